From an optimization exercise on the open Yosys and OpenROAD flow, aimed at a short achievable clock period and few clock cycles; shortcuts taken in it are not production practice.
In this exercise RTL edits were held to simulation tests only and were not proved equivalent to the original.
Runs are listed by start time; runs that overlapped did not see each other's results, and the first one shown may already differ from the original design.
Some runs may be left out. An edit can pass the tests and still lose a function that they never use.
Power is estimated from default activity; no workload was simulated.

==> design/flow/design.v <==
`timescale 1ns / 1ps
module Register(
		input [15:0] DIN,
		input WR_EN,
		input Reset,
		input CLK,
		output reg [15:0] DOUT
    );
	always @(posedge CLK or posedge Reset) begin
		if(Reset == 1)
			DOUT <= 0;
		else if (WR_EN == 1'b1)
				DOUT <= DIN;
		else
			DOUT <= DOUT;
	end
endmodule
`timescale 1ns / 1ps
module Decoder#(parameter N = 4, M = 16)(
		 input [N - 1 : 0] In,
		 input Reset,
		 output [M - 1 : 0] Out
    );
	 assign Out = (1 << In) & (~Reset);
endmodule
`timescale 1ns / 1ps
module SignExtender(
		input [15:0] In,
		input Reset,
		output reg [15:0] Out
    );
	parameter SIGN_BIT = 3;
	reg [15 -(SIGN_BIT + 1): 0] SignRail;
	always @(In or Reset)
		if (In[SIGN_BIT])
			SignRail <= 16'hFFFF;
		else
			SignRail <= 16'h0;
	always @(In or Reset or SignRail)
		if (Reset == 1)
			Out <= 0;
		else
			Out <= {SignRail, In[SIGN_BIT:0]};
endmodule
`timescale 1ns / 1ps
module ZeroExtender(
		input [15:0] In,
		input Reset,
		output reg [15:0] Out
	);
	parameter MSB = 3;
	wire [15 - (MSB + 1) : 0] ZeroRail = 16'h0;
	always @(In or Reset or ZeroRail)
		if (Reset)
			Out <= 16'b0;
		else 
			Out <= {ZeroRail, In[MSB:0]};
endmodule
`timescale 1ns / 1ps
module RegisterFile(
		input [3:0] RsAddr,
		input [2:0] RsShortAddr,
		input [2:0] RtAddr,
		input [3:0] RdAddr,
		input [2:0] RdShortAddr,
		input [3:0] WriteAddr,
		input [15:0] WriteData,
		input WriteEnable,
		input Reset,
		input Clock,
		output reg [15:0] Rs,
		output reg [15:0] RsShort,
		output reg [15:0] Rt,
		output reg [15:0] Rd,
		output reg [15:0] RdShort
	);
	wire [14:0] EnableLine;
	wire [15:0] OutputMatrix[15:0], DecodedAddr;
	Decoder Addresser (
		 .In(WriteAddr), 
		 .Reset(Reset), 
		 .Out(DecodedAddr)
	);
	assign EnableLine = DecodedAddr[15:1];
	assign OutputMatrix[0] = 0;
	generate
		genvar i;
		for (i = 1; i < 16; i = i + 1) begin : RegisterMatrix
			Register Reg(
				.DIN(WriteData), 
				.WR_EN(~Reset & WriteEnable & EnableLine[i - 1]), 
				.Reset(Reset), 
				.CLK(Clock), 
				.DOUT(OutputMatrix[i])
			);
		end
	endgenerate
	always @(Reset, RsAddr, RsShortAddr, RtAddr, RdAddr, RdShortAddr, OutputMatrix[RsAddr], OutputMatrix[RsShortAddr], OutputMatrix[RtAddr], OutputMatrix[RdAddr], OutputMatrix[RdShortAddr]) begin
		if (Reset) begin
			Rs <= 0;
			RsShort <= 0;
			Rt <= 0;
			Rd <= 0;
			RdShort <= 0;
		end
		else begin
			Rs <= OutputMatrix[RsAddr];
			RsShort <= OutputMatrix[RsShortAddr];
			Rt <= OutputMatrix[RtAddr];
			Rd <= OutputMatrix[RdAddr];
			RdShort <= OutputMatrix[RdShortAddr];
		end
	end
endmodule
`timescale 1ns / 1ns
module ALU(
		input [15:0] A,
		input [15:0] B,
		input [2:0] S,
		output GR,
		output EQ,
		output LT,
		output OVFL,
		output Z,
		output reg [15:0] R
    );
	 parameter Add = 3'd0, Sub = 3'd1, And = 3'd2, Or = 3'd3, Not = 3'd4, LeftShift = 3'd5, RightShift = 3'd6, Comp = 3'd7;
	 assign GR = A > B;
	 assign EQ = A == B;
	 assign LT = A < B;
	 assign Z = R == 0;
	 assign OVFL = ((S == Add) & ((A[15] & B[15] & ~R[15]) | (~A[15] & ~B[15] & R[15])))
						| ((S == Sub) & ((A[15] & ~B[15] & ~R[15]) | (~A[15] & B[15] & ~R[15])));
	 always @(S, A, B)
		case(S)
			Add: 
				R <= A + B;	
			Sub:
				R <= A - B;
			And:
				R <= A & B;
			Or:
				R <= A | B;
			Not:
				R <= ~A;
			LeftShift:
				R <= A << B;
			RightShift:
				R <= A >> B;
			Comp: begin
				if (A > B) 
					R <= 16'b1;
				else if (A < B)
					R <= 16'hFFFF;
				else
					R <= 16'b0;
			end
			default:
				R <= 16'd0;
		endcase
endmodule
`timescale 1ns / 1ps
module ALU_Subsystem(
		 input [15:0] A, B, PC_In, SE, SEL1, ZE,
		 input ALU_SrcA, ZE_SE,
		 input [1:0] ALU_SrcB,
		 input [2:0] ALU_Op,
		 input Reset, Clock,
		 output reg [15:0] ALU_Out, 
		 output [15:0] ALU_Result,
		 output EQ, GR, LT, Zero, Ovfl
    );
	 reg [15:0] SrcA, SrcB, ZE_Or_SE;
	 ALU MainALU (
		 .A(SrcA), 
		 .B(SrcB), 
		 .S(ALU_Op), 
		 .GR(GR), 
		 .EQ(EQ), 
		 .LT(LT), 
		 .OVFL(Ovfl), 
		 .Z(Zero), 
		 .R(ALU_Result)
    );
	always @(posedge Clock or posedge Reset)
		if (Reset)
			ALU_Out <= 0;
		else
			ALU_Out <= ALU_Result;
	 always @(A, PC_In, ALU_SrcA)
        if (ALU_SrcA)
            SrcA <= A;
        else
            SrcA <= PC_In;
	 always @(B, ZE_Or_SE, SEL1, ALU_SrcB) 
        case(ALU_SrcB)
            2'b00:
                SrcB <= B;
            2'b01:
                SrcB <= 16'd2;
            2'b10:
                SrcB <= SEL1;
            2'b11:
                SrcB <= ZE_Or_SE;
        endcase
	 always @(ZE, SE, ZE_SE)
        if (ZE_SE)
            ZE_Or_SE <= SE;
        else
            ZE_Or_SE <= ZE;
endmodule
`timescale 1ns / 1ps
module DecodeSubsystem(
		input [10:0] InstrParam, 
		input [15:0] ALUIN, MemoryIn, PCIN,
		input UpperLower, WriteEnable, HoldOldPCValue, OldNew,
		input [1:0] RegDest, RegData, RsRd, RsRt,
		input Reset, Clock,
		output reg [15:0] A, B,
		output [10:0] JumpImmediate, 
		output [15: 0] ZE, SE, SEL1
	);
	reg [15:0] ImmediateLoad, WriteData;
	wire [15:0] Upper, Lower, RsOut, RsShortOut, RtOut, RdOut, RdShort;
	wire [15:0] Rs, RsShort, Rt, Rd;
	reg [3:0] WriteAddr;
	always @(RegDest, InstrParam) begin
		case(RegDest)
			2'b00: 
				WriteAddr <= InstrParam[10:7];  
			2'b01: 
				WriteAddr <= {1'b0, InstrParam[10:8]};  
			2'b10: 
				WriteAddr <= 4'd5;  
			3'b11:
				WriteAddr <= 4'd0;
		endcase
	end
	wire [15:0] OldPCValue;
	Register OldPC (
		.DIN(PCIN), 
		.WR_EN(~HoldOldPCValue), 
		.Reset(Reset), 
		.CLK(Clock), 
		.DOUT(OldPCValue)
	);
	always @(RegData, RegDest, InstrParam, MemoryIn, ALUIN, PCIN, OldPCValue, ImmediateLoad, OldNew) begin
		case(RegData)
			2'b00: 
				WriteData <= MemoryIn;
			2'b01: 
				WriteData <= ALUIN;
			2'b10: 
				if (OldNew)
					WriteData <= PCIN;
				else 
					WriteData <= OldPCValue;
			3'b11:
				WriteData <= ImmediateLoad;
		endcase
	end
	assign Upper = {InstrParam[7:0], RdShort[7:0]};
	assign Lower = {RdShort[15:8], InstrParam[7:0]};
	always @(Upper, Lower, UpperLower) begin
		if (UpperLower) begin
			ImmediateLoad <= Lower;
		end
		else begin
			ImmediateLoad <= Upper;
		end
	end
	RegisterFile RegFile (
		.RsAddr(InstrParam[6:3]), 
		.RsShortAddr(InstrParam[6:4]), 
		.RtAddr(InstrParam[2:0]), 
		.RdAddr(InstrParam[10:7]), 
		.RdShortAddr(InstrParam[10:8]), 
		.WriteAddr(WriteAddr), 
		.WriteData(WriteData), 
		.WriteEnable(WriteEnable), 
		.Reset(Reset), 
		.Clock(Clock), 
		.Rs(RsOut), 
		.RsShort(RsShortOut), 
		.Rt(RtOut), 
		.Rd(RdOut), 
		.RdShort(RdShort)
	);
	ZeroExtender #(.MSB(3)) Z (
		.In(InstrParam[3:0]), 
		.Reset(Reset), 
		.Out(ZE)
	);
	SignExtender #(.SIGN_BIT(3)) S (
		.In(InstrParam[3:0]), 
		.Reset(Reset), 
		.Out(SE)
    );
	assign SEL1 = SE << 1'b1;
	assign JumpImmediate = InstrParam[10:0];
	Register RsReg (
		.DIN(RsOut), 
		.WR_EN(1'b1), 
		.Reset(Reset), 
		.CLK(Clock), 
		.DOUT(Rs)
	);
	Register RsShortReg (
		.DIN(RsShortOut), 
		.WR_EN(1'b1), 
		.Reset(Reset), 
		.CLK(Clock), 
		.DOUT(RsShort)
	);
	Register RtReg (
		.DIN(RtOut), 
		.WR_EN(1'b1), 
		.Reset(Reset), 
		.CLK(Clock), 
		.DOUT(Rt)
	);
	Register RdReg (
		.DIN(RdOut), 
		.WR_EN(1'b1), 
		.Reset(Reset), 
		.CLK(Clock), 
		.DOUT(Rd)
	);
	always @(Rs, RsShort, Rt, Rd, RsRd, RsRt) begin			
		case(RsRd)
			2'b00:
				A <= Rs;
			2'b01:
				A <= RsShort;
			2'b10:
				A <= Rd;
			2'b11:
				A <= SEL1;
		endcase
		case(RsRt)
			2'b00:
				B <= RsShort;
			2'b01:
				B <= Rt;
			2'b10:
				B <= Rd;
			2'b11:
				B <= 0;
		endcase
	end
endmodule
`timescale 1ns / 1ps
module PCMemorySubsystem(
		input [10:0] JumpImmediate,
		input [15:0] ALU_Result,
		input [15:0] ALU_Out,
		input [15:0] SrcA,
		input [15:0] SrcB,
		input [1:0] PC_Source,
		input PC_Write,
		input InstData,
		input IR_Write,
		input MemWrite,
		input [15:0] MemRData,
		input Reset,
		input Clock,
		output [15:0] PC_Out,
		output [15:0] MemoryOut,
		output [15:0] Instruction,
		output [13:0] MemAddr,
		output [15:0] MemWData,
		output MemWE
	);
	reg [15:0] MemoryAddress, PC_In;
	Register PC (
		.DIN(PC_In), 
		.WR_EN(PC_Write), 
		.Reset(Reset), 
		.CLK(Clock), 
		.DOUT(PC_Out)
	);
	assign MemAddr = MemoryAddress[14:1];
	assign MemWData = SrcB;
	assign MemWE = MemWrite;
	assign MemoryOut = MemRData;
	Register InstructionRegister (
		.DIN(MemoryOut), 
		.WR_EN(IR_Write), 
		.Reset(Reset), 
		.CLK(Clock), 
		.DOUT(Instruction)
	);
	always @(PC_Out, JumpImmediate, ALU_Result, ALU_Out, SrcA, PC_Source) begin
		case(PC_Source)
			2'b00:
				PC_In <= {PC_Out[15:11], JumpImmediate};
			2'b01:
				PC_In <= ALU_Result;
			2'b10:
				PC_In <= ALU_Out;
			2'b11:
				PC_In <= SrcA;
		endcase
	end
	always @(PC_Out, ALU_Out, InstData) begin
		if (InstData)
			MemoryAddress <= ALU_Out;
		else
			MemoryAddress <= PC_Out;
	end
endmodule
`timescale 1ns / 1ps
module PCMemoryDecodeSubsystem(
		input [15:0] ALU_Out, ALU_Result,
		input [1:0] PC_Source, RegData, RegDest, RsRd, RsRt,
		input PC_Write, InstData, MemoryWrite, IR_Write, WriteReg, UpperLower, HoldOldPCValue, OldNew,
		input [15:0] MemRData,
		input Reset, Clock,
		output [13:0] MemAddr,
		output [15:0] MemWData,
		output MemWE,
		output [15:0] A, B, PC_Out, ZE, SE, SEL1,
		output [4:0] Opcode
	);
	wire [10:0] JumpImmediate;
	wire [15:0] DataMemory, Instruction;
	assign Opcode = Instruction[15:11];
	PCMemorySubsystem PC_Memory (
		.JumpImmediate(JumpImmediate), 
		.ALU_Out(ALU_Out), 
		.ALU_Result(ALU_Result),
		.SrcA(A), 
		.SrcB(B), 
		.PC_Source(PC_Source), 
		.PC_Write(PC_Write), 
		.InstData(InstData), 
		.IR_Write(IR_Write), 
		.MemWrite(MemoryWrite), 
		.MemRData(MemRData),
		.Reset(Reset), 
		.Clock(Clock), 
		.PC_Out(PC_Out), 
		.MemoryOut(DataMemory), 
		.Instruction(Instruction),
		.MemAddr(MemAddr),
		.MemWData(MemWData),
		.MemWE(MemWE)
	);
	DecodeSubsystem RegFileOutputs (
		.InstrParam(Instruction[10:0]), 
		.ALUIN(ALU_Out),
		.PCIN(PC_Out),
		.MemoryIn(DataMemory),  
		.RsRt(RsRt), 
		.UpperLower(UpperLower), 
		.WriteEnable(WriteReg), 
		.RegDest(RegDest), 
		.RegData(RegData), 
		.RsRd(RsRd), 
		.HoldOldPCValue(HoldOldPCValue),
		.OldNew(OldNew),
		.Reset(Reset), 
		.Clock(Clock), 
		.A(A), 
		.B(B), 
		.JumpImmediate(JumpImmediate), 
		.ZE(ZE), 
		.SE(SE), 
		.SEL1(SEL1)
	);
endmodule
`timescale 1ns / 1ps
module PCMemoryDecodeALU_Subsystem(
		input WritePC,
		input InstData,
		input WriteMemory,
		input WriteIR,
		input HoldOldPCValue,
		input OldNew,
		input [1:0] RegData,
		input [1:0] RegDest,
		input WriteRegister,
		input [1:0] RsRd,
		input [1:0] RsRt,
		input ZE_SE,
		input ALU_SrcA,
		input [1:0] ALU_SrcB,
		input UpperLower,
		input [2:0] ALU_Op,
		input [1:0] PC_Src,
		input [15:0] MemRData,
		input Reset, 
		input Clock,
		output [13:0] MemAddr,
		output [15:0] MemWData,
		output MemWE,
		output [4:0] Opcode,
		output EQ, GR, LT, Zero, Ovfl
	);
	wire [15:0] ALU_Out, ALU_Result, A, B, ZE, SE, SEL1, PC_Out;
	PCMemoryDecodeSubsystem OperandsAndMemory (
		.ALU_Out(ALU_Out),
		.ALU_Result(ALU_Result),
		.PC_Source(PC_Src), 
		.RegData(RegData), 
		.RegDest(RegDest), 
		.RsRd(RsRd), 
		.PC_Write(WritePC), 
		.InstData(InstData), 
		.MemoryWrite(WriteMemory), 
		.IR_Write(WriteIR), 
		.WriteReg(WriteRegister), 
		.RsRt(RsRt), 
		.UpperLower(UpperLower), 
		.HoldOldPCValue(HoldOldPCValue),
		.OldNew(OldNew),
		.MemRData(MemRData),
		.Reset(Reset), 
		.Clock(Clock),
		.MemAddr(MemAddr),
		.MemWData(MemWData),
		.MemWE(MemWE),
		.PC_Out(PC_Out),
		.A(A), 
		.B(B), 
		.ZE(ZE), 
		.SE(SE), 
		.SEL1(SEL1), 
		.Opcode(Opcode)
	);
	ALU_Subsystem ALU (
		.A(A), 
		.B(B), 
		.PC_In(PC_Out), 
		.SE(SE), 
		.SEL1(SEL1), 
		.ZE(ZE), 
		.ALU_SrcA(ALU_SrcA), 
		.ZE_SE(ZE_SE), 
		.ALU_SrcB(ALU_SrcB), 
		.ALU_Op(ALU_Op), 
		.Reset(Reset), 
		.Clock(Clock), 
		.ALU_Out(ALU_Out), 
		.ALU_Result(ALU_Result),
		.EQ(EQ), 
		.GR(GR), 
		.LT(LT), 
		.Zero(Zero), 
		.Ovfl(Ovfl)
	);
endmodule
`timescale 1ns / 1ps
module FiniteStateMachineInVerilog(
		input Clock,Reset,
		input [4:0] opcode,
		output reg PCWrite, MemRead, MemWrite, IRWrite, ALUSrcA, InstData, WriteReg, ZeSe, UpperLower, BNE, BEQ, BLT, BLET, BGT, BGET, HoldOldPCValue, OldNew,
		output reg[1:0] ALUSrcB, PCSource, RegDest, RegData, RsRd, RsRt,
		output reg[2:0] ALUOp
	);
	reg[4:0] currentState, nextState;
	localparam startState = 5'd0, nextPCState = 5'd1, jumpState = 5'd2, callState = 5'd3, Load1State = 5'd4, load2State = 5'd5, 
				  store2State = 5'd6, luiState = 5'd7, lliState = 5'd8, addiState = 5'd9, srlState = 5'd10, sllState = 5'd11, 
				  beqState = 5'd12, bneState = 5'd13, bltState = 5'd14, bgtState = 5'd15, bletState = 5'd16, bgetState = 5'd17, 
				  addState = 5'd18, subState = 5'd19, andState = 5'd20, orState = 5'd21, notState = 5'd22, compState = 5'd23, 
				  nopState = 5'd25, jrState = 5'd26, regstoreState = 5'd27, ResetState = 5'd28, Load3State = 5'd29, Store3State = 5'd30, Store1State = 5'd31;
	localparam add=5'b00000, addi=5'b00001, sub=5'b00010, jump=5'b00011, call=5'b00100, beq=5'b00101, bne=5'b00110, load=5'b00111,
				  lli=5'b01000, lui=5'b01001, store=5'b01010, OR=5'b01011, AND=5'b01100, NOT=5'b01101, nop=5'b01110, comp=5'b01111, 
				  sll=5'b10000, srl=5'b10001, blt=5'b10010, bgt=5'b10011, blet=5'b10100, bget=5'b10101, jr=5'b10110; 
	always @(currentState, opcode)
		case (currentState)
		ResetState: 	nextState <= startState;
		startState:		nextState <= nextPCState;
		nextPCState:	case(opcode)
							jump:		nextState <= jumpState;
							call:		nextState <= callState;
							load:	   nextState <= Load1State;
							store:   nextState <= Store1State;
							lui:		nextState <= luiState;
							lli: 		nextState <= lliState;
							srl:	 	nextState <= srlState;
							sll:	 	nextState <= sllState;
							bne:	 	nextState <= bneState;
							beq:	 	nextState <= beqState;
							blt:	 	nextState <= bltState;
							bgt:	 	nextState <= bgtState;
							blet:	 	nextState <= bletState;
							bget:	 	nextState <= bgetState;
							addi:	 	nextState <= addiState;
							add:	 	nextState <= addState;
							sub:	 	nextState <= subState;
							AND:	 	nextState <= andState;
							OR:		nextState <= orState;
							NOT:	 	nextState <= notState;
							comp:	 	nextState <= compState;
							nop:		nextState <= nopState;
							jr:		nextState <= jrState;
							default: nextState <= currentState;
							endcase
		jumpState:		nextState <= ResetState;
		callState:		nextState <= ResetState;
		Load1State:		nextState <= load2State;
		load2State:		nextState <= Load3State;
		Load3State:		nextState <= ResetState;
		Store1State: 	nextState <= store2State;
		store2State:	nextState <= Store3State;
		Store3State: 	nextState <= ResetState;
		luiState:		nextState <= startState;
		lliState: 		nextState <= startState;
		srlState:	 	nextState <= regstoreState;
		sllState:	 	nextState <= regstoreState;
		bneState:	 	nextState <= ResetState;
		beqState:	 	nextState <= ResetState;
		bltState:	 	nextState <= ResetState;
		bgtState:	 	nextState <= ResetState;
		bletState:	 	nextState <= ResetState;
		bgetState:	 	nextState <= ResetState;
		addiState:	 	nextState <= regstoreState;
		addState:	 	nextState <= regstoreState;
		subState:	 	nextState <= regstoreState;
		andState:	 	nextState <= regstoreState;
		orState:		nextState <= regstoreState;
		notState:	 	nextState <= regstoreState;
		nopState:		nextState <= startState;
		compState:	 	nextState <= regstoreState;
		jrState:			nextState <= ResetState;
		regstoreState:	nextState <= startState;
					default:		nextState <= currentState;
		endcase
	always @(posedge Reset, posedge Clock) begin
		if(Reset) currentState <= ResetState;
		else currentState <= nextState;
	end
	always @(currentState) begin
		OldNew <= 0;
		HoldOldPCValue = 1;
		case(currentState)
		ResetState: begin
			PCWrite <= 0;
			InstData <= 0;
			MemRead <= 0;
			MemWrite <= 0;
			IRWrite <= 0;
			InstData <= 0;
			ALUSrcA <= 0;
			ALUSrcB <= 2'b00;
			PCSource <= 2'b00;
			WriteReg <= 0;
			ZeSe <= 0;
			UpperLower <= 0;
			RsRt <= 0;
			BNE <= 0;
			BEQ <= 0;
			BLT <= 0;
			BLET <= 0;
			BGT <= 0;
			BGET <= 0;
			RegDest <= 2'b00;
			RegData <= 2'b00;
			RsRd <= 2'b00;
			ALUOp = 3'b000;
		end
		startState: begin 
						PCWrite <= 1;
						InstData <= 0;
						OldNew <= 0;
						MemRead <= 1;
						MemWrite <= 0;
						IRWrite <= 1;
						ALUSrcA <= 0;
						ALUSrcB <= 2'b01;
						PCSource <= 2'b01;
						WriteReg <= 0;
						ZeSe <= 0;
						UpperLower <= 0;
						RsRt <= 0;
						BNE <= 0;
						BEQ <= 0;
						BLT <= 0;
						BLET <= 0;
						BGT <= 0;
						BGET <= 0;
						RegDest <= 2'b00;
						RegData <= 2'b00;
						RsRd <= 2'b00;
						ALUOp = 3'b000;
						HoldOldPCValue = 0;
						end
		nextPCState:		begin 
						PCWrite <= 0;
						InstData <= 0;
						MemRead <= 0;
						MemWrite <= 0;
						IRWrite <= 0;
						ALUSrcA <= 0;
						ALUSrcB <= 2'b10;
						PCSource <= 2'b01;
						WriteReg <= 0;
						ZeSe <= 1;
						UpperLower <= 0;
						RsRt <= 0;
						BNE <= 0;
						BEQ <= 0;
						BLT <= 0;
						BLET <= 0;
						BGT <= 0;
						BGET <= 0;
						RegDest <= 2'b00;
						RegData <= 2'b00;
						RsRd <= 2'b00;
						ALUOp = 3'b000;
						HoldOldPCValue = 1;
						end
		jumpState:	begin 
						PCWrite <= 1;
						InstData <= 0;
						MemRead <= 0;
						MemWrite <= 0;
						IRWrite <= 0;
						ALUSrcA <= 0;
						ALUSrcB <= 2'b00;
						PCSource <= 2'b00;
						WriteReg <= 0;
						ZeSe <= 0;
						UpperLower <= 0;
						RsRt <= 0;
						BNE <= 0;
						BEQ <= 0;
						BLT <= 0;
						BLET <= 0;
						BGT <= 0;
						BGET <= 0;
						RegDest <= 2'b00;
						RegData <= 2'b00;
						RsRd <= 2'b00;
						ALUOp = 3'b000;
						end
		callState:	begin 
						PCWrite <= 1;
						OldNew <= 1;
						InstData <= 0;
						MemRead <= 0;
						MemWrite <= 0;
						IRWrite <= 0;
						ALUSrcA <= 0;
						ALUSrcB <= 2'b00;
						PCSource <= 2'b00;
						WriteReg <= 1;
						ZeSe <= 0;
						UpperLower <= 0;
						RsRt <= 0;
						BNE <= 0;
						BEQ <= 0;
						BLT <= 0;
						BLET <= 0;
						BGT <= 0;
						BGET <= 0;
						RegDest <= 2'b10;
						RegData <= 2'b10;
						RsRd <= 00;
						ALUOp = 3'b000;
						end	
		Load1State:begin 
						PCWrite <= 0;
						InstData <= 1;
						MemRead <= 0;
						MemWrite <= 0;
						IRWrite <= 0;
						ALUSrcA <= 1;
						ALUSrcB <= 2'b11;
						PCSource <= 2'b00;
						WriteReg <= 0;
						ZeSe <= 0;
						UpperLower <= 0;
						RsRt <= 0;
						BNE <= 0;
						BEQ <= 0;
						BLT <= 0;
						BLET <= 0;
						BGT <= 0;
						BGET <= 0;
						RegDest <= 2'b00;
						RegData <= 2'b00;
						RsRd <= 2'b01;
						RsRt <= 2;
						ALUOp = 3'b000;
						end
		load2State: begin 
						PCWrite <= 0;
						InstData <= 1;
						MemRead <= 0;
						MemWrite <= 0;
						IRWrite <= 0;
						ALUSrcA <= 0;
						ALUSrcB <= 2'b00;
						PCSource <= 2'b00;
						WriteReg <= 0;
						ZeSe <= 0;
						UpperLower <= 0;
						RsRt <= 2;
						BNE <= 0;
						BEQ <= 0;
						BLT <= 0;
						BLET <= 0;
						BGT <= 0;
						BGET <= 0;
						RegDest <= 2'b00;
						RegData <= 2'b00;
						RsRd <= 2'b01;
						ALUOp = 3'b000;
						end
		Load3State: begin 
			PCWrite <= 0;
			InstData <= 1;
			MemRead <= 1;
			MemWrite <= 0;
			IRWrite <= 0;
			ALUSrcA <= 0;
			ALUSrcB <= 2'b00;
			PCSource <= 2'b00;
			WriteReg <= 1;
			ZeSe <= 0;
			UpperLower <= 0;
			RsRt <= 0;
			BNE <= 0;
			BEQ <= 0;
			BLT <= 0;
			BLET <= 0;
			BGT <= 0;
			BGET <= 0;
			RegDest <= 2'b00;
			RegData <= 2'b00;
			RsRd <= 2'b00;
			ALUOp = 3'b000;
		end
		Store1State: begin
						PCWrite <= 0;
						InstData <= 1;
						MemRead <= 0;
						MemWrite <= 0;
						IRWrite <= 0;
						ALUSrcA <= 1;
						ALUSrcB <= 2'b11;
						PCSource <= 2'b00;
						WriteReg <= 0;
						ZeSe <= 0;
						UpperLower <= 0;
						RsRt <= 0;
						BNE <= 0;
						BEQ <= 0;
						BLT <= 0;
						BLET <= 0;
						BGT <= 0;
						BGET <= 0;
						RegDest <= 2'b00;
						RegData <= 2'b00;
						RsRd <= 2'b01;
						RsRt <= 2;
						ALUOp = 3'b000;
						end
		store2State:begin 
						PCWrite <= 0;
						InstData <= 1;
						MemRead <= 0;
						MemWrite <= 0;
						IRWrite <= 0;
						ALUSrcA <= 1;
						ALUSrcB <= 2'b11;
						PCSource <= 2'b00;
						WriteReg <= 0;
						ZeSe <= 0;
						UpperLower <= 0;
						RsRt <= 2;
						BNE <= 0;
						BEQ <= 0;
						BLT <= 0;
						BLET <= 0;
						BGT <= 0;
						BGET <= 0;
						RegDest <= 2'b00;
						RegData <= 2'b00;
						RsRd <= 2'b01;
						ALUOp = 3'b000;
						end
		Store3State:begin 
						PCWrite <= 0;
						InstData <= 1;
						MemRead <= 0;
						MemWrite <= 1;
						IRWrite <= 0;
						ALUSrcA <= 0;
						ALUSrcB <= 2'b00;
						PCSource <= 2'b00;
						WriteReg <= 0;
						ZeSe <= 0;
						UpperLower <= 0;
						RsRt <= 2;
						BNE <= 0;
						BEQ <= 0;
						BLT <= 0;
						BLET <= 0;
						BGT <= 0;
						BGET <= 0;
						RegDest <= 2'b00;
						RegData <= 2'b00;
						RsRd <= 2'b01;
						ALUOp = 3'b000;
						end
		luiState:	begin 
						PCWrite <= 0;
						InstData <= 0;
						MemRead <= 0;
						MemWrite <= 0;
						IRWrite <= 0;
						ALUSrcA <= 0;
						ALUSrcB <= 2'b00;
						PCSource <= 2'b00;
						WriteReg <= 1;
						ZeSe <= 0;
						UpperLower <= 0;
						RsRt <= 0;
						BNE <= 0;
						BEQ <= 0;
						BLT <= 0;
						BLET <= 0;
						BGT <= 0;
						BGET <= 0;
						RegDest <= 2'b01;
						RegData <= 2'b11;
						RsRd <= 2'b00;
						ALUOp = 3'b000;
						end
		lliState: 	begin 
						PCWrite <= 0;
						InstData <= 0;
						MemRead <= 0;
						MemWrite <= 0;
						IRWrite <= 0;
						ALUSrcA <= 0;
						ALUSrcB <= 2'b00;
						PCSource <= 2'b00;
						WriteReg <= 1;
						ZeSe <= 0;
						UpperLower <= 1;
						RsRt <= 0;
						BNE <= 0;
						BEQ <= 0;
						BLT <= 0;
						BLET <= 0;
						BGT <= 0;
						BGET <= 0;
						RegDest <= 2'b01;
						RegData <= 2'b11;
						RsRd <= 2'b00;
						ALUOp = 3'b000;
						end
		addiState:	begin 
						PCWrite <= 0;
						InstData <= 0;
						MemRead <= 0;
						MemWrite <= 0;
						IRWrite <= 0;
						ALUSrcA <= 1;
						ALUSrcB <= 2'b11;
						PCSource <= 2'b00;
						WriteReg <= 0;
						ZeSe <= 1;
						UpperLower <= 0;
						RsRt <= 0;
						BNE <= 0;
						BEQ <= 0;
						BLT <= 0;
						BLET <= 0;
						BGT <= 0;
						BGET <= 0;
						RegDest <= 2'b00;
						RegData <= 2'b00;
						RsRd <= 2'b01;
						ALUOp = 3'b000;
						end
		srlState:	begin 
						PCWrite <= 0;
						InstData <= 0;
						MemRead <= 0;
						MemWrite <= 0;
						IRWrite <= 0;
						ALUSrcA <= 1;
						ALUSrcB <= 2'b11;
						PCSource <= 2'b00;
						WriteReg <= 0;
						ZeSe <= 0;
						UpperLower <= 0;
						RsRt <= 0;
						BNE <= 0;
						BEQ <= 0;
						BLT <= 0;
						BLET <= 0;
						BGT <= 0;
						BGET <= 0;
						RegDest <= 2'b00;
						RegData <= 2'b00;
						RsRd <= 2'b01;
						ALUOp = 3'b110;
						end
		sllState:	begin 
						PCWrite <= 0;
						InstData <= 0;
						MemRead <= 0;
						MemWrite <= 0;
						IRWrite <= 0;
						ALUSrcA <= 1;
						ALUSrcB <= 2'b11;
						PCSource <= 2'b00;
						WriteReg <= 0;
						ZeSe <= 0;
						UpperLower <= 0;
						RsRt <= 0;
						BNE <= 0;
						BEQ <= 0;
						BLT <= 0;
						BLET <= 0;
						BGT <= 0;
						BGET <= 0;
						RegDest <= 2'b00;
						RegData <= 2'b00;
						RsRd <= 2'b01;
						ALUOp = 3'b101;
						end
		bneState:	begin 
						PCWrite <= 0;
						InstData <= 0;
						MemRead <= 0;
						MemWrite <= 0;
						IRWrite <= 0;
						ALUSrcA <= 1;
						ALUSrcB <= 2'b00;
						PCSource <= 2'b10;
						WriteReg <= 0;
						ZeSe <= 0;
						UpperLower <= 0;
						RsRt <= 0;
						BNE <= 1;
						BEQ <= 0;
						BLT <= 0;
						BLET <= 0;
						BGT <= 0;
						BGET <= 0;
						RegDest <= 2'b00;
						RegData <= 2'b00;
						RsRd <= 2'b10;
						ALUOp = 3'b001;
						end
		beqState:	begin 
						PCWrite <= 0;
						InstData <= 0;
						MemRead <= 0;
						MemWrite <= 0;
						IRWrite <= 0;
						ALUSrcA <= 1;
						ALUSrcB <= 2'b00;
						PCSource <= 2'b10;
						WriteReg <= 0;
						ZeSe <= 0;
						UpperLower <= 0;
						RsRt <= 0;
						BNE <= 0;
						BEQ <= 1;
						BLT <= 0;
						BLET <= 0;
						BGT <= 0;
						BGET <= 0;
						RegDest <= 2'b00;
						RegData <= 2'b00;
						RsRd <= 2'b10;
						ALUOp = 3'b001;
						end
		bltState:	begin 
						PCWrite <= 0;
						InstData <= 0;
						MemRead <= 0;
						MemWrite <= 0;
						IRWrite <= 0;
						ALUSrcA <= 1;
						ALUSrcB <= 2'b00;
						PCSource <= 2'b10;
						WriteReg <= 0;
						ZeSe <= 0;
						UpperLower <= 0;
						RsRt <= 0;
						BNE <= 0;
						BEQ <= 0;
						BLT <= 1;
						BLET <= 0;
						BGT <= 0;
						BGET <= 0;
						RegDest <= 2'b00;
						RegData <= 2'b00;
						RsRd <= 2'b10;
						ALUOp = 3'b001;
						end
		bgtState:   begin 
						PCWrite <= 0;
						InstData <= 0;
						MemRead <= 0;
						MemWrite <= 0;
						IRWrite <= 0;
						ALUSrcA <= 1;
						ALUSrcB <= 2'b00;
						PCSource <= 2'b10;
						WriteReg <= 0;
						ZeSe <= 0;
						UpperLower <= 0;
						RsRt <= 0;
						BNE <= 0;
						BEQ <= 0;
						BLT <= 0;
						BLET <= 0;
						BGT <= 1;
						BGET <= 0;
						RegDest <= 2'b00;
						RegData <= 2'b00;
						RsRd <= 2'b10;
						ALUOp = 3'b001;
						end
		bletState:	begin 
						PCWrite <= 0;
						InstData <= 0;
						MemRead <= 0;
						MemWrite <= 0;
						IRWrite <= 0;
						ALUSrcA <= 1;
						ALUSrcB <= 2'b00;
						PCSource <= 2'b10;
						WriteReg <= 0;
						ZeSe <= 0;
						UpperLower <= 0;
						RsRt <= 0;
						BNE <= 0;
						BEQ <= 0;
						BLT <= 0;
						BLET <= 1;
						BGT <= 0;
						BGET <= 0;
						RegDest <= 2'b00;
						RegData <= 2'b00;
						RsRd <= 2'b10;
						ALUOp = 3'b001;
						end
		bgetState:	begin 
						PCWrite <= 0;
						InstData <= 0;
						MemRead <= 0;
						MemWrite <= 0;
						IRWrite <= 0;
						ALUSrcA <= 1;
						ALUSrcB <= 2'b00;
						PCSource <= 2'b10;
						WriteReg <= 0;
						ZeSe <= 0;
						UpperLower <= 0;
						RsRt <= 0;
						BNE <= 0;
						BEQ <= 0;
						BLT <= 0;
						BLET <= 0;
						BGT <= 0;
						BGET <= 1;
						RegDest <= 2'b00;
						RegData <= 2'b00;
						RsRd <= 2'b10;
						ALUOp = 3'b001;
						end
		addState:	begin 
						PCWrite <= 0;
						InstData <= 0;
						MemRead <= 0;
						MemWrite <= 0;
						IRWrite <= 0;
						ALUSrcA <= 1;
						ALUSrcB <= 2'b00;
						PCSource <= 2'b01;
						WriteReg <= 0;
						ZeSe <= 0;
						UpperLower <= 0;
						RsRt <= 1;
						BNE <= 0;
						BEQ <= 0;
						BLT <= 0;
						BLET <= 0;
						BGT <= 0;
						BGET <= 0;
						RegDest <= 2'b00;
						RegData <= 2'b00;
						RsRd <= 2'b00;
						ALUOp = 3'b000;
						end
		subState: 	begin 
						PCWrite <= 0;
						InstData <= 0;
						MemRead <= 0;
						MemWrite <= 0;
						IRWrite <= 0;
						ALUSrcA <= 1;
						ALUSrcB <= 2'b00;
						PCSource <= 2'b01;
						WriteReg <= 0;
						ZeSe <= 0;
						UpperLower <= 0;
						RsRt <= 1;
						BNE <= 0;
						BEQ <= 0;
						BLT <= 0;
						BLET <= 0;
						BGT <= 0;
						BGET <= 0;
						RegDest <= 2'b00;
						RegData <= 2'b00;
						RsRd <= 2'b00;
						ALUOp = 3'b001;
						end
		andState: 	begin 
						PCWrite <= 0;
						InstData <= 0;
						MemRead <= 0;
						MemWrite <= 0;
						IRWrite <= 0;
						ALUSrcA <= 1;
						ALUSrcB <= 2'b00;
						PCSource <= 2'b01;
						WriteReg <= 0;
						ZeSe <= 0;
						UpperLower <= 0;
						RsRt <= 1;
						BNE <= 0;
						BEQ <= 0;
						BLT <= 0;
						BLET <= 0;
						BGT <= 0;
						BGET <= 0;
						RegDest <= 2'b00;
						RegData <= 2'b00;
						RsRd <= 2'b00;
						ALUOp = 3'b010;
						end
		orState:	 	begin 
						PCWrite <= 0;
						InstData <= 0;
						MemRead <= 0;
						MemWrite <= 0;
						IRWrite <= 0;
						ALUSrcA <= 1;
						ALUSrcB <= 2'b00;
						PCSource <= 2'b01;
						WriteReg <= 0;
						ZeSe <= 0;
						UpperLower <= 0;
						RsRt <= 1;
						BNE <= 0;
						BEQ <= 0;
						BLT <= 0;
						BLET <= 0;
						BGT <= 0;
						BGET <= 0;
						RegDest <= 2'b00;
						RegData <= 2'b00;
						RsRd <= 2'b00;
						ALUOp = 3'b011;
						end
		notState:	begin 
						PCWrite <= 0;
						InstData <= 0;
						MemRead <= 0;
						MemWrite <= 0;
						IRWrite <= 0;
						ALUSrcA <= 1;
						ALUSrcB <= 2'b00;
						PCSource <= 2'b01;
						WriteReg <= 0;
						ZeSe <= 0;
						UpperLower <= 0;
						RsRt <= 1;
						BNE <= 0;
						BEQ <= 0;
						BLT <= 0;
						BLET <= 0;
						BGT <= 0;
						BGET <= 0;
						RegDest <= 2'b00;
						RegData <= 2'b00;
						RsRd <= 2'b00;
						ALUOp = 3'b100;
						end
		nopState:	begin 
						PCWrite <= 0;
						InstData <= 0;
						MemRead <= 0;
						MemWrite <= 0;
						IRWrite <= 0;
						ALUSrcA <= 0;
						ALUSrcB <= 2'b00;
						PCSource <= 2'b00;
						WriteReg <= 0;
						ZeSe <= 0;
						UpperLower <= 0;
						RsRt <= 0;
						BNE <= 0;
						BEQ <= 0;
						BLT <= 0;
						BLET <= 0;
						BGT <= 0;
						BGET <= 0;
						RegDest <= 2'b00;
						RegData <= 2'b00;
						RsRd <= 2'b00;
						ALUOp = 3'b000;
						end
		compState:	begin 
						PCWrite <= 0;
						InstData <= 0;
						MemRead <= 0;
						MemWrite <= 0;
						IRWrite <= 0;
						ALUSrcA <= 1;
						ALUSrcB <= 2'b00;
						PCSource <= 2'b01;
						WriteReg <= 0;
						ZeSe <= 0;
						UpperLower <= 0;
						RsRt <= 1;
						BNE <= 0;
						BEQ <= 0;
						BLT <= 0;
						BLET <= 0;
						BGT <= 0;
						BGET <= 0;
						RegDest <= 2'b00;
						RegData <= 2'b00;
						RsRd <= 2'b00;
						ALUOp = 3'b111;
						end
		jrState:		begin
						PCWrite <= 1;
						InstData <= 0;
						MemRead <= 0;
						MemWrite <= 0;
						IRWrite <= 0;
						ALUSrcA <= 1;
						ALUSrcB <= 2'b00;
						PCSource <= 2'b11;
						WriteReg <= 0;
						ZeSe <= 0;
						UpperLower <= 0;
						RsRt <= 0;
						BNE <= 0;
						BEQ <= 0;
						BLT <= 0;
						BLET <= 0;
						BGT <= 0;
						BGET <= 0;
						RegDest <= 2'b00;
						RegData <= 2'b00;
						RsRd <= 2'b10;
						ALUOp = 3'b000;
						end
		regstoreState: begin 
							PCWrite <= 0;
							InstData <= 0;
							MemRead <= 0;
							MemWrite <= 0;
							IRWrite <= 0;
							ALUSrcA <= 0;
							ALUSrcB <= 2'b00;
							PCSource <= 2'b00;
							WriteReg <= 1;
							ZeSe <= 0;
							UpperLower <= 0;
							RsRt <= 1;
							BNE <= 0;
							BEQ <= 0;
							BLT <= 0;
							BLET <= 0;
							BGT <= 0;
							BGET <= 0;
							RegDest <= 2'b00;
							RegData <= 2'b01;
							RsRd <= 2'b00;
							ALUOp = 3'b000;
							end
					default: begin
								PCWrite <= 0;
								InstData <= 0;
								MemRead <= 0;
								MemWrite <= 0;
								IRWrite <= 0;
								ALUSrcA <= 0;
								ALUSrcB <= 2'b00;
								PCSource <= 2'b00;
								WriteReg <= 1;
								ZeSe <= 0;
								UpperLower <= 0;
								RsRt <= 1;
								BNE <= 0;
								BEQ <= 0;
								BLT <= 0;
								BLET <= 0;
								BGT <= 0;
								BGET <= 0;
								RegDest <= 2'b00;
								RegData <= 2'b01;
								RsRd <= 2'b00;
								ALUOp = 3'b000;
								end
		endcase
	end
endmodule
`timescale 1ns / 1ps
module IntegratedDatapath(
	input Reset,
	input Clock,
	output [13:0] MemAddr,
	output [15:0] MemWData,
	output MemWE,
	input [15:0] MemRData
);
wire InstData;
wire WritePC, PCWrite, WriteMemory, WriteIR, WriteRegister, ZE_SE, UpperLower, ALU_SrcA, HoldOldPCValue, OldNew; 
wire BNE, BEQ, BLT, BLET, BGT, BGET;
wire EQ, GR, LT, Ovfl, Zero;
wire [1:0] PC_Src, ALU_SrcB, RsRd, RsRt, RegDest, RegData;
wire [2:0] ALU_Op;
wire [4:0] Opcode;
assign WritePC = PCWrite | (BEQ & EQ) | (BNE & ~EQ) | (BLT & LT) | (BGT & GR) | (BLET & (EQ | LT)) | (BGET & (EQ | GR));
FiniteStateMachineInVerilog Control (
		.Clock(Clock), 
		.Reset(Reset), 
		.opcode(Opcode), 
		.PCWrite(PCWrite), 
		.MemRead(), 
		.MemWrite(WriteMemory), 
		.IRWrite(WriteIR), 
		.ALUSrcA(ALU_SrcA), 
		.InstData(InstData), 
		.WriteReg(WriteRegister), 
		.ZeSe(ZE_SE), 
		.UpperLower(UpperLower), 
		.RsRt(RsRt), 
		.BNE(BNE), 
		.BEQ(BEQ), 
		.BLT(BLT), 
		.BLET(BLET), 
		.BGT(BGT), 
		.BGET(BGET), 
		.ALUSrcB(ALU_SrcB), 
		.PCSource(PC_Src), 
		.RegDest(RegDest), 
		.RegData(RegData), 
		.RsRd(RsRd),
		.ALUOp(ALU_Op),
		.HoldOldPCValue(HoldOldPCValue),
		.OldNew(OldNew)
	);
	PCMemoryDecodeALU_Subsystem Datapath (
		.WritePC(WritePC), 
		.InstData(InstData), 
		.WriteMemory(WriteMemory), 
		.WriteIR(WriteIR), 
		.RegData(RegData), 
		.RegDest(RegDest), 
		.WriteRegister(WriteRegister), 
		.RsRd(RsRd), 
		.RsRt(RsRt), 
		.ZE_SE(ZE_SE), 
		.ALU_SrcA(ALU_SrcA), 
		.ALU_SrcB(ALU_SrcB), 
		.UpperLower(UpperLower), 
		.ALU_Op(ALU_Op), 
		.PC_Src(PC_Src), 
		.HoldOldPCValue(HoldOldPCValue),
		.OldNew(OldNew),
		.MemRData(MemRData),
		.Reset(Reset), 
		.Clock(Clock), 
		.MemAddr(MemAddr),
		.MemWData(MemWData),
		.MemWE(MemWE),
		.Opcode(Opcode), 
		.EQ(EQ), 
		.GR(GR), 
		.LT(LT), 
		.Zero(Zero), 
		.Ovfl(Ovfl)
	);
endmodule
==> design/flow/run.sh <==
#!/bin/bash
# synth_recipe.tcl (not shown) runs the flow's synth.tcl, then flattens the netlist and writes it again
# the make line also repeats each setting of config.mk as NAME=value (left out here)
make -C /OpenROAD-flow-scripts/flow DESIGN_CONFIG=/design/flow/config.mk WORK_HOME=/design/flow/orfs CLKGATE_MAP_FILE= SYNTH_SCRIPT=/design/flow/synth_recipe.tcl finish
==> design/flow/config.mk <==
export PLATFORM = sky130hd
export DESIGN_NAME = IntegratedDatapath
export DESIGN_NICKNAME = IntegratedDatapath
export VERILOG_FILES = /design/flow/design.v
export SDC_FILE = /design/flow/constraint.sdc
export NUM_CORES = 4
export LEC_CHECK = 0
export CAP_MARGIN = 20
export CORE_MARGIN = 2
export CORE_UTILIZATION = 40
export SLEW_MARGIN = 20
==> design/flow/constraint.sdc <==
create_clock -name core_clock -period 9.0 [get_ports {Clock}]
set_input_delay 1.8000 -clock core_clock [delete_from_list [all_inputs] [get_ports {Clock}]]
set_output_delay 1.8000 -clock core_clock [all_outputs]
set_load 0.01 [all_outputs]
==> results of run 1 <==
[cell usage after synthesis (33+ instances only)]
cell type,count,share of area (%)
dfrtp_1,354,35
nand2_1,315,4.7
nor2_1,294,4.3
a21oi_1,250,4.9
o21ai_0,230,4.5
clkbuf_1,195,2.9
mux2_2,157,7.0
a22oi_1,106,3.1
a221oi_1,83,2.9
mux2i_1,80,3.1
nand3_1,76,1.5
nor3_1,65,1.3
inv_1,60,0.89
a31oi_1,59,1.5
ha_1,48,2.4
a211oi_1,37,1.1
a22o_1,33,1.1
[logic make-up (layout without fill, tap and decap cells)]
family | count (synthesis) | in the layout | synth area share, %
other | 0 | 3 | 0
AND/OR/NAND/NOR | 923 | 923 | 16.4
buffers and inverters | 319 | 287 | 4.98
flip-flops | 357 | 357 | 35.2
XOR/XNOR | 18 | 18 | 0.620
AO/OA/AOI/OAI | 1057 | 1057 | 28.2
adder cells (fa/ha/maj) | 50 | 50 | 2.52
multiplexers | 261 | 261 | 12.1
[cells in the final DEF, fill, tap and decap left out, drive strengths merged, types with 9 or more instances in the layout]
master	netlist	final
dfrtp	354	354
nand2	316	316
nor2	296	296
a21oi	251	251
o21ai	247	247
mux2	159	159
a22oi	106	106
buf	58	102
a221oi	84	84
mux2i	80	80
nand3	76	76
nor3	66	66
inv	63	64
a31oi	60	60
clkbuf	195	54
clkdlybuf4s50	0	48
ha	48	48
a211oi	39	39
a22o	33	33
a222oi	32	32
nor2b	32	32
nand2b	31	31
o211ai	30	30
and2	27	27
nand4	22	22
mux4	22	22
and3	19	19
a221o	18	18
o22ai	18	18
xnor2	15	15
clkinv	3	13
a21o	12	12
o21a	12	12
o31ai	12	12
a41oi	11	11
or3	9	9
or2	9	9
[worst reg2reg max path: cells and delay by family, from the launching register on]
kind | cells | cell delay [ps]
AND/OR/NAND/NOR | 8 | 3750
flip-flops | 1 | 1050
AO/OA/AOI/OAI | 5 | 1030
adder cells (fa/ha/maj) | 1 | 530
multiplexers | 2 | 520
buffers and inverters | 1 | 240
[routing by layer]
layer | GRT usage (%) | up-vias
li1 | - | 11100
met1 | 49.4 | 12800
met2 | 53.2 | 2243
met3 | 12.1 | 627
met4 | 20.6 | 6
met5 | 0 | -
[cell type report]
| cell class | instances | area [um^2] | area share (%) |
|---|---|---|---|
| multi-input combinational | 2309 | 15500 | 54.7 |
| sequential | 357 | 8950 | 31.5 |
| timing repair buffer | 150 | 1260 | 4.44 |
| clock buffer | 54 | 1110 | 3.92 |
| tap | 846 | 1060 | 3.72 |
| inverter | 66 | 251 | 0.885 |
| clock inverter | 17 | 243 | 0.854 |
| antenna | 3 | 7.51 | 0.0264 |
[through the flow]
stage / util, % / instances
floorplan: - / 2985
global placement: 42.9 / 3728
detailed placement: 42.9 / 3728
CTS: 45.0 / 3799
global route: 45.1 / 3800
finish: 45.1 / 3802
[worst max path at each step]
stage / start / to / slack [ps] / cells after the start
2_1_floorplan: Reset / Datapath.OperandsAndMemory.PC_Memory.PC.DOUT[11] / -2380 / 21
3_3_place_gp: Reset / Datapath.OperandsAndMemory.PC_Memory.PC.DOUT[12] / 1560 / 15
3_5_place_dp: Reset / Datapath.OperandsAndMemory.PC_Memory.PC.DOUT[12] / 1520 / 15
4_1_cts: Control.currentState[3] / Datapath.OperandsAndMemory.PC_Memory.PC.DOUT[12] / 1970 / 17
5_1_grt: Control.currentState[3] / Datapath.OperandsAndMemory.PC_Memory.PC.DOUT[15] / 1250 / 17
6_report: Control.currentState[3] / Datapath.OperandsAndMemory.PC_Memory.PC.DOUT[12] / 1750 / 17
==> flow_summary.yaml, run 1 <==
critical_path:
  path_cells: "and2b_4, o21a_2, nor3_2, a221oi_1, inv_1, a21oi_1, ha_1, nand4_1, or4_1, nor4_1, o21ai_0, mux2i_1, nand2_1, o311ai_0, nand2_1, nor2_4, mux2_1"
  r2r-start: "Control.currentState[3]"
  critPathKind: "reg -> reg"
  cp_common_cell: "nand2_1"
  crit_buf_inv: 1
  worstSetupEndpointType: "register"
  critPathMaxFanout: 42
  crit_family: "simple AND/OR/NAND/NOR gates"
  crit_required_ps: 9450
  arrival_ps: 7700
  start_kind: "register"
  rr_endpoint: "Datapath.OperandsAndMemory.PC_Memory.PC.DOUT[12]"
  reg2reg_slack_ps: 1750
  max_stage_delay_ps: 1050
  cp_slowest_cell: "dfstp_2"
  r2r_cells: 17
cells_and_area:
  syn2layout_area_growth_pct: 11.8
  final_cell_area_mm2: 0.0284
  drive_above_1_share_pct: 16.1
  nets: 2992
  fill_cells: 6224
drt:
  vias: 26800
  drt_pass1_iterations: 7
  postRouteAntennaNets: 0
  drc: 0
  wl_mm: 126
  drt-met1-wl_mm: 48.3
  routed.top_layer: "met5"
  wl_met2_mm: 51.1
  initialDrtViolationCount: 4716
  wl_per_cell_um: 33.1
  wl_met3_mm: 17.4
  vias_per_cell: 7.04
clocking:
  hold_buffers: 0
  h-tree-depth: 2
  cts_buffers: 40
  cts.sinks: 357
  cts_root_buffer: "clkbuf_16"
  cts_tree: "built"
  clk_path_buf_depth: 3
  path_clk_slew_ps: 60
  clock_latency_ps: 620
  cts_resized: 0
  cts_setup_buffers: 0
place:
  pre_cts_ws_ps: 1520
  port_buffers: 48
  place_area_mm2: 0.0270
  dp_hpwl_mm: 88.0
  gp_congestion: 1.07
sta:
  finalCritPeriodShare_pct: 80.6
  maxSlewHeadroom_pct: 15.3
  grt_setup_unrepaired: "false"
  clock_skew_ps: 55.6
  tns_ps: 0
  setup_violations: 0
  holdWs_ps: 510
  finalHoldViolations: 0
  layout_min_cycle_time_ps: 7250
  tightest_slew_ps: 1270
  fin_ws_ps: 1750
  final_max_slew_viol_count: 0
  fmax_mhz: 138
global_routing:
  grt_pass1_wl_mm: 181
  overflow: 0
  grt_pass1_vias: 25300
  grt_start_max_net_pins: 144
  antenna_found_initial: 7
  grtUsageTotal_pct: 37.2
synthesis:
  synth_flop_cell: "dfrtp_1"
  synth-edff-count: 0
  avgSynthCellArea_um2: 8.52
  synthArstFlopShare_pct: 100
  syn_nets: 3053
  ys_seq_area_share_pct: 35.2
  syn_area_mm2: 0.0254
  ys_ff_latch: 357
  ys_warn_count: 11
  postSynthCellCount: 2985
  synth_cell_type_count: 101
floorplan:
  die-area_mm2: 0.0656
  rows: 92
  initial_core_util_pct: 40.4
  dieHeight_um: 256
  die_w_um: 256
  coreArea_mm2: 0.0630
  ios: 49
job:
  maxCapViolations: 0
worst_hold_path:
  min_path_type: "reg -> reg"
  hold_depth: 2
outcome:
  status: "finished clean"
Testbench counts, summed over its fixed seeds: cycles 434,709.
Power of run 1 is not shown: the default activity estimate is doubtful for this run.
==> run 2: changes to the inputs <==
==> design/flow/design.v (replaced) <==
`timescale 1ns / 1ps
module IntegratedDatapath(
	input Reset,
	input Clock,
	output [13:0] MemAddr,
	output [15:0] MemWData,
	output MemWE,
	input [15:0] MemRData
);
localparam [4:0] OP_ADD=5'd0, OP_ADDI=5'd1, OP_SUB=5'd2, OP_JUMP=5'd3, OP_CALL=5'd4,
	OP_BEQ=5'd5, OP_BNE=5'd6, OP_LOAD=5'd7, OP_LLI=5'd8, OP_LUI=5'd9, OP_STORE=5'd10,
	OP_OR=5'd11, OP_AND=5'd12, OP_NOT=5'd13, OP_NOP=5'd14, OP_COMP=5'd15, OP_SLL=5'd16,
	OP_SRL=5'd17, OP_BLT=5'd18, OP_BGT=5'd19, OP_BLET=5'd20, OP_BGET=5'd21, OP_JR=5'd22;
reg  [15:0] fpc;                  
reg         d_valid;
reg  [15:0] d_pcp2;               
reg         e_valid;
reg  [15:0] e_pc, e_pcp2, e_alt;  
reg         e_pt;                 
reg         e_add, e_addi, e_sub, e_and, e_or, e_not, e_comp, e_sll, e_srl,
            e_lli, e_lui, e_call, e_load, e_store, e_jr;
reg         e_beq, e_bne, e_blt, e_bgt, e_blet, e_bget;
reg  [3:0]  e_rs, e_rd, e_dst;
reg  [2:0]  e_rt, e_rss, e_rds;
reg         u_rs, u_rt, u_rd, u_rss, u_rds;
reg  [15:0] v_rs, v_rt, v_rd, v_rss, v_rds;
reg  [7:0]  e_imm;
reg         e_wr;                 
reg         x_v;                  
reg  [3:0]  x_dst;
reg  [15:0] x_res;
reg         m_busy, m_ld, m_st;
reg  [3:0]  m_dst;
reg  [15:0] m_addr, m_wdata;
reg         lw_v;                 
reg  [3:0]  lw_dst;
reg         w_v;                  
reg  [3:0]  w_dst;
reg  [15:0] w_res;
wire fetch = ~m_busy;
assign MemAddr  = m_busy ? m_addr[14:1] : fpc[14:1];
assign MemWData = m_wdata;
assign MemWE    = m_st;
wire [15:0] rf [0:15];
assign rf[0] = 16'd0;
wire        rf_we_e;
wire [3:0]  rf_wa_e;
wire [15:0] rf_wd_e;
genvar gi;
generate
	for (gi = 1; gi < 16; gi = gi + 1) begin : RF
		reg [15:0] r;
		always @(posedge Clock or posedge Reset)
			if (Reset)
				r <= 16'd0;
			else if (rf_we_e && rf_wa_e == gi)
				r <= rf_wd_e;
			else if (lw_v && lw_dst == gi)
				r <= MemRData;
		assign rf[gi] = r;
	end
endgenerate
wire [15:0] ir = MemRData;
wire [4:0]  op = ir[15:11];
wire d_add = op == OP_ADD, d_addi = op == OP_ADDI, d_sub = op == OP_SUB;
wire d_jump = op == OP_JUMP, d_call = op == OP_CALL;
wire d_beq = op == OP_BEQ, d_bne = op == OP_BNE, d_blt = op == OP_BLT;
wire d_bgt = op == OP_BGT, d_blet = op == OP_BLET, d_bget = op == OP_BGET;
wire d_load = op == OP_LOAD, d_store = op == OP_STORE;
wire d_lli = op == OP_LLI, d_lui = op == OP_LUI;
wire d_or = op == OP_OR, d_and = op == OP_AND, d_not = op == OP_NOT;
wire d_comp = op == OP_COMP, d_sll = op == OP_SLL, d_srl = op == OP_SRL;
wire d_jr = op == OP_JR;
wire d_br = d_beq | d_bne | d_blt | d_bgt | d_blet | d_bget;
wire d_rtype = d_add | d_sub | d_or | d_and | d_comp;
wire [15:0] d_rs_v  = rf[ir[6:3]];
wire [15:0] d_rt_v  = rf[{1'b0, ir[2:0]}];
wire [15:0] d_rd_v  = rf[ir[10:7]];
wire [15:0] d_rss_v = rf[{1'b0, ir[6:4]}];
wire [15:0] d_rds_v = rf[{1'b0, ir[10:8]}];
wire [15:0] d_brt = d_pcp2 + {{11{ir[3]}}, ir[3:0], 1'b0};
wire [15:0] d_jt  = {d_pcp2[15:11], ir[10:0]};
wire        d_pt  = d_br & ir[3];
wire [3:0]  d_dst = d_call ? 4'd5 : (d_lli | d_lui) ? {1'b0, ir[10:8]} : ir[10:7];
wire        d_wr  = (d_rtype | d_not | d_addi | d_sll | d_srl | d_lli | d_lui | d_call) & (d_dst != 4'd0);
wire        e_flush;
wire        d_redirect = d_valid & ~e_flush & (d_jump | d_call | d_jr | d_pt);
wire [15:0] d_target = d_jr ? d_rd_v : (d_jump | d_call) ? d_jt : d_brt;
wire hx_rs  = x_v & (x_dst == e_rs),          hw_rs  = w_v & (w_dst == e_rs);
wire hx_rt  = x_v & (x_dst == {1'b0, e_rt}),  hw_rt  = w_v & (w_dst == {1'b0, e_rt});
wire hx_rd  = x_v & (x_dst == e_rd),          hw_rd  = w_v & (w_dst == e_rd);
wire hx_rss = x_v & (x_dst == {1'b0, e_rss}), hw_rss = w_v & (w_dst == {1'b0, e_rss});
wire hx_rds = x_v & (x_dst == {1'b0, e_rds}), hw_rds = w_v & (w_dst == {1'b0, e_rds});
wire [15:0] f_rs  = hx_rs  ? x_res : hw_rs  ? w_res : v_rs;
wire [15:0] f_rt  = hx_rt  ? x_res : hw_rt  ? w_res : v_rt;
wire [15:0] f_rd  = hx_rd  ? x_res : hw_rd  ? w_res : v_rd;
wire [15:0] f_rss = hx_rss ? x_res : hw_rss ? w_res : v_rss;
wire [15:0] f_rds = hx_rds ? x_res : hw_rds ? w_res : v_rds;
wire stall = e_valid & lw_v & (
	(u_rs  & lw_dst == e_rs) | (u_rt  & lw_dst == {1'b0, e_rt}) |
	(u_rd  & lw_dst == e_rd) | (u_rss & lw_dst == {1'b0, e_rss}) |
	(u_rds & lw_dst == {1'b0, e_rds}));
wire replay = e_valid & m_ld & (
	(u_rs  & m_dst == e_rs) | (u_rt  & m_dst == {1'b0, e_rt}) |
	(u_rd  & m_dst == e_rd) | (u_rss & m_dst == {1'b0, e_rss}) |
	(u_rds & m_dst == {1'b0, e_rds}));
wire e_done = e_valid & ~stall & ~replay;
wire [15:0] se4 = {{12{e_imm[3]}}, e_imm[3:0]};
wire [15:0] ze4 = {12'd0, e_imm[3:0]};
wire [15:0] r_add  = f_rs + f_rt;
wire [15:0] r_sub  = f_rs - f_rt;
wire [15:0] r_addi = f_rss + se4;
wire [15:0] r_sll  = f_rss << e_imm[3:0];
wire [15:0] r_srl  = f_rss >> e_imm[3:0];
wire        c_gt   = f_rs > f_rt;
wire        c_lt   = f_rs < f_rt;
wire [15:0] r_comp = c_gt ? 16'd1 : c_lt ? 16'hFFFF : 16'd0;
wire [15:0] r_lli  = {f_rds[15:8], e_imm};
wire [15:0] r_lui  = {e_imm, f_rds[7:0]};
assign rf_wd_e =
	({16{e_add}}  & r_add)  | ({16{e_sub}}  & r_sub)  | ({16{e_addi}} & r_addi) |
	({16{e_and}}  & (f_rs & f_rt)) | ({16{e_or}} & (f_rs | f_rt)) | ({16{e_not}} & ~f_rs) |
	({16{e_comp}} & r_comp) | ({16{e_sll}}  & r_sll)  | ({16{e_srl}}  & r_srl)  |
	({16{e_lli}}  & r_lli)  | ({16{e_lui}}  & r_lui)  | ({16{e_call}} & e_pcp2);
assign rf_we_e = e_done & e_wr;
assign rf_wa_e = e_dst;
wire b_eq = f_rd == f_rss;
wire b_lt = f_rd < f_rss;
wire b_gt = f_rd > f_rss;
wire taken = (e_beq & b_eq) | (e_bne & ~b_eq) | (e_blt & b_lt) | (e_bgt & b_gt) |
	(e_blet & ~b_gt) | (e_bget & ~b_lt);
wire e_br = e_beq | e_bne | e_blt | e_bgt | e_blet | e_bget;
wire br_mis = e_br & (taken != e_pt);
wire jr_mis = e_jr & (hx_rd | hw_rd);
wire e_redirect = e_done & (br_mis | jr_mis);
assign e_flush = e_redirect | replay;
wire [15:0] e_target = replay ? e_pc : e_jr ? f_rd : e_alt;
wire [15:0] ldst_addr = f_rss + ze4;
always @(posedge Clock or posedge Reset) begin
	if (Reset) begin
		fpc <= 16'd0;
		d_valid <= 1'b0; d_pcp2 <= 16'd0;
		e_valid <= 1'b0; e_pc <= 16'd0; e_pcp2 <= 16'd0; e_alt <= 16'd0; e_pt <= 1'b0;
		e_add <= 1'b0; e_addi <= 1'b0; e_sub <= 1'b0; e_and <= 1'b0; e_or <= 1'b0;
		e_not <= 1'b0; e_comp <= 1'b0; e_sll <= 1'b0; e_srl <= 1'b0; e_lli <= 1'b0;
		e_lui <= 1'b0; e_call <= 1'b0; e_load <= 1'b0; e_store <= 1'b0; e_jr <= 1'b0;
		e_beq <= 1'b0; e_bne <= 1'b0; e_blt <= 1'b0; e_bgt <= 1'b0; e_blet <= 1'b0; e_bget <= 1'b0;
		e_rs <= 4'd0; e_rd <= 4'd0; e_dst <= 4'd0; e_rt <= 3'd0; e_rss <= 3'd0; e_rds <= 3'd0;
		u_rs <= 1'b0; u_rt <= 1'b0; u_rd <= 1'b0; u_rss <= 1'b0; u_rds <= 1'b0;
		v_rs <= 16'd0; v_rt <= 16'd0; v_rd <= 16'd0; v_rss <= 16'd0; v_rds <= 16'd0;
		e_imm <= 8'd0; e_wr <= 1'b0;
		x_v <= 1'b0; x_dst <= 4'd0; x_res <= 16'd0;
		m_busy <= 1'b0; m_ld <= 1'b0; m_st <= 1'b0; m_dst <= 4'd0; m_addr <= 16'd0; m_wdata <= 16'd0;
		lw_v <= 1'b0; lw_dst <= 4'd0;
		w_v <= 1'b0; w_dst <= 4'd0; w_res <= 16'd0;
	end else begin
		if (e_flush)
			fpc <= e_target;
		else if (d_redirect)
			fpc <= d_target;
		else if (fetch)
			fpc <= fpc + 16'd2;
		d_valid <= fetch & ~e_flush & ~d_redirect;
		d_pcp2 <= fpc + 16'd2;
		if (stall & ~replay) begin
			v_rs <= f_rs; v_rt <= f_rt; v_rd <= f_rd; v_rss <= f_rss; v_rds <= f_rds;
		end else begin
			e_valid <= d_valid & ~e_flush;
			e_pc <= d_pcp2 - 16'd2;
			e_pcp2 <= d_pcp2;
			e_alt <= d_pt ? d_pcp2 : d_brt;
			e_pt <= d_pt;
			e_add <= d_add; e_addi <= d_addi; e_sub <= d_sub; e_and <= d_and; e_or <= d_or;
			e_not <= d_not; e_comp <= d_comp; e_sll <= d_sll; e_srl <= d_srl; e_lli <= d_lli;
			e_lui <= d_lui; e_call <= d_call; e_load <= d_load; e_store <= d_store; e_jr <= d_jr;
			e_beq <= d_beq; e_bne <= d_bne; e_blt <= d_blt; e_bgt <= d_bgt; e_blet <= d_blet; e_bget <= d_bget;
			e_rs <= ir[6:3]; e_rt <= ir[2:0]; e_rd <= ir[10:7]; e_rss <= ir[6:4]; e_rds <= ir[10:8];
			u_rs <= d_rtype | d_not;
			u_rt <= d_rtype;
			u_rd <= d_store | d_br | d_jr;
			u_rss <= d_addi | d_sll | d_srl | d_load | d_store | d_br;
			u_rds <= d_lli | d_lui;
			v_rs <= d_rs_v; v_rt <= d_rt_v; v_rd <= d_rd_v; v_rss <= d_rss_v; v_rds <= d_rds_v;
			e_imm <= ir[7:0];
			e_dst <= d_dst;
			e_wr <= d_wr;
		end
		x_v <= rf_we_e;
		x_dst <= rf_wa_e;
		x_res <= rf_wd_e;
		m_ld <= e_done & e_load & (e_rd != 4'd0);
		m_st <= e_done & e_store;
		m_busy <= e_done & (e_store | (e_load & (e_rd != 4'd0)));
		m_dst <= e_rd;
		m_addr <= ldst_addr;
		m_wdata <= f_rd;
		lw_v <= m_ld & ~(rf_we_e & rf_wa_e == m_dst);
		lw_dst <= m_dst;
		w_v <= lw_v;
		w_dst <= lw_dst;
		w_res <= MemRData;
	end
end
endmodule
--- a/design/flow/config.mk
+++ b/design/flow/config.mk
@@ -10,2 +10,3 @@
 export CORE_UTILIZATION = 40
+export SETUP_SLACK_MARGIN = 5
 export SLEW_MARGIN = 20
==> run 2 against run 1 <==
Compared with the run above: highest routed layer unchanged; largest cell class unchanged; synthesized area is 50% higher; critical path depth stayed put; via count rose by 49%; critical path type unchanged.
==> flow_summary.yaml, run 2 <==
clocking:
  cts_tree: "built"
  h-tree-depth: 3
  cts_buffers: 67
  cts.sinks: 527
  clock_latency_ps: 680
  clk_path_buf_depth: 3
  cts_root_buffer: "clkbuf_16"
  path_clk_slew_ps: 60
pwr:
  p_leak_uw: 0.0195
  power-per-cell-area_mw_per_mm2: 297
  total_power_uw: 14200
  peakVddDrop_mv: 0.168
job:
  maxCapViolations: 0
worst_hold_path:
  min_path_type: "reg -> reg"
  hold_depth: 0
  hp-start: "fpc[0]"
sta:
  finalCritPeriodShare_pct: 55.2
  fmax_mhz: 201
  final_max_slew_viol_count: 0
  grt_setup_unrepaired: "true"
  layout_min_cycle_time_ps: 4970
  tns_ps: 0
  maxSlewHeadroom_pct: 11.6
  clock_skew_ps: 40.4
  setup_violations: 0
  fin_ws_ps: 4030
  tightest_slew_ps: 1320
  finalHoldViolations: 0
outcome:
  status: "finished clean"
critical_path:
  max_stage_delay_ps: 550
  worstSetupEndpointType: "register"
  r2r-start: "w_dst[1]"
  crit_path_start: "w_dst[1]"
  path_cells: "xnor2_1, and2_2, and2_1, buf_12, buf_4, mux2i_1, o21ai_1, ha_1, nand4_1, or3_4, a221oi_2, nand2_1, a22o_1, a221o_2, o21ba_4, or4_1, o2bb2ai_1"
  crit_family: "compound AO/OA/AOI/OAI gates"
  start_kind: "register"
  critPathMaxFanout: 14
  arrival_ps: 5490
  critPathKind: "reg -> reg"
  path_depth: 17
  cp_slowest_cell: "o21ai_1"
  crit_required_ps: 9530
  r2r_cells: 17
  crit_buf_inv: 2
global_routing:
  grtUsageTotal_pct: 41.2
  overflow: 0
  grt_start_max_net_pins: 153
  grt_pass1_wl_mm: 289
  antenna_found_initial: 12
  grt_pass1_vias: 37000
cells_and_area:
  nets: 4580
  syn2layout_area_growth_pct: 25.4
  fin_util_pct: 50.5
  fill_cells: 8870
  final_common_cell: "dfrtp_1"
  area.sequential_mm2: 0.0132
  drive_above_1_share_pct: 28.2
  regMostFlops: "RF.r"
  final_cell_mix: "dfrtp_1 (513), nand2_1 (387), buf_4 (286), nor2_1 (261), mux2i_1 (256)"
  largest_reg_flops: 240
  multi_input_area_mm2: 0.0259
synthesis:
  synthXorXnorAreaFrac_pct: 3.76
  yosys.area.top_type_share_pct: 34.6
  yosys.area_share.simple_pct: 15.3
  synthArstFlopShare_pct: 100
  ys_seq_area_share_pct: 34.6
  yosysMostFrequentCell: "dfrtp_1"
  syn_nets: 4447
  postSynthCellCount: 4346
  muxShareOfSynthArea_pct: 14.3
  synth-edff-count: 0
  synth_top_cells_by_count: "dfrtp_1 (527), nand2_1 (477), clkbuf_1 (329), o21ai_0 (328), nor2_1 (303)"
  synth_compound_area_share_pct: 24.0
  avgSynthCellArea_um2: 8.77
  synth_flop_cell: "dfrtp_1"
  syn_area_mm2: 0.0381
  ys_warn_count: 1
  synth_top_area_cell: "dfrtp_1"
  synth_fa_ha_area_share_pct: 2.80
  synth_cell_type_count: 107
  synth_top_family_by_area: "compound AO/OA/AOI/OAI gates"
  ys_ff_latch: 527
  ys_top_cells_by_area: "dfrtp_1 (35%), mux2i_1 (7.1%), nand2_1 (4.7%)"
drt:
  postRouteAntennaNets: 0
  drc: 0
  vias_per_cell: 6.89
  initialDrtViolationCount: 6523
  vias: 40000
  wl_per_cell_um: 35.9
  drt_pass1_iterations: 7
  wl_mm: 208
floorplan:
  dieHeight_um: 313
  rows: 113
  initial_core_util_pct: 40.2
  die_w_um: 313
  ios: 49
  coreArea_mm2: 0.0947
  die-area_mm2: 0.0978
place:
  dp_hpwl_mm: 135
  gp_congestion: 1.06
  port_buffers: 48
  pre_cts_ws_ps: 2260
## run 2: stage by stage
step	hold slack [ps]	area, um^2	std cells
CTS	398	46100	5740
finish	407	47800	5798
detailed placement	386	40200	5426
floorplan	349	38400	4346
global placement	386	40200	5426
global route	411	47800	5796
## run 2: power by group
group          switching (uW)  internal [uW]  leakage [uW]
Sequential               1220           3270       0.00634
Combinational            3810           3070        0.0120
Clock                    1210           1640       0.00111
Total                    6240           7980        0.0195
## run 2: routing by layer
metal	vias to the layer above	GRT usage, %	routed length [um]	share of wire, %
li1	16300	-	-	-
met2	3009	59.0	85300	41
met3	918	13.3	26600	13
met5	-	0	231	0.11
met1	19800	53.4	78200	38
met4	14	26.6	17800	8.5
## run 2: path summary, 6_finish.rpt
check,to,slack [ps]
setup reg to reg,fpc[14],4030
hold reg to reg,d_pcp2[0],410
max in group asynchronous,m_wdata[15],6010
setup / recovery,fpc[14],4030
min in group asynchronous,e_dst[2],1610
hold / removal,d_pcp2[0],410
## run 2: layout make-up
| type | instances | area share [%] |
|---|---|---|
| Inverter | 110 | 0.960 |
| Timing Repair Buffer | 448 | 9.27 |
| Multi-Input combinational cell | 3325 | 54.1 |
| Antenna cell | 2 | 0.0105 |
| Tap cell | 1265 | 3.31 |
| Clock buffer | 92 | 4.06 |
| Clock inverter | 29 | 0.625 |
| Sequential cell | 527 | 27.6 |
## run 2: logic make-up after synthesis
logic type	after synthesis
flops	527
mux	455
compound gates	1363
buf+inv	500
simple gates	1258
xor+xnor	160
fa+ha+maj	83
## run 2: repair_timing
action | CTS | global route
gates cloned | 18 | 2
setup endpoints to repair | 380 | 305
pin swaps | 112 | 67
buffers inserted | 175 | 54
resized for setup | 465 | 356
hold buffers | 0 | 0
Testbench counts for the RTL of run 2, summed over its fixed seeds: cycles 143,667.
==> run 3: changes to the inputs <==
==> design/flow/design.v (replaced) <==
`timescale 1ns / 1ps
module KSAdd #(parameter W = 16) (
	input  [W-1:0] a,
	input  [W-1:0] b,
	input          cin,
	output [W-1:0] s,
	output         cout
);
	localparam L = 4;    
	wire [W-1:0] p0 = a ^ b;
	wire [W-1:0] g [0:L];
	wire [W-1:0] p [0:L];
	assign g[0] = {a[W-1:1] & b[W-1:1], (a[0] & b[0]) | (p0[0] & cin)};
	assign p[0] = p0;
	genvar l, i;
	generate
		for (l = 0; l < L; l = l + 1) begin : LV
			for (i = 0; i < W; i = i + 1) begin : B
				if (i >= (1 << l)) begin : C
					assign g[l+1][i] = g[l][i] | (p[l][i] & g[l][i - (1 << l)]);
					assign p[l+1][i] = p[l][i] & p[l][i - (1 << l)];
				end else begin : P
					assign g[l+1][i] = g[l][i];
					assign p[l+1][i] = p[l][i];
				end
			end
		end
	endgenerate
	assign s = p0 ^ {g[L][W-2:0], cin};
	assign cout = g[L][W-1];
endmodule
module UCmp (
	input  [15:0] a,
	input  [15:0] b,
	output        eq,
	output        lt,
	output        gt
);
	wire ge, le;
	KSAdd u_ge (.a(a), .b(~b), .cin(1'b1), .s(), .cout(ge));
	KSAdd u_le (.a(b), .b(~a), .cin(1'b1), .s(), .cout(le));
	assign eq = a == b;
	assign lt = ~ge;
	assign gt = ~le;
endmodule
`timescale 1ns / 1ps
module IntegratedDatapath(
	input Reset,
	input Clock,
	output [13:0] MemAddr,
	output [15:0] MemWData,
	output MemWE,
	input [15:0] MemRData
);
localparam [4:0] OP_ADD=5'd0, OP_ADDI=5'd1, OP_SUB=5'd2, OP_JUMP=5'd3, OP_CALL=5'd4,
	OP_BEQ=5'd5, OP_BNE=5'd6, OP_LOAD=5'd7, OP_LLI=5'd8, OP_LUI=5'd9, OP_STORE=5'd10,
	OP_OR=5'd11, OP_AND=5'd12, OP_NOT=5'd13, OP_NOP=5'd14, OP_COMP=5'd15, OP_SLL=5'd16,
	OP_SRL=5'd17, OP_BLT=5'd18, OP_BGT=5'd19, OP_BLET=5'd20, OP_BGET=5'd21, OP_JR=5'd22;
localparam NB = 16;               
localparam NC = 32;               
reg  [15:0] fpc;                  
reg  [13:0] addr_q;               
reg  [15:0] ras;                  
reg         d_valid;
reg  [15:0] d_pc, d_pcp2;
reg         d_hit;
reg  [NB-1:0] d_hitv;
reg  [15:0] d_tgt, d_bins;
reg         d_fc;                 
reg  [15:0] d_cir;
reg         d_mf;                 
reg         e_valid;              
reg         e_go;                 
reg         e_stl;                
reg         e_rep;                
reg  [15:0] e_pc, e_pcp2, e_alt;  
reg  [15:0] e_npc;                
reg  [15:0] e_brt, e_jt, e_ir;
reg         e_pt;                 
reg         e_hit;                
reg  [NB-1:0] e_hitv;
reg         e_add, e_addi, e_sub, e_and, e_or, e_not, e_comp, e_sll, e_srl,
            e_lli, e_lui, e_call, e_jump, e_load, e_store, e_jr, e_br;
reg         e_ldv;                
reg         e_teq, e_tlt, e_tgt;  
reg         e_meq, e_mlt, e_mgt;  
reg  [3:0]  e_rs, e_rd, e_dst;
reg  [2:0]  e_rt, e_rss, e_rds;
reg  [15:0] v_rs, v_rt, v_rd, v_rss, v_rds;
reg         hx_rs, hx_rt, hx_rd, hx_rss, hx_rds;    
reg  [7:0]  e_imm;
reg         e_wr;                 
reg         x_v;                  
reg  [3:0]  x_dst;                
reg  [15:0] x_res;
reg         m_busy, m_ld, m_st;
reg  [3:0]  m_dst;
reg  [15:0] m_wdata;
reg         lw_v;                 
reg  [3:0]  lw_dst;
wire          stall;
wire [NC-1:0] chitv;
wire [15:0]   cdat_c [0:NC];
assign cdat_c[0] = 16'd0;
wire          c_fill = d_mf & ~d_fc & ~stall;
wire          c_same = m_st & (addr_q == d_pc[14:1]);
genvar ci;
generate
	for (ci = 0; ci < NC; ci = ci + 1) begin : IC
		reg        v;
		reg [8:0]  tag;
		reg [15:0] dat;
		always @(posedge Clock or posedge Reset)
			if (Reset) begin
				v <= 1'b0; tag <= 9'd0; dat <= 16'd0;
			end else if (c_fill && d_pc[5:1] == ci && !c_same) begin
				v <= 1'b1; tag <= d_pc[14:6]; dat <= MemRData;
			end else if (m_st && addr_q[4:0] == ci && tag == addr_q[13:5]) begin
				v <= 1'b0;
			end
		assign chitv[ci] = v & (tag == fpc[14:6]) & (fpc[5:1] == ci);
		assign cdat_c[ci + 1] = cdat_c[ci] | ({16{chitv[ci]}} & dat);
	end
endgenerate
wire c_hit = |chitv;
wire fetch = (~m_busy | c_hit) & ~stall;
wire [15:0] fpc_p2;
KSAdd u_fpc (.a(fpc), .b(16'd2), .cin(1'b0), .s(fpc_p2), .cout());
assign MemAddr  = addr_q;
assign MemWData = m_wdata;
assign MemWE    = m_st;
wire [15:0] rf [0:15];
assign rf[0] = 16'd0;
genvar gi;
generate
	for (gi = 1; gi < 16; gi = gi + 1) begin : RF
		reg [15:0] r;
		always @(posedge Clock or posedge Reset)
			if (Reset)
				r <= 16'd0;
			else if (x_v && x_dst == gi)
				r <= x_res;
			else if (lw_v && lw_dst == gi)
				r <= MemRData;
		assign rf[gi] = r;
	end
endgenerate
wire          b_alloc, b_inval, b_fix;
wire [15:0]   b_wtgt;
wire          b_wret;
reg           bu_alloc, bu_inval, bu_fix, bu_ret;
reg  [15:0]   bu_pc, bu_ir, bu_tgt;
reg  [NB-1:0] bu_hitv;
reg  [3:0]    b_ptr;
wire [NB-1:0] bhit, bexist;
wire [15:0]   btgt_c [0:NB];
wire [15:0]   bins_c [0:NB];
wire [NB:0]   bret_c;
assign btgt_c[0] = 16'd0;
assign bins_c[0] = 16'd0;
assign bret_c[0] = 1'b0;
generate
	for (gi = 0; gi < NB; gi = gi + 1) begin : BTB
		reg        v, ret;
		reg [15:0] tag, tgt, ins;
		always @(posedge Clock or posedge Reset)
			if (Reset) begin
				v <= 1'b0; ret <= 1'b0; tag <= 16'd0; tgt <= 16'd0; ins <= 16'd0;
			end else if (bu_alloc && b_ptr == gi) begin
				v <= 1'b1; ret <= bu_ret; tag <= bu_pc; tgt <= bu_tgt; ins <= bu_ir;
			end else if (bu_inval && bu_hitv[gi]) begin
				v <= 1'b0;
			end else if (bu_fix && bu_hitv[gi]) begin
				tgt <= bu_tgt;
			end
		assign bhit[gi] = v & (tag == fpc);
		assign bexist[gi] = v & (tag == e_pc);
		assign btgt_c[gi + 1] = btgt_c[gi] | ({16{bhit[gi]}} & tgt);
		assign bins_c[gi + 1] = bins_c[gi] | ({16{bhit[gi]}} & ins);
		assign bret_c[gi + 1] = bret_c[gi] | (bhit[gi] & ret);
	end
endgenerate
wire        f_hit = |bhit;
wire [15:0] f_tgt = bret_c[NB] ? ras : btgt_c[NB];
wire [15:0] ir = d_fc ? d_cir : MemRData;
wire [4:0]  op = ir[15:11];
wire d_add = op == OP_ADD, d_addi = op == OP_ADDI, d_sub = op == OP_SUB;
wire d_jump = op == OP_JUMP, d_call = op == OP_CALL;
wire d_beq = op == OP_BEQ, d_bne = op == OP_BNE, d_blt = op == OP_BLT;
wire d_bgt = op == OP_BGT, d_blet = op == OP_BLET, d_bget = op == OP_BGET;
wire d_load = op == OP_LOAD, d_store = op == OP_STORE;
wire d_lli = op == OP_LLI, d_lui = op == OP_LUI;
wire d_or = op == OP_OR, d_and = op == OP_AND, d_not = op == OP_NOT;
wire d_comp = op == OP_COMP, d_sll = op == OP_SLL, d_srl = op == OP_SRL;
wire d_jr = op == OP_JR;
wire d_br = d_beq | d_bne | d_blt | d_bgt | d_blet | d_bget;
wire d_rtype = d_add | d_sub | d_or | d_and | d_comp;
wire [3:0] i_rs = ir[6:3], i_rt = {1'b0, ir[2:0]}, i_rd = ir[10:7];
wire [3:0] i_rss = {1'b0, ir[6:4]}, i_rds = {1'b0, ir[10:8]};
wire [15:0] d_rs_v  = (x_v & (x_dst == i_rs))  ? x_res : (lw_v & (lw_dst == i_rs))  ? MemRData : rf[i_rs];
wire [15:0] d_rt_v  = (x_v & (x_dst == i_rt))  ? x_res : (lw_v & (lw_dst == i_rt))  ? MemRData : rf[i_rt];
wire [15:0] d_rd_v  = (x_v & (x_dst == i_rd))  ? x_res : (lw_v & (lw_dst == i_rd))  ? MemRData : rf[i_rd];
wire [15:0] d_rss_v = (x_v & (x_dst == i_rss)) ? x_res : (lw_v & (lw_dst == i_rss)) ? MemRData : rf[i_rss];
wire [15:0] d_rds_v = (x_v & (x_dst == i_rds)) ? x_res : (lw_v & (lw_dst == i_rds)) ? MemRData : rf[i_rds];
wire [15:0] d_brt;
KSAdd u_brt (.a(d_pcp2), .b({{11{ir[3]}}, ir[3:0], 1'b0}), .cin(1'b0), .s(d_brt), .cout());
wire [15:0] d_jt  = {d_pcp2[15:11], ir[10:0]};
wire        d_sjr = d_jr & (i_rd == 4'd5);
wire        d_stk = d_jump | d_call | (d_br & ir[3]) | d_sjr;
wire [15:0] d_starget = d_sjr ? ras : (d_jump | d_call) ? d_jt : d_brt;
wire        d_match = d_hit & (ir == d_bins);    
wire        d_ptk = d_match | d_stk;
wire [15:0] d_npc = d_match ? d_tgt : d_starget;
wire        e_flush;
assign      stall = e_stl;
wire        d_redirect = d_valid & ~e_flush & ~stall & (d_hit ? ~d_match : d_stk);
wire [15:0] d_target = d_stk ? d_starget : d_pcp2;
wire [3:0]  d_dst = d_call ? 4'd5 : (d_lli | d_lui) ? i_rds : i_rd;
wire        d_wr  = (d_rtype | d_not | d_addi | d_sll | d_srl | d_lli | d_lui | d_call) & (d_dst != 4'd0);
wire u_rs = d_rtype | d_not;
wire u_rt = d_rtype;
wire u_rd = d_store | d_br | d_jr;
wire u_rss = d_addi | d_sll | d_srl | d_load | d_store | d_br;
wire u_rds = d_lli | d_lui;
wire t_eq = d_beq | d_blet | d_bget;
wire t_lt = d_bne | d_blt | d_blet;
wire t_gt = d_bne | d_bgt | d_bget;
wire ew = e_go & e_wr;
wire p_hx_rs = ew & (e_dst == i_rs), p_hx_rt = ew & (e_dst == i_rt), p_hx_rd = ew & (e_dst == i_rd);
wire p_hx_rss = ew & (e_dst == i_rss), p_hx_rds = ew & (e_dst == i_rds);
wire ml = m_ld & ~(ew & (e_dst == m_dst));
wire p_stall = ml & (
	(u_rs & (m_dst == i_rs)) | (u_rt & (m_dst == i_rt)) | (u_rd & (m_dst == i_rd)) |
	(u_rss & (m_dst == i_rss)) | (u_rds & (m_dst == i_rds)));
wire el = e_go & e_ldv;
wire p_replay = el & (
	(u_rs & (e_rd == i_rs)) | (u_rt & (e_rd == i_rt)) | (u_rd & (e_rd == i_rd)) |
	(u_rss & (e_rd == i_rss)) | (u_rds & (e_rd == i_rds)));
wire [15:0] f_rs  = hx_rs  ? x_res : v_rs;
wire [15:0] f_rt  = hx_rt  ? x_res : v_rt;
wire [15:0] f_rd  = hx_rd  ? x_res : v_rd;
wire [15:0] f_rss = hx_rss ? x_res : v_rss;
wire [15:0] f_rds = hx_rds ? x_res : v_rds;
wire [15:0] se4 = {{12{e_imm[3]}}, e_imm[3:0]};
wire [15:0] ze4 = {12'd0, e_imm[3:0]};
wire [15:0] r_add, r_sub, r_addi, ldst_addr;
wire        c_ge, c_le;
KSAdd u_add  (.a(f_rs),  .b(f_rt),   .cin(1'b0), .s(r_add),  .cout());
KSAdd u_sub  (.a(f_rs),  .b(~f_rt),  .cin(1'b1), .s(r_sub),  .cout(c_ge));
KSAdd u_cle  (.a(f_rt),  .b(~f_rs),  .cin(1'b1), .s(),       .cout(c_le));
KSAdd u_addi (.a(f_rss), .b(se4),    .cin(1'b0), .s(r_addi), .cout());
KSAdd u_ldst (.a(f_rss), .b(ze4),    .cin(1'b0), .s(ldst_addr), .cout());
wire [15:0] r_sll  = f_rss << e_imm[3:0];
wire [15:0] r_srl  = f_rss >> e_imm[3:0];
wire        c_gt   = ~c_le;
wire        c_lt   = ~c_ge;
wire [15:0] r_comp = c_gt ? 16'd1 : c_lt ? 16'hFFFF : 16'd0;
wire [15:0] r_lli  = {f_rds[15:8], e_imm};
wire [15:0] r_lui  = {e_imm, f_rds[7:0]};
wire [15:0] e_res =
	({16{e_add}}  & r_add)  | ({16{e_sub}}  & r_sub)  | ({16{e_addi}} & r_addi) |
	({16{e_and}}  & (f_rs & f_rt)) | ({16{e_or}} & (f_rs | f_rt)) | ({16{e_not}} & ~f_rs) |
	({16{e_comp}} & r_comp) | ({16{e_sll}}  & r_sll)  | ({16{e_srl}}  & r_srl)  |
	({16{e_lli}}  & r_lli)  | ({16{e_lui}}  & r_lui)  | ({16{e_call}} & e_pcp2);
wire e_we = e_go & e_wr;
wire eq0, lt0, gt0, eq1, lt1, gt1, eq2, lt2, gt2;
UCmp u_c0 (.a(v_rd),  .b(v_rss), .eq(eq0), .lt(lt0), .gt(gt0));
UCmp u_c1 (.a(x_res), .b(v_rss), .eq(eq1), .lt(lt1), .gt(gt1));
UCmp u_c2 (.a(v_rd),  .b(x_res), .eq(eq2), .lt(lt2), .gt(gt2));
wire tk0 = (eq0 & e_teq) | (lt0 & e_tlt) | (gt0 & e_tgt);
wire tk1 = (eq1 & e_teq) | (lt1 & e_tlt) | (gt1 & e_tgt);
wire tk2 = (eq2 & e_teq) | (lt2 & e_tlt) | (gt2 & e_tgt);
wire mi0 = (eq0 & e_meq) | (lt0 & e_mlt) | (gt0 & e_mgt);
wire mi1 = (eq1 & e_meq) | (lt1 & e_mlt) | (gt1 & e_mgt);
wire mi2 = (eq2 & e_meq) | (lt2 & e_mlt) | (gt2 & e_mgt);
wire taken  = hx_rd ? (hx_rss ? e_teq : tk1) : (hx_rss ? tk2 : tk0);
wire br_mis = hx_rd ? (hx_rss ? e_meq : mi1) : (hx_rss ? mi2 : mi0);
wire jne0 = v_rd != e_npc;
wire jne1 = x_res != e_npc;
wire jr_mis = e_jr & (~e_pt | (hx_rd ? jne1 : jne0));
wire e_redirect = e_go & (br_mis | jr_mis);
assign e_flush = e_redirect | e_rep;
wire [15:0] e_target = e_rep ? e_pc : e_jr ? f_rd : e_alt;
wire e_taken = e_jump | e_call | e_jr | (e_br & taken);
assign b_alloc = e_go & e_taken & ~e_hit & ~(|bexist) & ~(bu_alloc & (bu_pc == e_pc));
assign b_inval = e_go & e_br & ~taken & e_hit;
assign b_fix   = e_go & e_jr & e_hit & jr_mis;
assign b_wtgt  = e_jr ? f_rd : e_br ? e_brt : e_jt;
assign b_wret  = e_jr & (e_rd == 4'd5);
wire [15:0] fpc_seq = fetch ? (f_hit ? f_tgt : fpc_p2) : fpc;
wire [15:0] fpc_nx = e_flush ? e_target : d_redirect ? d_target : fpc_seq;
wire        m_next = e_go & (e_store | e_ldv);
always @(posedge Clock or posedge Reset) begin
	if (Reset) begin
		fpc <= 16'd0; addr_q <= 14'd0; ras <= 16'd0; b_ptr <= 4'd0;
		d_valid <= 1'b0; d_pc <= 16'd0; d_pcp2 <= 16'd0;
		d_hit <= 1'b0; d_hitv <= {NB{1'b0}}; d_tgt <= 16'd0; d_bins <= 16'd0;
		d_fc <= 1'b0; d_cir <= 16'd0; d_mf <= 1'b0;
		e_valid <= 1'b0; e_go <= 1'b0; e_stl <= 1'b0; e_rep <= 1'b0;
		e_pc <= 16'd0; e_pcp2 <= 16'd0; e_alt <= 16'd0; e_npc <= 16'd0;
		e_brt <= 16'd0; e_jt <= 16'd0; e_ir <= 16'd0;
		e_pt <= 1'b0; e_hit <= 1'b0; e_hitv <= {NB{1'b0}};
		e_add <= 1'b0; e_addi <= 1'b0; e_sub <= 1'b0; e_and <= 1'b0; e_or <= 1'b0;
		e_not <= 1'b0; e_comp <= 1'b0; e_sll <= 1'b0; e_srl <= 1'b0; e_lli <= 1'b0;
		e_lui <= 1'b0; e_call <= 1'b0; e_jump <= 1'b0; e_load <= 1'b0; e_store <= 1'b0;
		e_jr <= 1'b0; e_br <= 1'b0; e_ldv <= 1'b0;
		e_teq <= 1'b0; e_tlt <= 1'b0; e_tgt <= 1'b0; e_meq <= 1'b0; e_mlt <= 1'b0; e_mgt <= 1'b0;
		e_rs <= 4'd0; e_rd <= 4'd0; e_dst <= 4'd0; e_rt <= 3'd0; e_rss <= 3'd0; e_rds <= 3'd0;
		v_rs <= 16'd0; v_rt <= 16'd0; v_rd <= 16'd0; v_rss <= 16'd0; v_rds <= 16'd0;
		hx_rs <= 1'b0; hx_rt <= 1'b0; hx_rd <= 1'b0; hx_rss <= 1'b0; hx_rds <= 1'b0;
		e_imm <= 8'd0; e_wr <= 1'b0;
		x_v <= 1'b0; x_dst <= 4'd0; x_res <= 16'd0;
		m_busy <= 1'b0; m_ld <= 1'b0; m_st <= 1'b0; m_dst <= 4'd0; m_wdata <= 16'd0;
		lw_v <= 1'b0; lw_dst <= 4'd0;
		bu_alloc <= 1'b0; bu_inval <= 1'b0; bu_fix <= 1'b0; bu_ret <= 1'b0;
		bu_pc <= 16'd0; bu_ir <= 16'd0; bu_tgt <= 16'd0; bu_hitv <= {NB{1'b0}};
	end else begin
		fpc <= fpc_nx;
		addr_q <= m_next ? ldst_addr[14:1] : fpc_nx[14:1];
		if (~stall) begin
			d_valid <= fetch & ~e_flush & ~d_redirect;
			d_pcp2 <= fpc_p2;
			d_pc <= fpc;
			d_hit <= f_hit;
			d_hitv <= bhit;
			d_tgt <= f_tgt;
			d_bins <= bins_c[NB];
			d_fc <= c_hit;
			d_cir <= cdat_c[NC];
			d_mf <= ~m_busy;
		end
		if (d_valid & d_call & ~stall)
			ras <= d_pcp2;
		bu_alloc <= b_alloc; bu_inval <= b_inval; bu_fix <= b_fix; bu_ret <= b_wret;
		bu_pc <= e_pc; bu_ir <= e_ir; bu_tgt <= b_wtgt; bu_hitv <= e_hitv;
		if (bu_alloc)
			b_ptr <= b_ptr + 4'd1;
		if (stall) begin
			v_rs  <= (lw_v & (lw_dst == e_rs))           ? MemRData : f_rs;
			v_rt  <= (lw_v & (lw_dst == {1'b0, e_rt}))  ? MemRData : f_rt;
			v_rd  <= (lw_v & (lw_dst == e_rd))           ? MemRData : f_rd;
			v_rss <= (lw_v & (lw_dst == {1'b0, e_rss})) ? MemRData : f_rss;
			v_rds <= (lw_v & (lw_dst == {1'b0, e_rds})) ? MemRData : f_rds;
			hx_rs <= 1'b0; hx_rt <= 1'b0; hx_rd <= 1'b0; hx_rss <= 1'b0; hx_rds <= 1'b0;
			e_go <= 1'b1;
			e_stl <= 1'b0;
			e_rep <= 1'b0;
		end else begin
			e_valid <= d_valid & ~e_flush;
			e_go  <= d_valid & ~e_flush & ~p_stall & ~p_replay;
			e_stl <= d_valid & ~e_flush & p_stall & ~p_replay;
			e_rep <= d_valid & ~e_flush & p_replay;
			e_pc <= d_pc;
			e_pcp2 <= d_pcp2;
			e_alt <= d_ptk ? d_pcp2 : d_brt;
			e_npc <= d_npc;
			e_brt <= d_brt;
			e_jt <= d_jt;
			e_ir <= ir;
			e_pt <= d_ptk;
			e_hit <= d_match;
			e_hitv <= d_hitv & {NB{d_match}};
			e_add <= d_add; e_addi <= d_addi; e_sub <= d_sub; e_and <= d_and; e_or <= d_or;
			e_not <= d_not; e_comp <= d_comp; e_sll <= d_sll; e_srl <= d_srl; e_lli <= d_lli;
			e_lui <= d_lui; e_call <= d_call; e_jump <= d_jump; e_load <= d_load; e_store <= d_store;
			e_jr <= d_jr; e_br <= d_br;
			e_ldv <= d_load & (i_rd != 4'd0);
			e_teq <= t_eq; e_tlt <= t_lt; e_tgt <= t_gt;
			e_meq <= d_br & (t_eq ^ d_ptk);
			e_mlt <= d_br & (t_lt ^ d_ptk);
			e_mgt <= d_br & (t_gt ^ d_ptk);
			e_rs <= i_rs; e_rt <= ir[2:0]; e_rd <= i_rd; e_rss <= ir[6:4]; e_rds <= ir[10:8];
			v_rs <= d_rs_v; v_rt <= d_rt_v; v_rd <= d_rd_v; v_rss <= d_rss_v; v_rds <= d_rds_v;
			hx_rs <= p_hx_rs; hx_rt <= p_hx_rt; hx_rd <= p_hx_rd; hx_rss <= p_hx_rss; hx_rds <= p_hx_rds;
			e_imm <= ir[7:0];
			e_dst <= d_dst;
			e_wr <= d_wr;
		end
		x_v <= e_we;
		x_dst <= e_dst;
		x_res <= e_res;
		m_ld <= e_go & e_ldv;
		m_st <= e_go & e_store;
		m_busy <= m_next;
		m_dst <= e_rd;
		m_wdata <= f_rd;
		lw_v <= m_ld & ~(e_we & (e_dst == m_dst));
		lw_dst <= m_dst;
	end
end
endmodule
==> design/flow/flow/run.sh (new file) <==
#!/bin/bash
set -uo pipefail
bash standard.sh ADDER_MAP_FILE= SETUP_SLACK_MARGIN=6.5 MATCH_CELL_FOOTPRINT=0 finish > flow_make.log 2>&1
status=$?
tail -5 flow_make.log
exit $status
==> design/flow/standard.sh (new file) <==
#!/bin/bash
# synth_recipe.tcl (not shown) runs the flow's synth.tcl, then flattens the netlist and writes it again
# the make line also repeats each setting of config.mk as NAME=value (left out here)
make -C /OpenROAD-flow-scripts/flow DESIGN_CONFIG=/design/flow/config.mk WORK_HOME=/design/flow/orfs CLKGATE_MAP_FILE= SYNTH_SCRIPT=/design/flow/synth_recipe.tcl "${@:-finish}"
--- a/design/flow/config.mk
+++ b/design/flow/config.mk
@@ -10,3 +10,2 @@
 export CORE_UTILIZATION = 40
-export SETUP_SLACK_MARGIN = 5
 export SLEW_MARGIN = 20
removed: design/flow/run.sh
==> run 3 against run 2 <==
Compared with the run above: still clean on timing, DRC and antenna; first-iteration DRC count grew to 2.6 times the previous value; sequential share of layout area is 6.3 points higher; fmax is 21% higher; wire length grew to 3.3 times the previous value; setup slack better by 870 ps; critical path depth is 1 higher; clock-buffer cell count is 305 higher; sequential cell count is 1834 higher; register-to-register slack better by 870 ps; synthesized area grew to 3.4 times the previous value; largest cell class unchanged; highest routed layer unchanged.
==> flow_summary.yaml, run 3 <==
place:
  place_area_mm2: 0.134
  port_buffers: 48
  pre_cts_ws_ps: 2750
  gp_congestion: 1.02
  dp_hpwl_mm: 356
floorplan:
  coreArea_mm2: 0.321
  dieHeight_um: 572
  initial_core_util_pct: 40.2
  ios: 49
  rows: 208
  die-area_mm2: 0.328
  die_w_um: 572
critical_path:
  critPathKind: "reg -> reg"
  critPathMaxFanout: 8
  arrival_ps: 4920
  reg2reg_slack_ps: 4900
  r2r-start: "fpc[1]"
  rr_endpoint: "addr_q[2]"
  r2r_cells: 18
  crit_required_ps: 9830
  crit_path_start: "fpc[1]"
  start_kind: "register"
  worstSetupEndpointType: "register"
clocking:
  cts_root_buffer: "clkbuf_16"
  cts.sinks: 2361
  clk_path_buf_depth: 4
  cts_buffers: 275
  cts_tree: "built"
  h-tree-depth: 5
  hold_buffers: 0
  path_clk_slew_ps: 60
  clock_latency_ps: 1010
cells_and_area:
  regMostFlops: "IC.dat"
  final_cell_mix: "dfrtp_1 (2263), mux2_2 (1054), xnor2_1 (1049), nand2_1 (942), buf_4 (774)"
  largest_reg_flops: 512
  fill_cells: 26400
  largest_registers: "IC.dat x512, IC.tag x288"
  nets: 13300
  syn2layout_area_growth_pct: 35.0
  final_common_cell: "dfrtp_1"
  drive_above_1_share_pct: 39.3
  final_cell_area_mm2: 0.174
drt:
  vias: 119000
  drt_pass1_iterations: 11
  vias_per_cell: 6.69
  wl_mm: 679
  wl_per_cell_um: 38.1
  drc: 0
  postRouteAntennaNets: 0
  initialDrtViolationCount: 17300
global_routing:
  grt_start_max_net_pins: 168
  grt_pass1_vias: 115000
  antenna_found_initial: 41
  grtUsageTotal_pct: 39.3
  grt_pass1_wl_mm: 913
  overflow: 0
synthesis:
  synth_flop_cell: "dfrtp_1"
  ys_top_cells_by_area: "dfrtp_1 (46%), mux2_2 (15%), xnor2_1 (7.5%)"
  synth_top_cells_by_count: "dfrtp_1 (2361), mux2_2 (1729), xnor2_1 (1103), nand2_1 (1066), clkbuf_1 (792)"
  postSynthCellCount: 12200
  avgSynthCellArea_um2: 10.6
  ys_warn_count: 2
  syn_nets: 12200
  synth_cell_type_count: 100
  ys_ff_latch: 2361
  yosys.area.top_type_share_pct: 45.7
  synth-edff-count: 0
  yosysMostFrequentCell: "dfrtp_1"
  ys_seq_area_share_pct: 45.7
  synth_top_area_cell: "dfrtp_1"
  syn_area_mm2: 0.129
  synthArstFlopShare_pct: 100
sta:
  final_max_slew_viol_count: 0
  finalHoldViolations: 0
  layout_min_cycle_time_ps: 4100
  tns_ps: 0
  tightest_slew_ps: 1260
  finalCritPeriodShare_pct: 45.5
  fin_ws_ps: 4900
  holdWs_ps: 366
  maxSlewHeadroom_pct: 15.5
  clock_skew_ps: 71.9
  grt_setup_unrepaired: "true"
  fmax_mhz: 244
  setup_violations: 0
outcome:
  status: "finished clean"
worst_hold_path:
  hp-start: "e_hitv[14]"
  min_path_type: "reg -> reg"
  hold_depth: 0
  min_to: "bu_hitv[14]"
pwr:
  total_power_uw: 56000
  peakVddDrop_mv: 0.280
  p_leak_uw: 0.0752
  power-per-cell-area_mw_per_mm2: 321
job:
  maxCapViolations: 0
run 3: cell count changes in the layout (fill, tap and decap cells not counted), moves of 295 or more:
| cell | before | now |
|---|---|---|
| a21oi_1 | 209 | 504 |
| buf_4 | 286 | 774 |
| buf_6 | 58 | 366 |
| clkbuf_16 | 70 | 468 |
| dfrtp_1 | 513 | 2263 |
| mux2_2 | 117 | 1054 |
| mux2_4 | 10 | 676 |
| nand2_1 | 387 | 942 |
| xnor2_1 | 90 | 1049 |
run 3: per-layer routing:
layer / up-vias / GRT usage [%] / routed length [um]
met2: 9456 / 56.1 / 277000
met5: - / 1.01 / 622
li1: 46100 / - / -
met4: 42 / 29.0 / 65300
met1: 60200 / 48.1 / 243000
met3: 3321 / 14.8 / 93900
run 3: how the worst max path moves through the flow:
| stage | to | slack, ps | cells past startpoint |
|---|---|---|---|
| floorplan | BTB[0].ins[0] | -25610 | 1 |
| global placement | v_rs[5] | 2760 | 14 |
| detailed placement | v_rs[14] | 2750 | 14 |
| CTS | addr_q[1] | 5120 | 18 |
| global route | addr_q[2] | 4910 | 18 |
| finish | addr_q[2] | 4900 | 18 |
run 3: logic make-up after synthesis:
logic type	count (synthesis)	share of synthesized area, %
compound gates	2334	12.0
xor+xnor	1401	9.49
fa+ha+maj	48	0.373
buf+inv	1178	3.86
flops	2361	45.7
mux	2155	18.5
simple gates	2746	10.1
run 3: what timing repair did:
item,4_1_cts,5_1_grt
setup buffers,904,219
resized for setup,3078,915
cloned,209,37
pin swaps,558,364
setup endpoints to repair,3808,2626
run 3: where the power goes:
part           leakage [uW]  internal [uW]  switching, uW
logic                0.0412          11500          13200
registers            0.0296          14400           5290
clock network       0.00442           6630           4960
run 3: per-stage QoR:
| step | util, % | std cells |
|---|---|---|
| final | 54.3 | 17800 |
| after global routing | 54.3 | 17800 |
| after CTS | 52.2 | 17500 |
| after detailed placement | 41.8 | 15900 |
| after global placement | 41.8 | 15900 |
| after floorplan | - | 12200 |
run 3: area by class of cell:
class	count	area (um^2)	share of cell area [%]
Multi-Input combinational cell	8696	75900	43.5
Sequential cell	2361	59300	34.0
Timing Repair Buffer	1826	24500	14.0
Clock buffer	397	8050	4.61
Tap cell	4305	5390	3.09
Clock inverter	83	941	0.539
Inverter	117	468	0.268
Antenna cell	22	55.1	0.0315
Timing Repair inverter	1	5.00	0.00287
run 3: critical path, cell delays in order, from the launching register on:
cell and delay [ps]:
dfrtp_4 600, buf_4 190, and3b_2 310, buf_6 150, nand3_1 100, nor4_2 230
and3_4 280, buf_12 180, nor4_1 70, and4_4 210, a41o_4 260, buf_12 160
buf_4 130, buf_6 100, a21o_1 140, a211oi_1 240, o21a_1 170, o31ai_2 70
mux2_4 290
Testbench counts for the RTL of run 3, summed over its fixed seeds: cycles 117,510.
==> run 4: changes to the inputs <==
--- a/design/flow/design.v
+++ b/design/flow/design.v
@@ -45,2 +45,29 @@
 endmodule
+module RRAlu (
+	input  [15:0] a,
+	input  [15:0] b,
+	input         add, sub, andf, orf, notf, comp,
+	output [15:0] r
+);
+	wire [15:0] s_add, s_sub;
+	wire        ge, le;
+	KSAdd u_add (.a(a), .b(b),  .cin(1'b0), .s(s_add), .cout());
+	KSAdd u_sub (.a(a), .b(~b), .cin(1'b1), .s(s_sub), .cout(ge));
+	KSAdd u_le  (.a(b), .b(~a), .cin(1'b1), .s(),      .cout(le));
+	wire [15:0] s_comp = ~le ? 16'd1 : ~ge ? 16'hFFFF : 16'd0;
+	assign r = ({16{add}} & s_add) | ({16{sub}} & s_sub) | ({16{andf}} & (a & b)) |
+		({16{orf}} & (a | b)) | ({16{notf}} & ~a) | ({16{comp}} & s_comp);
+endmodule
+module RIAlu (
+	input  [15:0] a,
+	input  [3:0]  imm,
+	input         addi, sll, srl,
+	output [15:0] r,
+	output [15:0] ldst
+);
+	wire [15:0] s_addi;
+	KSAdd u_addi (.a(a), .b({{12{imm[3]}}, imm}), .cin(1'b0), .s(s_addi), .cout());
+	KSAdd u_ldst (.a(a), .b({12'd0, imm}),        .cin(1'b0), .s(ldst),   .cout());
+	assign r = ({16{addi}} & s_addi) | ({16{sll}} & (a << imm)) | ({16{srl}} & (a >> imm));
+endmodule
 `timescale 1ns / 1ps
@@ -58,3 +85,3 @@
 	OP_SRL=5'd17, OP_BLT=5'd18, OP_BGT=5'd19, OP_BLET=5'd20, OP_BGET=5'd21, OP_JR=5'd22;
-localparam NB = 16;               
+localparam NB = 8;                
 localparam NC = 32;               
@@ -62,2 +89,3 @@
 reg  [13:0] addr_q;               
+reg  [13:0] st_addr;              
 reg  [15:0] ras;                  
@@ -73,2 +101,4 @@
 reg         e_go;                 
+reg         r_fl;                 
+reg  [15:0] r_tg;                 
 reg         e_stl;                
@@ -101,7 +131,15 @@
 wire          stall;
-wire [NC-1:0] chitv;
-wire [15:0]   cdat_c [0:NC];
-assign cdat_c[0] = 16'd0;
+wire [NC-1:0] chs, chh;
+wire [15:0]   csd_c [0:NC], chd_c [0:NC];
+assign csd_c[0] = 16'd0;
+assign chd_c[0] = 16'd0;
+wire [15:0]   fpc_p2;
+reg           cs_hit, ch_hit;
+reg  [15:0]   cs_dat, ch_dat;
+reg           fs_seq, fs_hold;
+wire [15:0]   d_pcm2;
+KSAdd u_dpcm2 (.a(d_pc), .b(16'hFFFE), .cin(1'b0), .s(d_pcm2), .cout());
+wire [13:0]   d_wm1 = d_pcm2[14:1];
 wire          c_fill = d_mf & ~d_fc & ~stall;
-wire          c_same = m_st & (addr_q == d_pc[14:1]);
+wire          c_same = m_st & (st_addr == d_pc[14:1]);
 genvar ci;
@@ -111,2 +149,3 @@
 		reg [8:0]  tag;
+		reg [13:0] am1;           
 		reg [15:0] dat;
@@ -114,15 +153,17 @@
 			if (Reset) begin
-				v <= 1'b0; tag <= 9'd0; dat <= 16'd0;
+				v <= 1'b0; tag <= 9'd0; am1 <= 14'd0; dat <= 16'd0;
 			end else if (c_fill && d_pc[5:1] == ci && !c_same) begin
-				v <= 1'b1; tag <= d_pc[14:6]; dat <= MemRData;
-			end else if (m_st && addr_q[4:0] == ci && tag == addr_q[13:5]) begin
+				v <= 1'b1; tag <= d_pc[14:6]; am1 <= d_wm1; dat <= MemRData;
+			end else if (m_st && st_addr[4:0] == ci && tag == st_addr[13:5]) begin
 				v <= 1'b0;
 			end
-		assign chitv[ci] = v & (tag == fpc[14:6]) & (fpc[5:1] == ci);
-		assign cdat_c[ci + 1] = cdat_c[ci] | ({16{chitv[ci]}} & dat);
+		assign chs[ci] = v & (am1 == fpc[14:1]);
+		assign chh[ci] = v & (tag == fpc[14:6]) & (fpc[5:1] == ci);
+		assign csd_c[ci + 1] = csd_c[ci] | ({16{chs[ci]}} & dat);
+		assign chd_c[ci + 1] = chd_c[ci] | ({16{chh[ci]}} & dat);
 	end
 endgenerate
-wire c_hit = |chitv;
+wire c_hit = (fs_seq & cs_hit) | (fs_hold & ch_hit);
+wire [15:0] c_dat = fs_seq ? cs_dat : ch_dat;
 wire fetch = (~m_busy | c_hit) & ~stall;
-wire [15:0] fpc_p2;
 KSAdd u_fpc (.a(fpc), .b(16'd2), .cin(1'b0), .s(fpc_p2), .cout());
@@ -153,10 +194,15 @@
 reg  [NB-1:0] bu_hitv;
-reg  [3:0]    b_ptr;
-wire [NB-1:0] bhit, bexist;
-wire [15:0]   btgt_c [0:NB];
-wire [15:0]   bins_c [0:NB];
-wire [NB:0]   bret_c;
-assign btgt_c[0] = 16'd0;
-assign bins_c[0] = 16'd0;
-assign bret_c[0] = 1'b0;
+reg  [2:0]    b_ptr;
+wire [NB-1:0] hs, hh, bexist;
+wire [15:0]   stgt_c [0:NB], htgt_c [0:NB];
+wire [15:0]   sins_c [0:NB], hins_c [0:NB];
+wire [NB:0]   sret_c, hret_c;
+assign stgt_c[0] = 16'd0; assign htgt_c[0] = 16'd0;
+assign sins_c[0] = 16'd0; assign hins_c[0] = 16'd0;
+assign sret_c[0] = 1'b0;  assign hret_c[0] = 1'b0;
+wire [15:0]   bu_pcm2;
+KSAdd u_pcm2 (.a(bu_pc), .b(16'hFFFE), .cin(1'b0), .s(bu_pcm2), .cout());
+reg           ps_hit, ph_hit, ps_ret, ph_ret;
+reg  [NB-1:0] ps_hitv, ph_hitv;
+reg  [15:0]   ps_tgt, ph_tgt, ps_ins, ph_ins;
 generate
@@ -164,8 +210,8 @@
 		reg        v, ret;
-		reg [15:0] tag, tgt, ins;
+		reg [15:0] tag, tagm2, tgt, ins;
 		always @(posedge Clock or posedge Reset)
 			if (Reset) begin
-				v <= 1'b0; ret <= 1'b0; tag <= 16'd0; tgt <= 16'd0; ins <= 16'd0;
+				v <= 1'b0; ret <= 1'b0; tag <= 16'd0; tagm2 <= 16'd0; tgt <= 16'd0; ins <= 16'd0;
 			end else if (bu_alloc && b_ptr == gi) begin
-				v <= 1'b1; ret <= bu_ret; tag <= bu_pc; tgt <= bu_tgt; ins <= bu_ir;
+				v <= 1'b1; ret <= bu_ret; tag <= bu_pc; tagm2 <= bu_pcm2; tgt <= bu_tgt; ins <= bu_ir;
 			end else if (bu_inval && bu_hitv[gi]) begin
@@ -175,11 +221,18 @@
 			end
-		assign bhit[gi] = v & (tag == fpc);
+		assign hs[gi] = v & (tagm2 == fpc);
+		assign hh[gi] = v & (tag == fpc);
 		assign bexist[gi] = v & (tag == e_pc);
-		assign btgt_c[gi + 1] = btgt_c[gi] | ({16{bhit[gi]}} & tgt);
-		assign bins_c[gi + 1] = bins_c[gi] | ({16{bhit[gi]}} & ins);
-		assign bret_c[gi + 1] = bret_c[gi] | (bhit[gi] & ret);
+		assign stgt_c[gi + 1] = stgt_c[gi] | ({16{hs[gi]}} & tgt);
+		assign sins_c[gi + 1] = sins_c[gi] | ({16{hs[gi]}} & ins);
+		assign sret_c[gi + 1] = sret_c[gi] | (hs[gi] & ret);
+		assign htgt_c[gi + 1] = htgt_c[gi] | ({16{hh[gi]}} & tgt);
+		assign hins_c[gi + 1] = hins_c[gi] | ({16{hh[gi]}} & ins);
+		assign hret_c[gi + 1] = hret_c[gi] | (hh[gi] & ret);
 	end
 endgenerate
-wire        f_hit = |bhit;
-wire [15:0] f_tgt = bret_c[NB] ? ras : btgt_c[NB];
+wire          f_hit  = (fs_seq & ps_hit) | (fs_hold & ph_hit);
+wire [NB-1:0] bhit   = ({NB{fs_seq}} & ps_hitv) | ({NB{fs_hold}} & ph_hitv);
+wire          f_ret  = fs_seq ? ps_ret : ph_ret;
+wire [15:0]   f_tgt  = f_ret ? ras : fs_seq ? ps_tgt : ph_tgt;
+wire [15:0]   f_ins  = fs_seq ? ps_ins : ph_ins;
 wire [15:0] ir = d_fc ? d_cir : MemRData;
@@ -214,3 +267,4 @@
 wire        e_flush;
-assign      stall = e_stl;
+wire        eg = e_go & ~r_fl;
+assign      stall = e_stl & ~r_fl;
 wire        d_redirect = d_valid & ~e_flush & ~stall & (d_hit ? ~d_match : d_stk);
@@ -227,3 +281,3 @@
 wire t_gt = d_bne | d_bgt | d_bget;
-wire ew = e_go & e_wr;
+wire ew = eg & e_wr;
 wire p_hx_rs = ew & (e_dst == i_rs), p_hx_rt = ew & (e_dst == i_rt), p_hx_rd = ew & (e_dst == i_rd);
@@ -234,3 +288,3 @@
 	(u_rss & (m_dst == i_rss)) | (u_rds & (m_dst == i_rds)));
-wire el = e_go & e_ldv;
+wire el = eg & e_ldv;
 wire p_replay = el & (
@@ -243,24 +297,17 @@
 wire [15:0] f_rds = hx_rds ? x_res : v_rds;
-wire [15:0] se4 = {{12{e_imm[3]}}, e_imm[3:0]};
-wire [15:0] ze4 = {12'd0, e_imm[3:0]};
-wire [15:0] r_add, r_sub, r_addi, ldst_addr;
-wire        c_ge, c_le;
-KSAdd u_add  (.a(f_rs),  .b(f_rt),   .cin(1'b0), .s(r_add),  .cout());
-KSAdd u_sub  (.a(f_rs),  .b(~f_rt),  .cin(1'b1), .s(r_sub),  .cout(c_ge));
-KSAdd u_cle  (.a(f_rt),  .b(~f_rs),  .cin(1'b1), .s(),       .cout(c_le));
-KSAdd u_addi (.a(f_rss), .b(se4),    .cin(1'b0), .s(r_addi), .cout());
-KSAdd u_ldst (.a(f_rss), .b(ze4),    .cin(1'b0), .s(ldst_addr), .cout());
-wire [15:0] r_sll  = f_rss << e_imm[3:0];
-wire [15:0] r_srl  = f_rss >> e_imm[3:0];
-wire        c_gt   = ~c_le;
-wire        c_lt   = ~c_ge;
-wire [15:0] r_comp = c_gt ? 16'd1 : c_lt ? 16'hFFFF : 16'd0;
+wire [15:0] rr0, rr1, rr2, rr3, ri0, ri1, la0, la1;
+RRAlu u_rr0 (.a(v_rs),  .b(v_rt),  .add(e_add), .sub(e_sub), .andf(e_and), .orf(e_or), .notf(e_not), .comp(e_comp), .r(rr0));
+RRAlu u_rr1 (.a(x_res), .b(v_rt),  .add(e_add), .sub(e_sub), .andf(e_and), .orf(e_or), .notf(e_not), .comp(e_comp), .r(rr1));
+RRAlu u_rr2 (.a(v_rs),  .b(x_res), .add(e_add), .sub(e_sub), .andf(e_and), .orf(e_or), .notf(e_not), .comp(e_comp), .r(rr2));
+RRAlu u_rr3 (.a(x_res), .b(x_res), .add(e_add), .sub(e_sub), .andf(e_and), .orf(e_or), .notf(e_not), .comp(e_comp), .r(rr3));
+RIAlu u_ri0 (.a(v_rss), .imm(e_imm[3:0]), .addi(e_addi), .sll(e_sll), .srl(e_srl), .r(ri0), .ldst(la0));
+RIAlu u_ri1 (.a(x_res), .imm(e_imm[3:0]), .addi(e_addi), .sll(e_sll), .srl(e_srl), .r(ri1), .ldst(la1));
+wire [15:0] r_rr = hx_rs ? (hx_rt ? rr3 : rr1) : (hx_rt ? rr2 : rr0);
+wire [15:0] r_ri = hx_rss ? ri1 : ri0;
+wire [15:0] ldst_addr = hx_rss ? la1 : la0;
 wire [15:0] r_lli  = {f_rds[15:8], e_imm};
 wire [15:0] r_lui  = {e_imm, f_rds[7:0]};
-wire [15:0] e_res =
-	({16{e_add}}  & r_add)  | ({16{e_sub}}  & r_sub)  | ({16{e_addi}} & r_addi) |
-	({16{e_and}}  & (f_rs & f_rt)) | ({16{e_or}} & (f_rs | f_rt)) | ({16{e_not}} & ~f_rs) |
-	({16{e_comp}} & r_comp) | ({16{e_sll}}  & r_sll)  | ({16{e_srl}}  & r_srl)  |
+wire [15:0] e_res = r_rr | r_ri |
 	({16{e_lli}}  & r_lli)  | ({16{e_lui}}  & r_lui)  | ({16{e_call}} & e_pcp2);
-wire e_we = e_go & e_wr;
+wire e_we = eg & e_wr;
 wire eq0, lt0, gt0, eq1, lt1, gt1, eq2, lt2, gt2;
@@ -280,9 +327,10 @@
 wire jr_mis = e_jr & (~e_pt | (hx_rd ? jne1 : jne0));
-wire e_redirect = e_go & (br_mis | jr_mis);
-assign e_flush = e_redirect | e_rep;
-wire [15:0] e_target = e_rep ? e_pc : e_jr ? f_rd : e_alt;
+wire e_redirect = eg & (br_mis | jr_mis);
+wire e_repl = e_rep & ~r_fl;
+assign e_flush = r_fl | e_repl;
+wire [15:0] e_target = r_fl ? r_tg : e_pc;
 wire e_taken = e_jump | e_call | e_jr | (e_br & taken);
-assign b_alloc = e_go & e_taken & ~e_hit & ~(|bexist) & ~(bu_alloc & (bu_pc == e_pc));
-assign b_inval = e_go & e_br & ~taken & e_hit;
-assign b_fix   = e_go & e_jr & e_hit & jr_mis;
+assign b_alloc = eg & e_taken & ~e_hit & ~(|bexist) & ~(bu_alloc & (bu_pc == e_pc));
+assign b_inval = eg & e_br & ~taken & e_hit;
+assign b_fix   = eg & e_jr & e_hit & jr_mis;
 assign b_wtgt  = e_jr ? f_rd : e_br ? e_brt : e_jt;
@@ -291,6 +339,9 @@
 wire [15:0] fpc_nx = e_flush ? e_target : d_redirect ? d_target : fpc_seq;
-wire        m_next = e_go & (e_store | e_ldv);
+wire        m_next = eg & (e_store | e_ldv);
 always @(posedge Clock or posedge Reset) begin
 	if (Reset) begin
-		fpc <= 16'd0; addr_q <= 14'd0; ras <= 16'd0; b_ptr <= 4'd0;
+		fpc <= 16'd0; addr_q <= 14'd0; st_addr <= 14'd0;
+		cs_hit <= 1'b0; ch_hit <= 1'b0; cs_dat <= 16'd0; ch_dat <= 16'd0;
+		ps_hit <= 1'b0; ph_hit <= 1'b0; ps_ret <= 1'b0; ph_ret <= 1'b0; fs_seq <= 1'b0; fs_hold <= 1'b0;
+		ps_hitv <= {NB{1'b0}}; ph_hitv <= {NB{1'b0}}; ps_tgt <= 16'd0; ph_tgt <= 16'd0; ps_ins <= 16'd0; ph_ins <= 16'd0; ras <= 16'd0; b_ptr <= 3'd0;
 		d_valid <= 1'b0; d_pc <= 16'd0; d_pcp2 <= 16'd0;
@@ -298,3 +349,3 @@
 		d_fc <= 1'b0; d_cir <= 16'd0; d_mf <= 1'b0;
-		e_valid <= 1'b0; e_go <= 1'b0; e_stl <= 1'b0; e_rep <= 1'b0;
+		e_valid <= 1'b0; e_go <= 1'b0; e_stl <= 1'b0; e_rep <= 1'b0; r_fl <= 1'b0; r_tg <= 16'd0;
 		e_pc <= 16'd0; e_pcp2 <= 16'd0; e_alt <= 16'd0; e_npc <= 16'd0;
@@ -319,2 +370,9 @@
 		addr_q <= m_next ? ldst_addr[14:1] : fpc_nx[14:1];
+		st_addr <= ldst_addr[14:1];
+		cs_hit <= |chs & ~(m_st & (st_addr == fpc_p2[14:1])); cs_dat <= csd_c[NC];
+		ch_hit <= |chh & ~(m_st & (st_addr == fpc[14:1]));    ch_dat <= chd_c[NC];
+		ps_hit <= |hs; ps_hitv <= hs; ps_tgt <= stgt_c[NB]; ps_ins <= sins_c[NB]; ps_ret <= sret_c[NB];
+		ph_hit <= |hh; ph_hitv <= hh; ph_tgt <= htgt_c[NB]; ph_ins <= hins_c[NB]; ph_ret <= hret_c[NB];
+		fs_seq  <= ~e_flush & ~d_redirect & fetch & ~f_hit;
+		fs_hold <= ~e_flush & ~d_redirect & ~fetch;
 		if (~stall) begin
@@ -326,5 +384,5 @@
 			d_tgt <= f_tgt;
-			d_bins <= bins_c[NB];
+			d_bins <= f_ins;
 			d_fc <= c_hit;
-			d_cir <= cdat_c[NC];
+			d_cir <= c_dat;
 			d_mf <= ~m_busy;
@@ -336,3 +394,3 @@
 		if (bu_alloc)
-			b_ptr <= b_ptr + 4'd1;
+			b_ptr <= b_ptr + 3'd1;
 		if (stall) begin
@@ -381,4 +439,6 @@
 		x_res <= e_res;
-		m_ld <= e_go & e_ldv;
-		m_st <= e_go & e_store;
+		m_ld <= eg & e_ldv;
+		m_st <= eg & e_store;
+		r_fl <= e_redirect;
+		r_tg <= e_jr ? f_rd : e_alt;
 		m_busy <= m_next;
==> design/flow/flow/run.sh (replaced) <==
#!/bin/bash
set -uo pipefail
bash standard.sh ADDER_MAP_FILE= SETUP_SLACK_MARGIN=6.5 MATCH_CELL_FOOTPRINT=0 \
	"BUFFER_PORTS_ARGS=-buffer_cell sky130_fd_sc_hd__buf_4" finish > flow_make.log 2>&1
status=$?
tail -5 flow_make.log
exit $status
==> run 4 against run 3 <==
Compared with the run above: the flow now stops in 5_1_grt; synthesized area is 14% higher; synthesized cell count rose by 28%.
==> flow_summary.yaml, run 4 <==
outcome:
  status: "aborted with a tool error"
  lastStage: "5_1_grt"
  error_line: "[ERROR GRT-0232] Routing congestion too high. Check the congestion heatmap in the GUI."
floorplan:
  dieHeight_um: 612
  ios: 49
  initial_core_util_pct: 40.1
  rows: 223
  die_w_um: 612
clocking:
  hold_buffers: 0
  clk_path_buf_depth: 4
  h-tree-depth: 5
  cts_buffers: 297
  cts_root_buffer: "clkbuf_16"
  cts.sinks: 2655
global_routing:
  overflow: 1
  grtUsageTotal_pct: 46.7
  grt_start_max_net_pins: 155
synthesis:
  syn_nets: 15600
  synth_top_area_cell: "dfrtp_1"
  ys_top_cells_by_area: "dfrtp_1 (45%), xnor2_1 (7.9%), mux2_2 (6.3%)"
  synth_cell_type_count: 99
  ys_seq_area_share_pct: 44.9
  yosys.area.top_type_share_pct: 44.9
  postSynthCellCount: 15600
  syn_area_mm2: 0.148
  avgSynthCellArea_um2: 9.46
  synth_top_cells_by_count: "dfrtp_1 (2655), nand2_1 (1868), xnor2_1 (1335), nor2_1 (1280), a21oi_1 (1171)"
  ys_warn_count: 2
  synth-edff-count: 0
  synth_flop_cell: "dfrtp_1"
  yosysMostFrequentCell: "dfrtp_1"
  ys_ff_latch: 2655
  synthArstFlopShare_pct: 100
place:
  gp_congestion: 1.01
  port_buffers: 48
  dp_hpwl_mm: 404
## run 4: cell count changes after synthesis, sizes merged, moves of 90 or more
cell / before / now
a21oi: 599 / 1171
a221oi: 158 / 263
a22oi: 347 / 490
clkbuf: 792 / 1023
dfrtp: 2361 / 2655
mux2: 1729 / 834
nand2: 1068 / 1868
nand3: 294 / 393
nor2: 544 / 1282
nor2b: 62 / 152
o21ai: 486 / 621
xnor2: 1103 / 1335
xor2: 298 / 485
## run 4: cells by family after synthesis
kind of cell | share of synthesized area (%)
AND/OR/NAND/NOR | 14.3
AO/OA/AOI/OAI | 15.7
buffers and inverters | 3.91
flip-flops | 44.9
XOR/XNOR | 10.8
adder cells (fa/ha/maj) | 0.542
multiplexers | 9.82
## run 4: per-layer routing
metal  GRT usage [%]  overflow
met2            59.6         1
met4            39.9         0
met5            14.7         0
met3            30.5         0
met1            51.7         0
## run 4: metrics by stage
| stage | utilization (%) | instances | instance area, um^2 | setup slack, ps |
|---|---|---|---|---|
| after floorplan | - | 15600 | 148000 | -29730 |
| after global placement | 41.8 | 19700 | 154000 | 3070 |
| after detailed placement | 41.8 | 19700 | 154000 | 3000 |
| after CTS | 53.3 | 21800 | 196000 | 5420 |
## run 4: how the worst max path moves through the flow
stage,startpoint,end,slack [ps],cells after the start
2_1_floorplan,Reset,BTB[0].ins[0],-29730,1
3_3_place_gp,MemRData[10],addr_q[11],3070,14
3_5_place_dp,MemRData[15],addr_q[12],3000,11
4_1_cts,MemRData[0],addr_q[6],5420,14
## run 4: timing repair
action | 4_1_cts
setup endpoints to repair | 3821
cloned | 412
gates resized for setup | 3456
pin swaps | 912
setup buffers | 1134
Testbench counts for the RTL of run 4, summed over its fixed seeds: cycles 124,670.
==> run 5: changes to the inputs <==
--- a/design/flow/design.v
+++ b/design/flow/design.v
@@ -121,2 +121,3 @@
 reg  [7:0]  e_imm;
+reg  [15:0] e_nimm;               
 reg         e_wr;                 
@@ -264,4 +265,7 @@
 wire        d_match = d_hit & (ir == d_bins);    
-wire        d_ptk = d_match | d_stk;
-wire [15:0] d_npc = d_match ? d_tgt : d_starget;
+wire        d_zv  = (d_bne | d_beq) & (i_rss == 4'd0) & eg & e_addi & (e_dst == i_rd) &
+                    ({1'b0, e_rss} == e_dst);
+wire        d_zz  = f_rss == e_nimm;
+wire        d_ptk = d_zv ? (d_bne ^ d_zz) : (d_match | d_stk);
+wire [15:0] d_npc = (d_match & ~d_zv) ? d_tgt : d_starget;
 wire        e_flush;
@@ -269,4 +273,4 @@
 assign      stall = e_stl & ~r_fl;
-wire        d_redirect = d_valid & ~e_flush & ~stall & (d_hit ? ~d_match : d_stk);
-wire [15:0] d_target = d_stk ? d_starget : d_pcp2;
+wire        d_redirect = d_valid & ~e_flush & ~stall & (d_hit ? (~d_match | ~d_ptk) : d_ptk);
+wire [15:0] d_target = d_ptk ? d_starget : d_pcp2;
 wire [3:0]  d_dst = d_call ? 4'd5 : (d_lli | d_lui) ? i_rds : i_rd;
@@ -361,3 +365,3 @@
 		hx_rs <= 1'b0; hx_rt <= 1'b0; hx_rd <= 1'b0; hx_rss <= 1'b0; hx_rds <= 1'b0;
-		e_imm <= 8'd0; e_wr <= 1'b0;
+		e_imm <= 8'd0; e_nimm <= 16'd0; e_wr <= 1'b0;
 		x_v <= 1'b0; x_dst <= 4'd0; x_res <= 16'd0;
@@ -433,2 +437,3 @@
 			e_imm <= ir[7:0];
+			e_nimm <= 16'd0 - {{12{ir[3]}}, ir[3:0]};
 			e_dst <= d_dst;
--- a/design/flow/config.mk
+++ b/design/flow/config.mk
@@ -9,3 +9,3 @@
 export CORE_MARGIN = 2
-export CORE_UTILIZATION = 40
+export CORE_UTILIZATION = 28
 export SLEW_MARGIN = 20
==> run 5 against run 4 <==
Compared with the run above: the flow again stops in 5_1_grt; synthesized cell count increased by 2.2%; synthesized area increased by 0.66%.
==> flow_summary.yaml, run 5 <==
outcome:
  status: "aborted with a tool error"
  lastStage: "5_1_grt"
  error_line: "[ERROR GRT-0232] Routing congestion too high. Check the congestion heatmap in the GUI."
synthesis:
  yosys.area.top_type_share_pct: 44.7
  ys_ff_latch: 2659
  ys_seq_area_share_pct: 44.7
  syn_area_mm2: 0.149
  synth_top_cells_by_count: "dfrtp_1 (2659), nand2_1 (2215), xnor2_1 (1371), nor2_1 (1261), a21oi_1 (1147)"
  yosysMostFrequentCell: "dfrtp_1"
  ys_warn_count: 2
  syn_nets: 16000
  synth_top_area_cell: "dfrtp_1"
  synth-edff-count: 0
  avgSynthCellArea_um2: 9.32
  synthArstFlopShare_pct: 100
  postSynthCellCount: 16000
  synth_flop_cell: "dfrtp_1"
  ys_top_cells_by_area: "dfrtp_1 (45%), xnor2_1 (8.1%), nand2_1 (5.6%)"
  synth_cell_type_count: 97
clocking:
  hold_buffers: 0
  h-tree-depth: 5
  clk_path_buf_depth: 4
  cts.sinks: 2659
  cts_root_buffer: "clkbuf_16"
  cts_buffers: 304
global_routing:
  overflow: 15
  grtUsageTotal_pct: 42.8
  grt_start_max_net_pins: 137
place:
  gp_congestion: 1.01
  port_buffers: 48
  dp_hpwl_mm: 413
floorplan:
  ios: 49
  dieHeight_um: 733
  die_w_um: 733
  rows: 267
  initial_core_util_pct: 28.1
run 5: per-layer routing:
metal  GRT usage [%]  overflow
met2            51.2         0
met4            38.7        13
met5            28.6         0
met1            42.4         0
met3            36.5         2
run 5: stage by stage:
step                utilization [%]  setup WS (ps)  cells  hold slack, ps  instance area (um^2)
floorplan                         -         -29780  16000             352                149000
global placement               29.8           2700  22000             359                157000
detailed placement             29.8           2630  22000             365                157000
CTS                            38.5           5380  24200             379                204000
run 5: logic make-up after synthesis:
family / count (synthesis) / synth area share [%]
AOI/OAI and AO/OA: 3579 / 15.8
buffers and inverters: 1546 / 4.02
adders and majority gates: 88 / 0.593
muxes: 1208 / 8.93
xor gates and xnor gates: 1836 / 10.8
and+or+nand+nor: 5055 / 15.1
DFF: 2659 / 44.7
run 5: timing repair:
action                                 4_1_cts
pin swaps                                 1160
buffers inserted                          1107
endpoints found under the hold margin        0
setup endpoints to repair                 4076
resized for setup                         4041
cloned                                     496
run 5: how the worst min path moves through the flow:
stage | to | cells after the start
after floorplan | bu_ir[10] | 0
after global placement | bu_hitv[5] | 0
after detailed placement | bu_hitv[6] | 0
after CTS | bu_hitv[6] | 0
Testbench counts for the RTL of run 5, summed over its fixed seeds: cycles 122,599.

[port drivers added, routing unchanged]
Ports are ideal in the flow. The routed layouts listed here were re-timed in OpenROAD. Step 1 (the two cells are an assumption about what drives the block):
set clk [get_ports {Clock}]
set_driving_cell -lib_cell sky130_fd_sc_hd__clkbuf_16 $clk
set_driving_cell -lib_cell sky130_fd_sc_hd__buf_2 [delete_from_list [all_inputs] $clk]
Step 2 times the ports against the registers' clock, not the clock port: input delays grow and output delays shrink by t, the midpoint of the rising clock arrivals with the driver on. Three values: no drivers, after step 1, after step 2; two values: the first two.
run | shift t [ns] | slack for setup (ns) | hold WS [ns] | latest minus earliest clock arrival (ns) | pins driven straight from the clock port
run 1 | 0.653 | 1.749 / 1.749 / 1.234 | 0.510 / 0.510 / 0.510 | 0.056 / 0.056 | 1
run 2 | 0.726 | 4.033 / 4.033 / 3.666 | 0.407 / 0.407 / 0.407 | 0.041 / 0.041 | 1
run 3 | 1.083 | 4.904 / 4.904 / 3.843 | 0.366 / 0.366 / 0.366 | 0.073 / 0.073 | 1
After both steps setup and hold are still met in every run listed. The setup slack of run 3, which loses most, moves by 0.000 ns with the drivers and by -1.061 ns with both steps.
